Background: an optimization exercise with open tools, aiming at small area. Do not read the settings as production practice. RTL that was checked went through simulation tests only; none was proved equivalent to the original. Runs are listed by start time; runs that overlapped did not see each other's results, and the first one shown may already differ from the original design. Not every run is shown, and edits may drop behaviour that the tests do not exercise. Only the layout flow was run in run 2; the RTL was not checked for function there. The clock cells of runs 5 and 6 come from the design's own scripts or RTL, not from TritonCTS. No driver is modelled on the clock port, so clock power and skew are understated where the tree is cut down; a real chip needs a root buffer or a tree. Power is estimated from default activity; no workload was simulated.

==> flow/constraint.sdc <==
create_clock -name core_clock -period 25.0 [get_ports {clk}]
set_input_delay 5.0000 -clock core_clock [delete_from_list [all_inputs] [get_ports {clk}]]
set_output_delay 5.0000 -clock core_clock [all_outputs]
set_load 0.01 [all_outputs]
==> flow/config.mk <==
export PLATFORM = sky130hd
export DESIGN_NAME = top
export DESIGN_NICKNAME = top
export VERILOG_FILES = /design/flow/design.v
export SDC_FILE = /design/flow/constraint.sdc
export NUM_CORES = 8
export LEC_CHECK = 0
export CAP_MARGIN = 20
export CORE_MARGIN = 2
export CORE_UTILIZATION = 40
export SLEW_MARGIN = 20
==> flow/design.v <==
module rst(
    input [3:0] key_input,
    output rst_n
);
assign rst_n = (key_input == 4'b0000) ? 1'b0 : 1'b1;
endmodule
module key (
    input clk,
    input rst_n,
    input [3:0] key_in,
    output reg [3:0] key_out
);
    reg [3:0] last_valid_value;
    always @(posedge clk) begin
        if (~rst_n) begin
            key_out <= 4'b0001;  
            last_valid_value <= 4'b0001; 
        end
        else begin
            case (~key_in) 
                4'b0001: begin 
                    key_out <= 4'b0001;
                    last_valid_value <= 4'b0001;
                end
                4'b0010: begin 
                    key_out <= 4'b0010;
                    last_valid_value <= 4'b0010;
                end
                4'b0100: begin 
                    key_out <= 4'b0011;
                    last_valid_value <= 4'b0011;
                end
                4'b1000: begin 
                    key_out <= 4'b0100;
                    last_valid_value <= 4'b0100;
                end
                4'b0000: begin  
                    key_out <= last_valid_value;
                end
                default: begin  
                    key_out <= 4'b1111;  
                end
            endcase
        end
    end
endmodule
module sw(
    input [3:0] sw_i,
    output reg [3:0] sw_o
);
    always @(*) begin
        case (sw_i)
            4'b0001: sw_o = 4'b0001; 
            4'b0010: sw_o = 4'b0010; 
            4'b0100: sw_o = 4'b0011; 
            4'b1000: sw_o = 4'b0100; 
            default: sw_o = 4'b1111;  
        endcase
    end
endmodule
module clk_divider 
#(
   parameter   clk_freq = 480_000  
) 
(
    input         clk,
    input         rst_n,
    input [3:0]   period,  
    output reg    clk_out,
    output        tick      
);
    reg [31:0] counter;
    localparam [31:0] PERIOD_VALUE0 = clk_freq / 240000 / 2;
    localparam [31:0] PERIOD_VALUE1 = clk_freq / 120000 / 2;
    localparam [31:0] PERIOD_VALUE2 = clk_freq / 80000 / 2;
    localparam [31:0] PERIOD_VALUE3 = clk_freq / 60000 / 2;
    reg toggle;
    always @(*) begin
        case (period)
            4'd1: toggle = (counter >= PERIOD_VALUE0);
            4'd2: toggle = (counter >= PERIOD_VALUE1);
            4'd3: toggle = (counter >= PERIOD_VALUE2);
            4'd4: toggle = (counter >= PERIOD_VALUE3);
            default: toggle = 1'b0;
        endcase
    end
    assign tick = toggle & ~clk_out;
    always @(posedge clk) begin
        if (~rst_n) begin
            counter <= 0;
            clk_out <= 0;
        end
        else begin
            counter <= counter + 1;
            case (period)
                4'd1, 4'd2, 4'd3, 4'd4: begin
                    if (toggle) begin
                        counter <= 0;
                        clk_out <= ~clk_out;
                    end
                end
                default: begin
                    counter <= 0;
                    clk_out <= 0;
                end
            endcase
        end
    end
endmodule
module seg_display (
    input clk,
    input rst_n,
    input [7:0] value,   
    output [8:0] seg1,   
    output [8:0] seg2    
);
    reg [7:0] value_reg;
    always @(posedge clk) begin
        if(~rst_n)begin
            value_reg <= 8'hFF;
        end
        else begin
            value_reg <= value;
        end
    end
    wire [3:0] digit1 = value_reg[7:4];  
    wire [3:0] digit2 = value_reg[3:0];  
    nine_seg_decoder decoder1(.binary_value(digit1), .seg(seg1));
    nine_seg_decoder decoder2(.binary_value(digit2), .seg(seg2));
endmodule
module nine_seg_decoder (
    input [3:0] binary_value,
    output reg [8:0] seg
);
    always @(*) begin
        case (binary_value)
            4'h0: seg = 9'b111111000;  
            4'h1: seg = 9'b011000000;  
            4'h2: seg = 9'b110110100;  
            4'h3: seg = 9'b111100100;  
            4'h4: seg = 9'b011001100;  
            4'h5: seg = 9'b101101100;  
            4'h6: seg = 9'b101111100;  
            4'h7: seg = 9'b111000000;  
            4'h8: seg = 9'b111111100;  
            4'h9: seg = 9'b111101100;  
            4'hA: seg = 9'b111011100;  
            4'hB: seg = 9'b001111100;  
            4'hC: seg = 9'b100111000;  
            4'hD: seg = 9'b011110100;  
            4'hE: seg = 9'b100111100;  
            4'hF: seg = 9'b100011100;  
            default: seg = 9'b000000001;  
        endcase
    end
endmodule
module LED_mode1_driver 
#(
    parameter PERIOD = 240000   
) 
(
    input clk,
    input en,
    input rst_n,
    output reg [7:0] led_out
);
    reg [31:0] counter; 
    reg [2:0] current_led;
    always @(posedge clk) begin
        if (~rst_n) begin
            counter <= 32'd0;
            current_led <= 8'd0;
            led_out <= 8'b0000_0000; 
        end
        else if (en) begin
            if (counter < PERIOD / 4) begin
                led_out <= 1 << current_led;
                counter <= counter + 1;
            end
            else if (counter >= PERIOD / 4 && counter < PERIOD / 2) begin
                led_out <= 8'b0000_0000;
                counter <= counter + 1;
            end
            else if (counter >= PERIOD / 2 && counter < PERIOD / 4 * 3) begin
                led_out <= 1 << current_led;
                counter <= counter + 1;
            end
            else if (counter >= PERIOD / 4 * 3 && counter < PERIOD) begin
                led_out <= 8'b0000_0000;
                counter <= counter + 1;
            end
            else begin
                counter <= 32'd0;
                current_led <= current_led + 1;
                if (current_led >= 7) begin
                    current_led <= 8'd0;
                end
            end
        end
    end
endmodule
module LED_mode2_driver
#(
    parameter PERIOD = 240000   
)
(
    input clk,
    input en,
    input rst_n,
    output reg [7:0] led_out
);
    reg [31:0] counter; 
    reg [2:0] current_led; 
    reg [31:0] duty;
    reg [31:0] duty_counter; 
    wire [31:0] counter_inc = counter + 1;
    always @(posedge clk) begin
        if (~rst_n) begin
            duty <= 32'd0;
            counter <= 12'd0;
            current_led <= 8'd0;
        end
        else if (en) begin
            if (counter <= PERIOD / 4) begin
                counter <= counter_inc;
                if(counter_inc % 60 == 0) begin
                    duty <= duty + 1;
                end
            end
            else if (counter > PERIOD / 4 && counter <= PERIOD / 2) begin
                counter <= counter_inc;
                if(counter_inc % 60 == 0) begin
                    duty <= duty - 1;
                end
            end
            else if (counter > PERIOD / 2 && counter <= PERIOD / 4 * 3) begin
                counter <= counter_inc;
                if(counter_inc % 60 == 0) begin
                    duty <= duty + 1;
                end
            end
            else if (counter > PERIOD / 4 * 3 && counter < PERIOD) begin
                counter <= counter_inc;
                if(counter_inc % 60 == 0) begin
                    duty <= duty - 1;
                end
            end
            else if (counter == PERIOD) begin
                counter <= 32'd0;
                current_led <= current_led + 1;
            end
        end
    end
    wire [31:0] duty_counter_next = duty_counter >= PERIOD / 8 / 60  ? 0 : duty_counter + 1;
    always @(posedge clk) begin
        if(~rst_n)begin
            led_out <= 8'b0000_0000;
            duty_counter <= 32'd0;
        end
        else if (en) begin
            duty_counter <= duty_counter_next;
            led_out <= (duty_counter_next <= duty) ? (1 << current_led) : (8'b0000_0000); 
        end
    end
endmodule
module LED_mode3_driver(
    input clk,
    input en,
    input rst_n,
    output reg [7:0] led_out
);
reg [31:0] counter;
reg [31:0] pwm_counter[7:0];
reg [31:0] pwm_duty[7:0];
reg [2:0] current_led;
integer i;
always @(posedge clk) begin
    if (~rst_n) begin
        counter <= 0;
        current_led <= 0;
        for (i = 0; i < 8; i++) begin
            pwm_duty[i] <= 0;
        end
    end 
    else if (en) begin
        if (counter >= 30000) begin
            counter <= 0;
            current_led <= (current_led - 1) % 8;  
            pwm_duty[current_led] <= 900; 
            pwm_duty[(current_led + 1) % 8] <= pwm_duty[(current_led + 1) % 8] > 50 ? pwm_duty[(current_led + 1) % 8] - 250 : 0;
            pwm_duty[(current_led + 2) % 8] <= pwm_duty[(current_led + 2) % 8] > 50 ? pwm_duty[(current_led + 2) % 8] - 250 : 0;
            pwm_duty[(current_led + 3) % 8] <= pwm_duty[(current_led + 3) % 8] > 50 ? pwm_duty[(current_led + 3) % 8] - 100 : 0;
            pwm_duty[(current_led + 4) % 8] <= pwm_duty[(current_led + 4) % 8] > 50 ? pwm_duty[(current_led + 4) % 8] - 100 : 0;
            pwm_duty[(current_led + 5) % 8] <= pwm_duty[(current_led + 5) % 8] > 50 ? pwm_duty[(current_led + 5) % 8] - 50 : 0;
            pwm_duty[(current_led + 6) % 8] <= pwm_duty[(current_led + 6) % 8] > 50 ? pwm_duty[(current_led + 6) % 8] - 50 : 0;
            pwm_duty[(current_led + 7) % 8] <= pwm_duty[(current_led + 7) % 8] > 50 ? pwm_duty[(current_led + 7) % 8] - 50 : 0;
        end
        else begin
            counter <= counter + 1;
        end
    end
end
always @(posedge clk) begin
    if (~rst_n) begin
        for (i = 0; i < 8; i++) begin
            pwm_counter[i] <= 0;
        end
        led_out <= 0;
    end else if (en) begin
        for (i = 0; i < 8; i++) begin
            pwm_counter[i] <= pwm_counter[i] >= 900 ? 0 : pwm_counter[i] + 1;
            led_out[i] <= (pwm_counter[i] < pwm_duty[i]) ? 1 : 0;
        end
    end
end
endmodule
module LED_mode4_driver 
#(
    parameter PERIOD = 240000  
)
(
    input clk,
    input en,
    input rst_n,
    output reg [7:0] led_out
);
    reg [31:0] counter;
    reg [7:0] led_mask; 
    always @(posedge clk) begin
        if(~rst_n) begin
            led_mask <= 8'b0;
        end
        else if (en) begin
            if (counter <= PERIOD / 2 + 1) begin
                led_mask <= 8'b1111_0000;
            end
            else begin
                led_mask <= 8'b0000_1111;
            end
        end
    end
    wire [31:0] counter_inc = counter + 1;
    always @(posedge clk) begin
        if(~rst_n) begin
            led_out <= 8'b0;
            counter <= 32'd0;
        end
        else if (en) begin
            counter <= counter_inc;
            if (counter_inc % (PERIOD / 2 / 6) == 0) begin  
                led_out <= led_out ^ led_mask;
            end
            if (counter_inc == PERIOD) begin
                counter <= 32'd0;
            end
        end
    end 
endmodule
module driver_selector(
    input clk,
    input en,
    input rst_n,
    input [3:0]  mode_select,  
    output reg [7:0]  signal 
);
    wire [31:0] dirvers_signal;
    LED_mode1_driver driver1(
        .clk(clk),
        .en(en),
        .rst_n(rst_n),
        .led_out(dirvers_signal[7:0])
    );
    LED_mode2_driver driver2(
        .clk(clk),
        .en(en),
        .rst_n(rst_n),
        .led_out(dirvers_signal[15:8])
    );
    LED_mode3_driver driver3(
        .clk(clk),
        .en(en),
        .rst_n(rst_n),
        .led_out(dirvers_signal[23:16])
    );
    LED_mode4_driver driver4(
        .clk(clk),
        .en(en),
        .rst_n(rst_n),
        .led_out(dirvers_signal[31:24])
    );
    always @(posedge clk) begin
        if(~rst_n)begin
            signal <= 8'b1111_1111;
        end
        else if (en)
            case (mode_select)
                4'b0001: begin
                    signal <= ~dirvers_signal[7:0];
                end
                4'b0010: begin
                    signal <= ~dirvers_signal[15:8];
                end
                4'b0011: begin
                    signal <= ~dirvers_signal[23:16];
                end
                4'b0100: begin
                    signal <= ~dirvers_signal[31:24];
                end
                default: begin
                    signal <= 8'b1111_1111;
                end
            endcase
    end
endmodule   
module top (
    input clk,           
    input [3:0] sw_input,
    input [3:0] key_input,
    output [7:0] led,
    output [8:0] seg1,   
    output [8:0] seg2    
);
    wire [3:0] key_reg;
    wire [3:0] sw_input_reg;
    wire clk_divided;
    wire clk_tick;
    wire rst_n;
    rst rst_inst(
        .key_input(key_input),
        .rst_n(rst_n)
    );
    key key_inst(
        .clk(clk),
        .rst_n(rst_n),
        .key_in(key_input),
        .key_out(key_reg)
    );
    sw sw_inst(
        .sw_i(sw_input),
        .sw_o(sw_input_reg)
    );
    clk_divider clk_divider_inst(
        .clk(clk),
        .rst_n(rst_n),
        .period(sw_input_reg),
        .clk_out(clk_divided),
        .tick(clk_tick)
    );
    seg_display seg_display_inst(
        .clk(clk),
        .rst_n(rst_n),
        .value({key_reg, sw_input_reg}),
        .seg1(seg1),
        .seg2(seg2)
    );
    driver_selector driver_selector_inst(
        .clk(clk),
        .en(clk_tick),
        .rst_n(rst_n),
        .mode_select(key_reg),
        .signal(led)
    );
endmodule
==> flow/run.sh <==
#!/bin/bash
# synth_recipe.tcl (not shown) runs the flow's synth.tcl, then flattens the netlist and writes it again
# the make line also repeats each setting of config.mk as NAME=value (left out here)
make -C /OpenROAD-flow-scripts/flow DESIGN_CONFIG=/design/flow/config.mk WORK_HOME=/design/flow/orfs CLKGATE_MAP_FILE= SYNTH_SCRIPT=/design/flow/synth_recipe.tcl finish
==> summary.txt, run 1 <==
GRT overflow = 0
Async S/R FF share, synth = 0
Final min period = 21.60 ns
GPL Wtd Cong = 1.127
initial drt markers = 11.58k
vias in the first global route = 72.09k
Post-DP HPWL = 235.7 mm
CP Class = reg -> reg
CP Data Required Time = 25.61 ns
Layout area overhead = 8.678%
layout net count = 9282
Area contributors post-synth = dfxtp_1 15%, edfxtp_1 10%, mux4_2 7.9%, nor2_1 6.1%, ha_1 6.0%
Least-Margin Pin Slew = 1.232 ns
share of layout cells above drive strength 1 = 0.08922
CP max stage delay = 0.76 ns
FMAX = 0.04629 GHz
Worst-path clk slew = 0.06 ns
Mapped Cells = 9140
max cap viols = 0
final WL = 332.0 mm
total die area = 186900 um2
Seq/Total Area, Yosys = 0.2557
largest net degree at the start of global routing = 93
Fin Hold WS = 0.4574 ns
IO buf count = 30
Worst Hold Class = reg -> reg
Setup TNS Final = 0 ns
Tcrit/Tclk final = 0.8641
DRT antenna net count = 0
Syn Area/Cell = 8.027 um2
Total Routing Usage GR = 0.3412
Hold-fix buffers, CTS = 0
met3 usage = 0.1365
total number of vias = 77.88k
Slew Viols, Final = 0
status = no timing/DRC/antenna violations
htree depth = 3
grt met1 use = 0.4097
total CTS buffers = 96
Top Usage Layer GRT = met2
Buf+Inv Stages, Crit Path = 0
r2r setup slk = 3.40 ns
CTS resizes = 0
Yosys top cell area share = 0.1509
starting density of the core = 0.4016
RSZ-0062 raised after global routing = false
DR pass1 iterations = 13
antenna violations before repair = 25
routed vias/inst = 6.831
Synth area leader = dfxtp_1
ys flop type = dfxtp_1
Slowest-stage cell, CP = a211oi_2
CTS tree = yes
die width = 432.3 um
netlist area before placement = 73370 um2
CP arrival = 22.21 ns
Remaining DRCs = 0
Clk Latency, worst-skew pair = 0.79 ns
I/O pin cnt = 35
commonest non-fill, non-tap cell in the layout = nor2_1
setup violators final = 0
Netlist cell types = 135
crit path max fanout = 13
max_slew headroom = 0.1722
CTS max path bufs = 3
clock skew = 0.04312 ns
synth warn = 11
number of enable flip-flop cells after synthesis = 256
synthesis-stage register bit count = 809
root buffer cell = clkbuf_16
Avg WL per Cell = 29.12 um
clock sinks = 809
CP endpoint kind = register
most frequent cells in the layout = 1183 x nor2_1, 731 x a21oi_1, 638 x nand2_1
Core Region = 182700 um2
row count = 157
chip height = 432.3 um
Hold Vio Cnt, Final = 0
first-pass GRT wire length = 479.3 mm
grt met2 use = 0.5015
crit start category = register
post-CTS setup buffer count = 0
family with the most delay on the worst path = compound AO/OA/AOI/OAI gates
## stage by stage
step | setup slack, ns | instances | instance area [um2] | utilization
after floorplan | 7.589 | 9195 | 73580 | -
after global placement | 4.038 | 11203 | 76270 | 0.4175
after detailed placement | 3.640 | 11203 | 76280 | 0.4175
after CTS | 3.608 | 11382 | 79660 | 0.4360
after global routing | 1.741 | 11387 | 79700 | 0.4363
final | 3.398 | 11401 | 79740 | 0.4365
## worst paths after layout
kind	from	end	cells after the start
setup / recovery	driver_selector_inst.driver4.counter[0]	driver_selector_inst.driver4.led_out[2]	66
hold / removal	driver_selector_inst.driver3.led_out[2]	driver_selector_inst.driver3.led_out[2]	2
hold reg to reg	driver_selector_inst.driver3.led_out[2]	driver_selector_inst.driver3.led_out[2]	2
setup reg to reg	driver_selector_inst.driver4.counter[0]	driver_selector_inst.driver4.led_out[2]	66
## logic make-up after synthesis
family / Yosys count / share of synthesized area
multiplexers: 527 / 0.1159
XOR/XNOR: 496 / 0.06039
other: 1 / 0.00005111
flip-flops: 809 / 0.2557
adder cells (fa/ha/maj): 370 / 0.06260
AO/OA/AOI/OAI: 2553 / 0.2300
AND/OR/NAND/NOR: 3407 / 0.2243
buffers and inverters: 977 / 0.05107
## area by class of cell
class,count,area (um2)
sequential,809,18770
antenna,16,40.04
tap,2385,2984
inverter,418,1569
fill,18073,103000
timing repair buffer,185,1484
clock buffer,123,2654
clock inverter,56,724.4
multi-input combinational,7409,51520
## sequential cells by signal, indices dropped and copies added, names as in the netlist, 4 cells and up
name / cells
driver_selector_inst.driver3.pwm_counter: 256
driver_selector_inst.driver3.pwm_duty: 256
clk_divider_inst.counter: 32
driver_selector_inst.driver1.counter: 32
driver_selector_inst.driver2.counter: 32
driver_selector_inst.driver2.duty: 32
driver_selector_inst.driver2.duty_counter: 32
driver_selector_inst.driver3.counter: 32
driver_selector_inst.driver4.counter: 32
driver_selector_inst.driver1.led_out: 8
driver_selector_inst.driver2.led_out: 8
driver_selector_inst.driver3.led_out: 8
driver_selector_inst.driver4.led_out: 8
driver_selector_inst.signal: 8
seg1: 7
seg2: 7
key_inst.key_out: 4
## cell usage after synthesis (all sizes together) (39+ instances only)
cell type  number
nor2         1202
a21oi         737
nand2         656
dfxtp         553
clkbuf        458
o21ai         428
inv           414
ha            354
xnor2         286
edfxtp        256
mux4          256
nand3         256
nor3          255
mux2i         254
o22ai         226
xor2          210
and3          198
a211oi        176
nand4         143
a31oi         139
nor4          128
nand2b        119
and2          103
o221ai        103
a2111oi       101
buf           101
nor2b          92
a22oi          81
or3            78
a221oi         76
o211ai         59
a21o           45
or2            45
and4           42
o21a           39
## metal layers
layer / up-vias / routed length, um
met5: - / 415
met4: 22 / 27380
met3: 1630 / 44810
met2: 5687 / 136600
met1: 36741 / 122800
li1: 33797 / -
## tightest hold or removal path, cell delays in order (launching register included)
cell and delay (ns):
dfxtp_1 0.31, nand2_1 0.05, a21oi_1 0.05
Power of run 1 is left out: the tool's default activity adds up to more than one toggle a clock period on the data nets, which glitch-free logic cannot reach.
==> inputs of run 2 (changes only) <==
==> flow/design.v (replaced) <==
module top (
    input        clk,
    input  [3:0] sw_input,
    input  [3:0] key_input,
    output [7:0] led,
    output [8:0] seg1,
    output [8:0] seg2
);
    wire rst = (key_input == 4'b0000);
    wire       sw_ok  = (sw_input == 4'b0001) | (sw_input == 4'b0010) |
                        (sw_input == 4'b0100) | (sw_input == 4'b1000);
    wire [1:0] sw_idx = {sw_input[3] | sw_input[2], sw_input[3] | sw_input[1]};
    wire [3:0] nk     = ~key_input;
    wire       k_one  = (nk == 4'b0001) | (nk == 4'b0010) | (nk == 4'b0100) | (nk == 4'b1000);
    wire       k_none = (nk == 4'b0000);
    wire [1:0] k_idx  = {nk[3] | nk[2], nk[3] | nk[1]};
    reg  [1:0] lv;
    reg        kinv;
    always @(posedge clk) begin
        if (rst) begin
            lv   <= 2'd0;
            kinv <= 1'b0;
        end else begin
            if (k_one) lv <= k_idx;
            kinv <= ~(k_one | k_none);
        end
    end
    reg       kd_inv, sd_inv;
    reg [1:0] kd_idx, sd_idx;
    always @(posedge clk) begin
        if (rst) begin
            kd_inv <= 1'b1;
            sd_inv <= 1'b1;
        end else begin
            kd_inv <= kinv;
            sd_inv <= ~sw_ok;
        end
        kd_idx <= lv;
        sd_idx <= sw_idx;
    end
    function [8:0] segdec(input inv, input [1:0] idx);
        begin
            if (inv) segdec = 9'b100011100;
            else case (idx)
                2'd0: segdec = 9'b011000000;
                2'd1: segdec = 9'b110110100;
                2'd2: segdec = 9'b111100100;
                default: segdec = 9'b011001100;
            endcase
        end
    endfunction
    assign seg1 = segdec(kd_inv, kd_idx);
    assign seg2 = segdec(sd_inv, sd_idx);
    reg  [2:0] dcnt;
    reg        dco;
    wire       tog  = sw_ok & (dcnt > {1'b0, sw_idx});
    wire       tick = tog & ~dco;
    always @(posedge clk) begin
        if (rst | ~sw_ok) begin
            dcnt <= 3'd0;
            dco  <= 1'b0;
        end else if (tog) begin
            dcnt <= 3'd0;
            dco  <= ~dco;
        end else begin
            dcnt <= dcnt + 3'd1;
        end
    end
    reg       mv;
    reg [1:0] mi;
    always @(posedge clk) begin
        if (rst) begin
            mv <= 1'b0;
            mi <= 2'b10;
        end else if (tick) begin
            if (~mv & mi[1]) begin
                mv <= 1'b0;
                mi <= 2'b00;
            end else begin
                mv <= ~kinv;
                mi <= kinv ? 2'b00 : lv;
            end
        end
    end
    reg [5:0] r;
    reg [9:0] d;
    reg       up, sec;
    reg [2:0] cur;
    wire      wrap12 = ~up & (d == 10'd0);
    always @(posedge clk) begin
        if (rst) begin
            r   <= 6'd59;
            d   <= 10'd1;
            up  <= 1'b0;
            sec <= 1'b1;
            cur <= 3'd7;
        end else if (tick) begin
            if (wrap12) begin
                up  <= 1'b1;
                sec <= 1'b0;
                cur <= cur + 3'd1;
            end else if (r == 6'd59) begin
                r <= 6'd0;
                if (up) begin
                    d <= d + 10'd1;
                    if (d == 10'd999) up <= 1'b0;
                end else begin
                    d <= d - 10'd1;
                    if (d == 10'd1 && !sec) begin
                        up  <= 1'b1;
                        sec <= 1'b1;
                    end
                end
            end else begin
                r <= r + 6'd1;
            end
        end
    end
    reg [8:0] dc;
    always @(posedge clk) begin
        if (rst) dc <= 9'd500;
        else if (tick) dc <= (dc == 9'd500) ? 9'd0 : dc + 9'd1;
    end
    reg [14:0] c3;
    reg [2:0]  h3;
    reg [3:0]  nev;
    reg [9:0]  pwm;
    always @(posedge clk) begin
        if (rst) begin
            c3  <= 15'd29999;
            h3  <= 3'd2;
            nev <= 4'd15;
            pwm <= 10'd899;
        end else if (tick) begin
            pwm <= (pwm == 10'd900) ? 10'd0 : pwm + 10'd1;
            if (c3 == 15'd30000) begin
                c3 <= 15'd0;
                h3 <= h3 - 3'd1;
                if (nev != 4'd8) nev <= nev + 4'd1;
            end else begin
                c3 <= c3 + 15'd1;
            end
        end
    end
    reg [14:0] t4;
    reg [3:0]  s4;
    always @(posedge clk) begin
        if (rst) begin
            t4 <= 15'd19999;
            s4 <= 4'd11;
        end else if (tick) begin
            if (t4 == 15'd19999) begin
                t4 <= 15'd0;
                s4 <= (s4 == 4'd11) ? 4'd0 : s4 + 4'd1;
            end else begin
                t4 <= t4 + 15'd1;
            end
        end
    end
    wire sel1 = mv & (mi == 2'd0);
    wire sel2 = mv & (mi == 2'd1);
    wire sel3 = mv & (mi == 2'd2);
    wire sel4 = mv & (mi == 2'd3);
    wire on1  = up;
    wire on2  = ({1'b0, dc} <= d);
    wire blk  = s4[0];
    wire hi4  = (s4 >= 4'd6);
    wire [7:0] thr;
    assign thr[0] = (nev > 4'd0) & (pwm < 10'd900);
    assign thr[1] = (nev > 4'd1) & (pwm < 10'd650);
    assign thr[2] = (nev > 4'd2) & (pwm < 10'd400);
    assign thr[3] = (nev > 4'd3) & (pwm < 10'd300);
    assign thr[4] = (nev > 4'd4) & (pwm < 10'd200);
    assign thr[5] = (nev > 4'd5) & (pwm < 10'd150);
    assign thr[6] = (nev > 4'd6) & (pwm < 10'd100);
    assign thr[7] = (nev > 4'd7) & (pwm < 10'd50);
    wire [7:0] p;
    assign p[0]   = (sel1 & on1) | (sel2 & on2) | (sel3 & thr[0]) | (sel4 & blk);
    assign p[3:1] = ({3{sel3}} & thr[3:1]) | {3{sel4 & blk}};
    assign p[7:4] = {4{sel3}} & thr[7:4];
    wire [2:0] a = sel3 ? h3 : sel4 ? {~hi4, 2'b00} : cur;
    wire [15:0] pp = {p, p} << a;
    assign led = ~pp[15:8];
endmodule
==> summary.txt, run 2 <==
IO buf count = 30 (unchanged)
r2r setup slk = 22.18 ns (+18.78 ns)
Worst Reg2Reg Path Length in Cells = 8 (-88%)
Layout area overhead = 10.54%
clock sinks = 97 (-88%)
FMAX = 0.1182 GHz (+160%)
CTS max path bufs = 2 (-1)
Least-Margin Pin Slew = 0.9650 ns (-0.2671 ns)
GRT overflow = 0 (unchanged)
CTS tree = yes
peak supply drop = 0.05013 mV
Total Routing Usage GR = 0.1834 (-0.1578)
Slew Viols, Final = 0 (unchanged)
Synth area leader = dfxtp_1
Clk Latency, worst-skew pair = 0.35 ns (-0.44 ns)
CP max stage delay = 0.52 ns (-0.24 ns)
crit start category = register
Psw = 0.2772 mW
final WL = 14.59 mm (-96%)
Syn Area/Cell = 7.929 um2 (-1.2%)
htree depth = 3 (unchanged)
Worst Hold Class = reg -> reg
Fin Hold WS = 0.4105 ns (-0.04696 ns)
instance count on the critical path = 9 (-86%)
most frequent cells in the layout = 97 x dfxtp_1, 70 x nand2_1, 57 x nor2_1
Storage cell area = 1942 um2 (-90%)
max cap viols = 0 (unchanged)
setup violators final = 0 (unchanged)
row count = 45 (-71%)
commonest non-fill, non-tap cell in the layout = dfxtp_1
initial drt markers = 404 (-97%)
Post-DP HPWL = 10.29 mm (-96%)
largest net degree at the start of global routing = 57 (-39%)
terminus of the critical flop-to-flop path = h3[1]
routed vias/inst = 5.810 (-15%)
clock skew = 0.007380 ns (-0.03574 ns)
Setup crit start = d[7]
Multi-input gate area = 3829 um2 (-93%)
layout net count = 820 (-91%)
# diodes = 0 (-16)
Setup TNS Final = 0 ns (unchanged)
netlist area before placement = 6137 um2 (-92%)
CP cell instances = inv_1, ha_1, a211oi_1, o21ai_0, o32ai_1, nand2_1, a211o_1, mux2_2, clkdlybuf4s50_1
RR Startpoint = dcnt[1]
Seq/Total Area, Yosys = 0.3164 (+0.06075)
Remaining DRCs = 0 (unchanged)
share of layout cells above drive strength 1 = 0.06298 (-0.02624)
synth warn = 1 (-10)
CP Data Required Time = 20.00 ns (-5.61 ns)
status = no timing/DRC/antenna violations
Mapped Cells = 774 (-92%)
commonest cells in the netlist = 97 x dfxtp_1, 70 x nand2_1, 57 x nor2_1
Sequential Power Share = 0.378
CP endpoint kind = primary output
grt met2 use = 0.3042 (-0.1973)
fillers = 1487 (-92%)
Area contributors post-synth = dfxtp_1 32%, ha_1 7.7%, xnor2_1 5.7%, nand2_1 4.3%, nand3_1 4.1%
Hold-fix buffers, CTS = 0 (unchanged)
synthesis-stage register bit count = 97 (-88%)
Leak = 2.588 nW
I/O pin cnt = 35 (unchanged)
first-pass GRT wire length = 24.78 mm (-95%)
root buffer cell = clkbuf_16
post-CTS setup buffer count = 0 (unchanged)
Top Usage Layer GRT = met2
family with the most delay on the worst path = compound AO/OA/AOI/OAI gates
Slowest-stage cell, CP = o32ai_1
CTS resizes = 0 (unchanged)
antenna violations before repair = 0 (-100%)
count leader, synth = dfxtp_1
Final min period = 8.459 ns (-13.14 ns)
Avg WL per Cell = 15.10 um (-48%)
DR pass1 iterations = 5 (-8)
vias in the first global route = 5272 (-93%)
dpl ws = 16.75 ns (+13.11 ns)
Largest regs = c3: 15 flops, t4: 15 flops
RSZ-0062 raised after global routing = false
Core Region = 15090 um2 (-92%)
worst setup path end = led[0]
Hold Vio Cnt, Final = 0 (unchanged)
Yosys top cell area share = 0.3164 (+0.1655)
total number of vias = 5612 (-93%)
PwrDens = 98.13 nW/um2
die width = 127.9 um (-70%)
starting density of the core = 0.4067 (+0.005100)
Buf+Inv Stages, Crit Path = 2 (+2)
number of enable flip-flop cells after synthesis = 0 (-100%)
chip height = 127.9 um (-70%)
GPL Wtd Cong = 0.9062 (-20%)
power share of the combinational group = 0.420
max_slew headroom = 0.3550 (+0.1828)
total CTS buffers = 9 (-91%)
ys flop type = dfxtp_1
clock power share = 0.202
DRT antenna net count = 0 (unchanged)
Netlist cell types = 76 (-44%)
total die area = 16350 um2 (-91%)
grt met1 use = 0.2387 (-0.1710)
Tcrit/Tclk final = 0.3384 (-0.5257)
Worst-path clk slew = 0.07 ns (about the same)
CP arrival = 3.46 ns (-18.75 ns)
P_int = 0.3885 mW
met3 usage = 0.03381 (-0.1027)
sw frac = 0.4164
CP Class = reg -> out
final worst slack = 16.54 ns (+13.14 ns)
Async S/R FF share, synth = 0 (unchanged)
crit path max fanout = 4 (-9)
## run 2: changes by cell type in the layout (fill, tap and decap cells not counted), sizes merged, moves of 256 or more
| cell | previous run | this run |
|---|---|---|
| mux4 | 256 | 0 |
| dfxtp | 553 | 97 |
| a21oi | 737 | 27 |
| edfxtp | 256 | 0 |
| nand2 | 656 | 70 |
| nor2 | 1202 | 57 |
| ha | 354 | 38 |
| inv | 418 | 46 |
| o21ai | 428 | 44 |
## run 2: worst min-delay path by stage
stage / start / endpoint / slack (ns) / depth (start not counted)
after floorplan: lv[0] / kd_idx[0] / 0.37 / 0
after global placement: lv[0] / kd_idx[0] / 0.40 / 0
after detailed placement: lv[0] / kd_idx[0] / 0.41 / 0
after CTS: lv[0] / kd_idx[0] / 0.41 / 0
after global routing: lv[1] / kd_idx[1] / 0.44 / 0
final: lv[0] / kd_idx[0] / 0.41 / 0
## run 2: logic make-up after synthesis
kind of cell / Yosys count / share of synthesized area
AND/OR/NAND/NOR: 336 / 0.2903
AO/OA/AOI/OAI: 156 / 0.1743
flip-flops: 97 / 0.3164
buffers and inverters: 93 / 0.06259
XOR/XNOR: 43 / 0.06137
adder cells (fa/ha/maj): 39 / 0.07910
multiplexers: 9 / 0.01529
other: 1 / 0.0006110
## run 2: worst register-to-register path: cells and delay by family (launching register included)
kind,cells,cell delay (ns)
AOI/OAI and AO/OA,3,0.72
DFF,1,0.32
and+or+nand+nor,3,1.00
buffers and inverters,1,0.34
adders and majority gates,1,0.30
## run 2: final cells by class
type / instances / area share
Clock buffer: 11 / 0.03578
Multi-Input combinational cell: 587 / 0.5644
Tap cell: 188 / 0.03467
Clock inverter: 5 / 0.005349
Timing Repair Buffer: 35 / 0.04980
Inverter: 43 / 0.02379
Sequential cell: 97 / 0.2862
## run 2: routing by layer
| metal | vias to the layer above | share of wire |
|---|---|---|
| met5 | - | 0 |
| met4 | 0 | 0.022 |
| met3 | 23 | 0.038 |
| met2 | 133 | 0.47 |
| met1 | 2645 | 0.47 |
| li1 | 2811 | - |
## run 2: metrics by stage
step	std cells	instance area, um2	power (mW)	utilization
floorplan	777	6148	0.4486	-
global placement	950	6505	0.5239	0.4311
detailed placement	950	6505	0.5312	0.4311
CTS	966	6784	0.6677	0.4496
global route	966	6784	0.7208	0.4496
finish	966	6784	0.6657	0.4496
## run 2: power groups by stage
stage          clock (mW)  sequential [mW]  combinational, mW
6_report            0.135            0.251              0.280
5_1_grt             0.144            0.259              0.317
4_1_cts             0.138            0.250              0.280
3_5_place_dp            0            0.253              0.278
3_3_place_gp            0            0.251              0.272
2_1_floorplan           0            0.229              0.220
==> inputs of run 3 (changes only) <==
--- a/flow/design.v
+++ b/flow/design.v
@@ -87,6 +87,10 @@
     reg       up, sec;
     reg [2:0] cur;
     wire      wrap12 = ~up & (d == 10'd0);
+    wire      adv12  = tick & ~wrap12;
+    wire      r_end  = adv12 & r[5] & r[4] & r[3] & r[1] & r[0];           
+    wire      d_top  = d[9] & d[8] & d[7] & d[6] & d[5] & d[2] & d[1] & d[0];  
+    wire      d_one  = (d == 10'd1);
     always @(posedge clk) begin
         if (rst) begin
             r   <= 6'd59;
@@ -94,77 +98,70 @@
             up  <= 1'b0;
             sec <= 1'b1;
             cur <= 3'd7;
-        end else if (tick) begin
-            if (wrap12) begin
+        end else begin
+            r   <= r_end ? 6'd0 : r + {5'd0, adv12};
+            if (r_end) d <= up ? d + 10'd1 : d - 10'd1;
+            if (tick & wrap12) begin
                 up  <= 1'b1;
                 sec <= 1'b0;
-                cur <= cur + 3'd1;
-            end else if (r == 6'd59) begin
-                r <= 6'd0;
-                if (up) begin
-                    d <= d + 10'd1;
-                    if (d == 10'd999) up <= 1'b0;
-                end else begin
-                    d <= d - 10'd1;
-                    if (d == 10'd1 && !sec) begin
-                        up  <= 1'b1;
-                        sec <= 1'b1;
-                    end
-                end
-            end else begin
-                r <= r + 6'd1;
+            end else if (r_end & up & d_top) begin
+                up  <= 1'b0;
+            end else if (r_end & ~up & d_one & ~sec) begin
+                up  <= 1'b1;
+                sec <= 1'b1;
             end
+            cur <= cur + {2'd0, tick & wrap12};
         end
     end
-    reg [8:0] dc;
+    reg  [8:0] dc;
+    wire       dc_end = tick & dc[8] & dc[7] & dc[6] & dc[5] & dc[4] & dc[2];   
     always @(posedge clk) begin
         if (rst) dc <= 9'd500;
-        else if (tick) dc <= (dc == 9'd500) ? 9'd0 : dc + 9'd1;
+        else dc <= dc_end ? 9'd0 : dc + {8'd0, tick};
     end
-    reg [14:0] c3;
-    reg [2:0]  h3;
-    reg [3:0]  nev;
-    reg [9:0]  pwm;
+    reg  [14:0] c3;
+    reg  [2:0]  h3;
+    reg  [3:0]  nev;
+    reg  [9:0]  pwm;
+    wire        c3_end  = tick & c3[14] & c3[13] & c3[12] & c3[10] & c3[8] & c3[5] & c3[4];  
+    wire        pwm_end = tick & pwm[9] & pwm[8] & pwm[7] & pwm[2];   
     always @(posedge clk) begin
         if (rst) begin
             c3  <= 15'd29999;
             h3  <= 3'd2;
             nev <= 4'd15;
             pwm <= 10'd899;
-        end else if (tick) begin
-            pwm <= (pwm == 10'd900) ? 10'd0 : pwm + 10'd1;
-            if (c3 == 15'd30000) begin
-                c3 <= 15'd0;
-                h3 <= h3 - 3'd1;
-                if (nev != 4'd8) nev <= nev + 4'd1;
-            end else begin
-                c3 <= c3 + 15'd1;
+        end else begin
+            pwm <= pwm_end ? 10'd0 : pwm + {9'd0, tick};
+            c3  <= c3_end ? 15'd0 : c3 + {14'd0, tick};
+            h3  <= h3 - {2'd0, c3_end};
+            nev <= nev + {3'd0, c3_end & ~(nev[3] & ~nev[2])};
+        end
+    end
+    reg  [14:0] t4;
+    reg         blk;
+    reg  [2:0]  q4;
+    wire        t4_end = tick & t4[14] & t4[11] & t4[10] & t4[9] & t4[4] & t4[3] & t4[2] & t4[1] & t4[0];  
+    always @(posedge clk) begin
+        if (rst) begin
+            t4  <= 15'd19999;
+            blk <= 1'b1;
+            q4  <= 3'b100;
+        end else begin
+            t4  <= t4_end ? 15'd0 : t4 + {14'd0, tick};
+            if (t4_end) begin
+                blk <= ~blk;
+                if (blk) q4 <= {q4[1:0], ~q4[2]};
             end
         end
     end
-    reg [14:0] t4;
-    reg [3:0]  s4;
-    always @(posedge clk) begin
-        if (rst) begin
-            t4 <= 15'd19999;
-            s4 <= 4'd11;
-        end else if (tick) begin
-            if (t4 == 15'd19999) begin
-                t4 <= 15'd0;
-                s4 <= (s4 == 4'd11) ? 4'd0 : s4 + 4'd1;
-            end else begin
-                t4 <= t4 + 15'd1;
-            end
-        end
-    end
+    wire hi4 = q4[2];
     wire sel1 = mv & (mi == 2'd0);
     wire sel2 = mv & (mi == 2'd1);
     wire sel3 = mv & (mi == 2'd2);
     wire sel4 = mv & (mi == 2'd3);
     wire on1  = up;
-    wire on2  = ({1'b0, dc} <= d);
-    wire blk  = s4[0];
-    wire hi4  = (s4 >= 4'd6);
+    wire on2  = d[9] | (dc <= d[8:0]);
     wire [7:0] thr;
     assign thr[0] = (nev > 4'd0) & (pwm < 10'd900);
     assign thr[1] = (nev > 4'd1) & (pwm < 10'd650);
==> summary.txt, run 3 <==
status = no timing/DRC/antenna violations
overall power = 0.5887 mW (-12%)
GPL Wtd Cong = 0.8808 (-2.8%)
I/O pin cnt = 35 (unchanged)
Fin Hold WS = 0.4160 ns (+0.005581 ns)
starting density of the core = 0.4094 (+0.002694)
final WL = 11.21 mm (-23%)
peak supply drop = 0.03199 mV (-36%)
clock sinks = 97 (unchanged)
CP cell instances = clkdlybuf4s50_1, or2_2, ha_1, nand2_1, o21ai_0, nand2_1, or4b_4, clkinv_2, ha_1, ha_1, nand3_1, nor3_1, and3_1, nand3_1, xor2_1, o21ai_0
Netlist cell types = 62 (-18%)
IO buf count = 30 (unchanged)
Async S/R FF share, synth = 0 (unchanged)
post-synthesis compound-gate area fraction = 0.1253 (-0.04896)
Final min period = 8.494 ns (+0.03520 ns)
Util after Layout = 0.4635 (+0.01389)
die width = 120.2 um (-6.0%)
Worst Hold Class = reg -> reg
htree depth = 3 (unchanged)
Total Routing Usage GR = 0.1637 (-0.01965)
Slowest-stage cell, CP = or4b_4
max_slew headroom = 0.3720 (+0.01697)
total CTS buffers = 9 (unchanged)
share of layout cells above drive strength 1 = 0.05357 (-0.009411)
crit path max fanout = 23 (+19)
Synth Area in Adders = 0.08990 (+0.01080)
family with the most delay on the worst path = simple AND/OR/NAND/NOR gates
synthesis-stage register bit count = 97 (unchanged)
Hold-fix buffers, CTS = 0 (unchanged)
Min-Delay Path Depth = 0 (unchanged)
grt met1 use = 0.2093 (-0.02935)
Setup TNS Final = 0 ns (unchanged)
# diodes = 0 (unchanged)
Least-Margin Pin Slew = 0.9348 ns (-0.03021 ns)
initial drt markers = 289 (-28%)
Syn Area/Cell = 8.245 um2 (+4.0%)
RR Startpoint = dcnt[0]
r2r setup slk = 21.48 ns (-0.70 ns)
DR pass1 iterations = 4 (-1)
antenna violations before repair = 0 (unchanged)
CP Class = in -> reg
largest net degree at the start of global routing = 54 (-5.3%)
vias in the first global route = 4221 (-20%)
Core Region = 13190 um2 (-13%)
terminus of the critical flop-to-flop path = c3[12]
CTS max path bufs = 2 (unchanged)
main combinational cell family by area after synthesis = simple AND/OR/NAND/NOR gates
Seq/Total Area, Yosys = 0.3596 (+0.04318)
root buffer cell = clkbuf_16
Synth Area in Simple Gates = 0.2486 (-0.04171)
commonest non-fill, non-tap cell in the layout = dfxtp_1
Worst-path clk slew = 0.07 ns (about the same)
Synth area leader = dfxtp_1
clock skew = 0.01230 ns (+0.004925 ns)
Post-Synth XOR/XNOR Area = 0.09569 (+0.03432)
Layout area overhead = 13.21%
CP endpoint kind = register
CTS tree = yes
synth warn = 1 (unchanged)
ys flop type = dfxtp_1
met3 usage = 0.02500 (-0.008806)
grt met2 use = 0.2678 (-0.03643)
Worst Reg2Reg Path Length in Cells = 15 (+7)
setup violators final = 0 (unchanged)
hold path startpoint = lv[0]
CP max stage delay = 0.55 ns (+0.03 ns)
Mapped Cells = 655 (-15%)
PwrDens = 96.30 nW/um2 (-1.9%)
CP arrival = 8.71 ns (+5.25 ns)
total die area = 14450 um2 (-12%)
netlist area before placement = 5400 um2 (-12%)
routed vias/inst = 5.314 (-8.5%)
crit start category = input port
post-CTS setup buffer count = 0 (unchanged)
RSZ-0062 raised after global routing = false
Buf+Inv Stages, Crit Path = 2 (unchanged)
CTS resizes = 0 (unchanged)
chip height = 120.2 um (-6.0%)
layout net count = 714 (-13%)
Setup crit start = sw_input[3]
Largest regs = c3: 15 flops, t4: 15 flops
Avg WL per Cell = 13.21 um (-12%)
Post-DP HPWL = 7.918 mm (-23%)
row count = 42 (-6.7%)
hold path endpoint = kd_idx[0]
Remaining DRCs = 0 (unchanged)
Slew Viols, Final = 0 (unchanged)
GRT overflow = 0 (unchanged)
count leader, synth = dfxtp_1
FMAX = 0.1177 GHz (-0.41%)
number of enable flip-flop cells after synthesis = 0 (unchanged)
Hold Vio Cnt, Final = 0 (unchanged)
DRT antenna net count = 0 (unchanged)
max cap viols = 0 (unchanged)
CP dominant cell by count = ha_1
first-pass GRT wire length = 19.23 mm (-22%)
most frequent cells in the layout = 97 x dfxtp_1, 55 x nand2_1, 54 x nor2_1
Area contributors post-synth = dfxtp_1 36%, ha_1 8.8%, xnor2_1 5.5%, nand3_1 4.4%, o21ai_0 4.4%
total number of vias = 4506 (-20%)
Top Usage Layer GRT = met2
commonest cells in the netlist = 97 x dfxtp_1, 55 x nand2_1, 54 x nor2_1
Yosys top cell area share = 0.3596 (+0.04318)
Clk Latency, worst-skew pair = 0.36 ns (about the same)
Tcrit/Tclk final = 0.3398 (+0.001408)
Leak = 2.481 nW (-4.2%)
mux cell area share after synthesis = 0.02456 (+0.009269)
CP Data Required Time = 25.21 ns (+5.21 ns)
==> run 3: kinds of logic after synthesis <==
logic type | Yosys count
flip-flops | 97
adder cells (fa/ha/maj) | 39
AO/OA/AOI/OAI | 111
AND/OR/NAND/NOR | 263
buffers and inverters | 72
other | 1
multiplexers | 13
XOR/XNOR | 59
==> run 3: cell type report <==
cell class,count,area [um2]
fillers,1291,7077
repair buffers,32,315.3
clock inverters,5,80.08
inverters,38,143.9
well taps,176,220.2
flip-flops and latches,97,1942
multi-input cells,489,3179
clock buffers,11,232.7
==> run 3: through the flow <==
step / area, um2 / cells / setup WS (ns)
2_1_floorplan: 5411 / 658 / 16.89
3_3_place_gp: 5797 / 832 / 16.33
3_5_place_dp: 5797 / 832 / 16.19
4_1_cts: 6110 / 848 / 16.52
5_1_grt: 6113 / 848 / 16.29
6_report: 6113 / 848 / 16.51
==> run 3: how the worst max path moves through the flow <==
stage               endpoint  cells past startpoint
global placement      c3[12]                     16
detailed placement    c3[12]                     16
CTS                   c3[12]                     16
floorplan             c3[12]                     17
finish                c3[12]                     16
global route          c3[12]                     16
==> run 3: routing by layer <==
| metal | routed length (um) | share of wire |
|---|---|---|
| met5 | 0 | 0 |
| met4 | 254 | 0.023 |
| met3 | 325 | 0.029 |
| met2 | 5140 | 0.46 |
| met1 | 5484 | 0.49 |
==> run 3: report_power, final <==
group | total [mW] | switching [mW] | internal (mW)
clock | 0.147 | 0.0599 | 0.0876
combinational | 0.198 | 0.103 | 0.0954
sequential | 0.243 | 0.0475 | 0.196
total | 0.589 | 0.210 | 0.379
==> inputs of run 4 (changes only) <==
--- a/flow/design.v
+++ b/flow/design.v
@@ -25,32 +25,30 @@
             kinv <= ~(k_one | k_none);
         end
     end
-    reg       kd_inv, sd_inv;
-    reg [1:0] kd_idx, sd_idx;
+    wire [3:0] swv = sw_input;
+    wire       s8 = ~((swv == 4'b0001) | (swv == 4'b1000));                
+    wire       s6 = (swv == 4'b0001) | (swv == 4'b0100) | (swv == 4'b1000);  
+    wire       s3 = ~((swv == 4'b0001) | (swv == 4'b0010) | (swv == 4'b0100));  
+    wire       k8 = kinv | (lv == 2'd1) | (lv == 2'd2);
+    wire       k6 = ~kinv & (lv != 2'd1);
+    wire       k3 = kinv | (lv == 2'd3);
+    reg  [2:0] ks, ss;    
     always @(posedge clk) begin
         if (rst) begin
-            kd_inv <= 1'b1;
-            sd_inv <= 1'b1;
+            ks <= 3'b101;
+            ss <= 3'b101;
         end else begin
-            kd_inv <= kinv;
-            sd_inv <= ~sw_ok;
+            ks <= {k8, k6, k3};
+            ss <= {s8, s6, s3};
         end
-        kd_idx <= lv;
-        sd_idx <= sw_idx;
     end
-    function [8:0] segdec(input inv, input [1:0] idx);
+    function [8:0] segdec(input [2:0] e);
         begin
-            if (inv) segdec = 9'b100011100;
-            else case (idx)
-                2'd0: segdec = 9'b011000000;
-                2'd1: segdec = 9'b110110100;
-                2'd2: segdec = 9'b111100100;
-                default: segdec = 9'b011001100;
-            endcase
+            segdec = {e[2], ~(e[2] & e[0]), e[1], e[2] & ~e[0], ~e[1], e[0], e[2] | e[0], 2'b00};
         end
     endfunction
-    assign seg1 = segdec(kd_inv, kd_idx);
-    assign seg2 = segdec(sd_inv, sd_idx);
+    assign seg1 = segdec(ks);
+    assign seg2 = segdec(ss);
     reg  [2:0] dcnt;
     reg        dco;
     wire       tog  = sw_ok & (dcnt > {1'b0, sw_idx});
@@ -68,14 +66,16 @@
     end
     reg       mv;
     reg [1:0] mi;
+    wire      m_r0 = ~mv & mi[1];
+    wire      m_r1 = ~mv & mi[0];
     always @(posedge clk) begin
         if (rst) begin
             mv <= 1'b0;
             mi <= 2'b10;
         end else if (tick) begin
-            if (~mv & mi[1]) begin
+            if (m_r0) begin
                 mv <= 1'b0;
-                mi <= 2'b00;
+                mi <= 2'b01;
             end else begin
                 mv <= ~kinv;
                 mi <= kinv ? 2'b00 : lv;
@@ -121,23 +121,33 @@
     end
     reg  [14:0] c3;
     reg  [2:0]  h3;
-    reg  [3:0]  nev;
-    reg  [9:0]  pwm;
+    reg         sat;
+    reg  [4:0]  pwa;    
+    reg  [5:0]  pwb;
     wire        c3_end  = tick & c3[14] & c3[13] & c3[12] & c3[10] & c3[8] & c3[5] & c3[4];  
-    wire        pwm_end = tick & pwm[9] & pwm[8] & pwm[7] & pwm[2];   
+    wire        pwb_end = tick & pwb[5] & pwb[4] & pwb[0];           
+    wire        pwm_end = tick & pwa[4] & pwa[1];                    
     always @(posedge clk) begin
         if (rst) begin
             c3  <= 15'd29999;
             h3  <= 3'd2;
-            nev <= 4'd15;
-            pwm <= 10'd899;
+            sat <= 1'b0;
+            pwa <= 5'd17;
+            pwb <= 6'd49;
         end else begin
-            pwm <= pwm_end ? 10'd0 : pwm + {9'd0, tick};
+            pwb <= (pwb_end | pwm_end) ? 6'd0 : pwb + {5'd0, tick};
+            pwa <= pwm_end ? 5'd0 : pwa + {4'd0, pwb_end};
             c3  <= c3_end ? 15'd0 : c3 + {14'd0, tick};
             h3  <= h3 - {2'd0, c3_end};
-            nev <= nev + {3'd0, c3_end & ~(nev[3] & ~nev[2])};
+            if (c3_end & (h3 == 3'd2) & ~m_r1) sat <= 1'b1;
         end
     end
+    wire [7:0] vis;
+    genvar gv;
+    generate for (gv = 0; gv < 8; gv = gv + 1) begin : g_vis
+        if (gv == 0) assign vis[gv] = sat | (h3 != 3'd1);
+        else         assign vis[gv] = sat | ((h3 >= 3'd2) & (h3 <= gv));
+    end endgenerate
     reg  [14:0] t4;
     reg         blk;
     reg  [2:0]  q4;
@@ -163,19 +173,19 @@
     wire on1  = up;
     wire on2  = d[9] | (dc <= d[8:0]);
     wire [7:0] thr;
-    assign thr[0] = (nev > 4'd0) & (pwm < 10'd900);
-    assign thr[1] = (nev > 4'd1) & (pwm < 10'd650);
-    assign thr[2] = (nev > 4'd2) & (pwm < 10'd400);
-    assign thr[3] = (nev > 4'd3) & (pwm < 10'd300);
-    assign thr[4] = (nev > 4'd4) & (pwm < 10'd200);
-    assign thr[5] = (nev > 4'd5) & (pwm < 10'd150);
-    assign thr[6] = (nev > 4'd6) & (pwm < 10'd100);
-    assign thr[7] = (nev > 4'd7) & (pwm < 10'd50);
+    assign thr[0] = (pwa < 5'd18);
+    assign thr[1] = (pwa < 5'd13);
+    assign thr[2] = (pwa < 5'd8);
+    assign thr[3] = (pwa < 5'd6);
+    assign thr[4] = (pwa < 5'd4);
+    assign thr[5] = (pwa < 5'd3);
+    assign thr[6] = (pwa < 5'd2);
+    assign thr[7] = (pwa < 5'd1);
     wire [7:0] p;
     assign p[0]   = (sel1 & on1) | (sel2 & on2) | (sel3 & thr[0]) | (sel4 & blk);
     assign p[3:1] = ({3{sel3}} & thr[3:1]) | {3{sel4 & blk}};
     assign p[7:4] = {4{sel3}} & thr[7:4];
     wire [2:0] a = sel3 ? h3 : sel4 ? {~hi4, 2'b00} : cur;
     wire [15:0] pp = {p, p} << a;
-    assign led = ~pp[15:8];
+    assign led = ~(pp[15:8] & (sel3 ? vis : 8'hff));
 endmodule
==> flow/flow/run.sh (new file) <==
#!/bin/bash
# Own layout flow: ORFS with the standard synthesis steps, except that ABC
# maps for area (flow/area.abc), ports get the smallest buffer, and CTS uses no
# dummy loads. Each tool's output goes to a log file in this folder.
set -euo pipefail
W=$PWD
F=$W/flow
KNOBS=$(sed -n 's/^make .*CLKGATE_MAP_FILE= \(.*\) "\${@:-finish}"$/\1/p' standard.sh)

# synthesis script: synth_recipe.tcl, with the abc call using our own script
{
  echo "proc abc {args} {"
  echo "  set i [lsearch -exact \$args -script]"
  echo "  if {\$i >= 0} { set args [lreplace \$args \$i [expr {\$i + 1}] -script $F/area.abc] }"
  echo "  yosys abc {*}\$args"
  echo "}"
  cat synth_recipe.tcl
} > my_synth.tcl

MK=(make -C "$FLOW_HOME" DESIGN_CONFIG="$W/config.mk" WORK_HOME="$W/orfs" CLKGATE_MAP_FILE=)
eval "KN=($KNOBS)"
# drop the standard flow's SYNTH_SCRIPT, use ours
ARGS=()
for a in "${KN[@]}"; do
  case "$a" in SYNTH_SCRIPT=*) ;; *) ARGS+=("$a") ;; esac
done
ARGS+=("SYNTH_SCRIPT=$W/my_synth.tcl" "ADDER_MAP_FILE=")
ARGS+=("BUFFER_PORTS_ARGS=-buffer_cell sky130_fd_sc_hd__buf_1")
ARGS+=("CTS_ARGS=-sink_clustering_enable -repair_clock_nets -dont_use_dummy_load -buf_list sky130_fd_sc_hd__clkbuf_8")

"${MK[@]}" "${ARGS[@]}" synth > "$W/log_synth.txt" 2>&1
"${MK[@]}" "${ARGS[@]}" finish > "$W/log_layout.txt" 2>&1
R=$W/orfs/results/$FLOW_PLATFORM/top/base
: # left out here: write the final layout as DEF
==> flow/flow/area.abc (new file) <==
strash; ifraig; dc2; balance -l; resub -K 6 -l; rewrite -l; resub -K 6 -N 2 -l; refactor -l; resub -K 8 -l; balance -l; resub -K 8 -N 2 -l; rewrite -l; resub -K 10 -l; rewrite -z -l; resub -K 10 -N 2 -l; balance -l; resub -K 12 -l; refactor -z -l; resub -K 12 -N 2 -l; rewrite -z -l; balance -l; &get -n; &deepsyn -T 20; &put; &get -n; &dch -f; &nf -R 1000; &put; topo
==> flow/standard.sh (new file) <==
#!/bin/bash
# synth_recipe.tcl (not shown) runs the flow's synth.tcl, then flattens the netlist and writes it again
# the make line also repeats each setting of config.mk as NAME=value (left out here)
make -C /OpenROAD-flow-scripts/flow DESIGN_CONFIG=/design/flow/config.mk WORK_HOME=/design/flow/orfs CLKGATE_MAP_FILE= SYNTH_SCRIPT=/design/flow/synth_recipe.tcl "${@:-finish}"
removed: flow/run.sh
==> summary.txt, run 4 <==
CP cell instances = clkinv_1, maj3_1, a21o_1, o221ai_1, a31oi_1, a221oi_1, nor2_1, o21ai_0, nand2_1, a211oi_1, o31a_1, a21boi_0, nand3_1, nor2_1, a21oi_1, buf_1
CTS max path bufs = 2 (unchanged)
Leak = 1.725 nW (-30%)
CP max stage delay = 0.50 ns (-0.05 ns)
commonest cells in the netlist = 95 x dfxtp_1, 53 x a21oi_1, 50 x nor2_1
first-pass GRT wire length = 15.10 mm (-21%)
antenna violations before repair = 0 (unchanged)
Clk Latency, worst-skew pair = 0.35 ns (about the same)
final instance area = 4587 um2 (-25%)
routed vias/inst = 5.290 (-0.45%)
total number of vias = 3650 (-19%)
starting density of the core = 0.4071 (-0.002292)
clock power share = 0.226 (-0.024)
Avg WL per Cell = 12.52 um (-5.2%)
peak supply drop = 0.02593 mV (-19%)
Psw = 0.1085 mW (-48%)
number of enable flip-flop cells after synthesis = 0 (unchanged)
ys flop type = dfxtp_1
sw frac = 0.3165 (-0.04048)
Worst Reg2Reg Path Length in Cells = 15 (unchanged)
most frequent cells in the layout = 95 x dfxtp_1, 53 x a21oi_1, 50 x nor2_1
family with the most delay on the worst path = compound AO/OA/AOI/OAI gates
Least-Margin Pin Slew = 0.8550 ns (-0.07979 ns)
Layout area overhead = 10.12%
status = no timing/DRC/antenna violations
Async S/R FF share, synth = 0 (unchanged)
Syn Area/Cell = 8.119 um2 (-1.5%)
CP arrival = 3.74 ns (-4.97 ns)
final WL = 8.642 mm (-23%)
Setup TNS Final = 0 ns (unchanged)
power share of the combinational group = 0.200 (-0.137)
Netlist cell types = 47 (-24%)
vias in the first global route = 3334 (-21%)
Yosys top cell area share = 0.4566 (+0.09700)
CTS resizes = 0 (unchanged)
chip height = 106.0 um (-12%)
instance count on the critical path = 16 (unchanged)
Post-Synth XOR/XNOR Area = 0.02734 (-0.06835)
Remaining DRCs = 0 (unchanged)
Synth Area in Simple Gates = 0.2397 (-0.008898)
Sequential Power Share = 0.574 (+0.161)
Hold-fix buffers, CTS = 0 (unchanged)
I/O pin cnt = 35 (unchanged)
commonest non-fill, non-tap cell in the layout = dfxtp_1
Hold Vio Cnt, Final = 0 (unchanged)
Tcrit/Tclk final = 0.3497 (+0.009884)
Slowest-stage cell, CP = dfxtp_1
Area contributors post-synth = dfxtp_1 46%, a21oi_1 6.4%, o21ai_0 5.5%, nor2_1 4.5%, nand2_1 4.1%
setup violators final = 0 (unchanged)
clock skew = 0.02411 ns (+0.01181 ns)
Synth area leader = dfxtp_1
FMAX = 0.1144 GHz (-2.8%)
P_int = 0.2343 mW (-38%)
Core Region = 10230 um2 (-22%)
max_slew headroom = 0.4256 (+0.05360)
GPL Wtd Cong = 0.8426 (-4.3%)
row count = 37 (-12%)
CP Class = reg -> out
share of layout cells above drive strength 1 = 0.02527 (-0.02830)
clock sinks = 95 (-2.1%)
die width = 106.0 um (-12%)
post-CTS setup buffer count = 0 (unchanged)
layout net count = 565 (-21%)
synthesis-stage register bit count = 95 (-2.1%)
Synth Area in Adders = 0.002403 (-0.08749)
hold path startpoint = t4[13]
synth warn = 1 (unchanged)
Largest regs = c3: 15 flops, t4: 15 flops, d: 10 flops
DR pass1 iterations = 4 (unchanged)
PwrDens = 74.72 nW/um2 (-22%)
Worst Hold Class = reg -> reg
Fin Hold WS = 0.4599 ns (+0.04386 ns)
Seq/Total Area, Yosys = 0.4566 (+0.09700)
post-synthesis compound-gate area fraction = 0.2322 (+0.1069)
Buf+Inv Stages, Crit Path = 2 (unchanged)
DRT antenna net count = 0 (unchanged)
Final min period = 8.741 ns (+0.2471 ns)
Min-Delay Path Depth = 1 (+1)
htree depth = 3 (unchanged)
Util after Layout = 0.4483 (-0.01515)
overall power = 0.3427 mW (-42%)
initial drt markers = 161 (-44%)
mux cell area share after synthesis = 0.007510 (-0.01705)
# diodes = 0 (unchanged)
max cap viols = 0 (unchanged)
root buffer cell = clkbuf_8
Total Routing Usage GR = 0.1618 (-0.001954)
CP dominant cell by count = nor2_1
CTS tree = yes
total CTS buffers = 9 (unchanged)
crit start category = register
count leader, synth = dfxtp_1
total die area = 11250 um2 (-22%)
crit path max fanout = 8 (-65%)
RR Startpoint = dcnt[0]
CP endpoint kind = primary output
Post-DP Area = 4463 um2 (-23%)
IO buf count = 30 (unchanged)
Slew Viols, Final = 0 (unchanged)
Setup crit start = d[1]
CP Data Required Time = 20.00 ns (-5.21 ns)
RSZ-0062 raised after global routing = false
Worst-path clk slew = 0.09 ns (+0.02 ns)
netlist area before placement = 4165 um2 (-23%)
largest net degree at the start of global routing = 50 (-7.4%)
r2r setup slk = 21.43 ns (-0.05 ns)
fillers = 1020 (-21%)
Post-DP HPWL = 6.213 mm (-22%)
Mapped Cells = 513 (-22%)
GRT overflow = 0 (unchanged)
main combinational cell family by area after synthesis = simple AND/OR/NAND/NOR gates
[run 4: cells by family (layout without fill, tap and decap cells)]
| kind of cell | after synthesis | in the layout |
|---|---|---|
| muxes | 3 | 3 |
| and+or+nand+nor | 206 | 206 |
| buffers and inverters | 33 | 71 |
| adders and majority gates | 1 | 1 |
| AOI/OAI and AO/OA | 161 | 161 |
| xor gates and xnor gates | 13 | 13 |
| DFF | 95 | 95 |
| other | 1 | 4 |
[run 4: final timing paths]
kind | endpoint
setup reg to reg | d[9]
hold / removal | t4[13]
setup / recovery | led[5]
hold reg to reg | t4[13]
[run 4: per-layer routing]
layer	up-vias	track usage	share of wire
met5	-	0	0
met4	0	0.05733	0.011
met1	1671	0.2185	0.51
li1	1927	-	-
met2	42	0.2627	0.46
met3	10	0.02575	0.020
[run 4: area by class of cell]
class	count	area, um2	area share
Inverter	29	108.9	0.02373
Sequential cell	95	1902	0.4146
Timing Repair Buffer	33	135.1	0.02946
Multi-Input combinational cell	388	2147	0.4681
Tap cell	136	170.2	0.03710
Clock buffer	9	123.9	0.02700
[run 4: power groups by stage]
| stage | logic [mW] | registers, mW | clock network, mW |
|---|---|---|---|
| final | 0.0687 | 0.197 | 0.0774 |
| after global routing | 0.0800 | 0.200 | 0.0850 |
| after CTS | 0.0688 | 0.196 | 0.0803 |
| after detailed placement | 0.0688 | 0.200 | 0 |
| after global placement | 0.0673 | 0.199 | 0 |
| after floorplan | 0.0533 | 0.194 | 0 |
[run 4: metrics by stage]
step,setup slack [ns],instances
6_report,16.26,690
5_1_grt,15.88,690
4_1_cts,16.23,690
3_5_place_dp,16.31,681
3_3_place_gp,16.45,681
2_1_floorplan,16.05,516
==> inputs of run 5 (changes only) <==
--- a/flow/flow/run.sh
+++ b/flow/flow/run.sh
@@ -1,7 +1,10 @@
 #!/bin/bash
-# Own layout flow: ORFS with the standard synthesis steps, except that ABC
-# maps for area (flow/area.abc), ports get the smallest buffer, and CTS uses no
-# dummy loads. Each tool's output goes to a log file in this folder.
+# Own layout flow: ORFS with the standard synthesis steps, except that
+# Yosys does not extract adders and ABC maps for area (flow/area.abc); ports
+# get the smallest buffer; the clock tree is built by flow/mycts.tcl (a few
+# clock buffers, each driving one group of nearby flip-flops); one tie cell
+# drives all constant outputs.  Each tool's output goes to a log file in this
+# folder.
 set -euo pipefail
 W=$PWD
 F=$W/flow
@@ -26,7 +29,8 @@
 done
 ARGS+=("SYNTH_SCRIPT=$W/my_synth.tcl" "ADDER_MAP_FILE=")
 ARGS+=("BUFFER_PORTS_ARGS=-buffer_cell sky130_fd_sc_hd__buf_1")
-ARGS+=("CTS_ARGS=-sink_clustering_enable -repair_clock_nets -dont_use_dummy_load -buf_list sky130_fd_sc_hd__clkbuf_8")
+ARGS+=("SKIP_REPAIR_TIE_FANOUT=1")
+export PRE_CTS_TCL=$F/mycts.tcl MYCTS_K=5 MYCTS_LEAF=sky130_fd_sc_hd__clkbuf_8 MYCTS_ROOT=sky130_fd_sc_hd__clkbuf_4 MYCTS_SLEW=115
 
 "${MK[@]}" "${ARGS[@]}" synth > "$W/log_synth.txt" 2>&1
 "${MK[@]}" "${ARGS[@]}" finish > "$W/log_layout.txt" 2>&1
==> flow/flow/mycts.tcl (new file) <==
# Own clock tree: the flops are split into groups by position (k-means); each
# group gets one clock buffer at its centre, driven straight from the clock
# port (or from one root buffer when there are more than 4 groups).
# Settings: MYCTS_K (groups), MYCTS_LEAF (leaf buffer), MYCTS_ROOT (root buffer).
proc mycts_build {} {
set mycts_k    $::env(MYCTS_K)
set mycts_leaf $::env(MYCTS_LEAF)
set mycts_root $::env(MYCTS_ROOT)
set block [ord::get_db_block]
set db [ord::get_db]
set clk_net [$block findNet clk]
set sinks {}
foreach it [$clk_net getITerms] {
  set inst [$it getInst]
  if {[string match "sky130_fd_sc_hd__df*" [[$inst getMaster] getName]]} {
    set b [$inst getBBox]
    lappend sinks [list $it [expr {([$b xMin] + [$b xMax]) / 2.0}] [expr {([$b yMin] + [$b yMax]) / 2.0}]]
  }
}
set n [llength $sinks]
puts "mycts: $n sinks, $mycts_k groups"
# k-means, deterministic start: sinks sorted by x then split evenly
set sorted [lsort -real -index 1 $sinks]
set cent {}
for {set k 0} {$k < $mycts_k} {incr k} {
  set grp [lrange $sorted [expr {$k * $n / $mycts_k}] [expr {($k + 1) * $n / $mycts_k - 1}]]
  set gx 0; set gy 0
  foreach s $grp { set gx [expr {$gx + [lindex $s 1]}]; set gy [expr {$gy + [lindex $s 2]}] }
  lappend cent [list [expr {$gx / [llength $grp]}] [expr {$gy / [llength $grp]}]]
}
set cap [expr {int(ceil(double($n) / $mycts_k))}]
for {set iter 0} {$iter < 30} {incr iter} {
  # balanced assignment: each sink to nearest centre with room (greedy by distance)
  set pairs {}
  set i 0
  foreach s $sinks {
    set k 0
    foreach c $cent {
      set d [expr {abs([lindex $s 1] - [lindex $c 0]) + abs([lindex $s 2] - [lindex $c 1])}]
      lappend pairs [list $d $i $k]
      incr k
    }
    incr i
  }
  set pairs [lsort -real -index 0 $pairs]
  array unset asg; array unset cnt
  for {set k 0} {$k < $mycts_k} {incr k} { set cnt($k) 0 }
  set left $n
  foreach p $pairs {
    set i [lindex $p 1]; set k [lindex $p 2]
    if {[info exists asg($i)] || $cnt($k) >= $cap} { continue }
    set asg($i) $k; incr cnt($k); incr left -1
    if {$left == 0} { break }
  }
  set newc {}
  for {set k 0} {$k < $mycts_k} {incr k} { set sx($k) 0.0; set sy($k) 0.0 }
  for {set i 0} {$i < $n} {incr i} {
    set k $asg($i); set s [lindex $sinks $i]
    set sx($k) [expr {$sx($k) + [lindex $s 1]}]; set sy($k) [expr {$sy($k) + [lindex $s 2]}]
  }
  for {set k 0} {$k < $mycts_k} {incr k} { lappend newc [list [expr {$sx($k) / max(1,$cnt($k))}] [expr {$sy($k) / max(1,$cnt($k))}]] }
  set cent $newc
}
set leafm [$db findMaster $mycts_leaf]
set src $clk_net
if {$mycts_k > 4} {
  set rootm [$db findMaster $mycts_root]
  set rx 0; set ry 0
  foreach c $cent { set rx [expr {$rx + [lindex $c 0]}]; set ry [expr {$ry + [lindex $c 1]}] }
  set r [odb::dbInst_create $block $rootm "clkbuf_root"]
  $r setLocation [expr {int($rx / $mycts_k)}] [expr {int($ry / $mycts_k)}]
  $r setPlacementStatus PLACED
  set rnet [odb::dbNet_create $block "clknet_root"]
  $rnet setSigType CLOCK
  [$r findITerm A] connect $clk_net
  [$r findITerm X] connect $rnet
  set src $rnet
}
for {set k 0} {$k < $mycts_k} {incr k} {
  set b [odb::dbInst_create $block $leafm "clkbuf_leaf_$k"]
  set c [lindex $cent $k]
  $b setLocation [expr {int([lindex $c 0])}] [expr {int([lindex $c 1])}]
  $b setPlacementStatus PLACED
  set net [odb::dbNet_create $block "clknet_leaf_$k"]
  $net setSigType CLOCK
  [$b findITerm A] connect $src
  [$b findITerm X] connect $net
  set leafnet($k) $net
}
for {set i 0} {$i < $n} {incr i} {
  set it [lindex [lindex $sinks $i] 0]
  $it disconnect
  $it connect $leafnet($asg($i))
}
for {set k 0} {$k < $mycts_k} {incr k} { puts "mycts: group $k: $cnt($k) sinks" }
}
mycts_build
# size each leaf buffer up until the estimated slew at its flops is under
# MYCTS_SLEW ps (placement parasitics)
proc mycts_slew {k} {
  set w 0
  foreach pin [get_pins -of_objects [get_nets clknet_leaf_$k] -filter "direction == input"] {
    foreach edge {rise fall} {
      set s [get_property $pin slew_max_$edge]
      set w [expr {max($w, [sta::time_ui_sta $s] * 1e12)}]
    }
  }
  return $w
}
proc mycts_size {} {
  set sizes {sky130_fd_sc_hd__clkbuf_2 sky130_fd_sc_hd__clkbuf_4 sky130_fd_sc_hd__clkbuf_8 sky130_fd_sc_hd__clkbuf_16}
  set_propagated_clock [all_clocks]
  estimate_parasitics -placement
  set k 0
  while {[llength [get_nets -quiet clknet_leaf_$k]]} {
    set inst [get_cells clkbuf_leaf_$k]
    while {1} {
      set w [mycts_slew $k]
      set cur [get_property [get_lib_cells -of_objects $inst] name]
      set i [lsearch $sizes $cur]
      puts "mycts: leaf $k $cur slew [format %.1f $w]"
      if {$w <= $::env(MYCTS_SLEW) || $i < 0 || $i >= [llength $sizes] - 1} { break }
      replace_cell $inst [lindex $sizes [expr {$i + 1}]]
      estimate_parasitics -placement
    }
    incr k
  }
}
mycts_size
# the clock tree is built; skip TritonCTS
rename clock_tree_synthesis triton_clock_tree_synthesis
proc clock_tree_synthesis {args} { puts "mycts: TritonCTS skipped" }
--- a/flow/config.mk
+++ b/flow/config.mk
@@ -7,5 +7,5 @@
 export LEC_CHECK = 0
 export CAP_MARGIN = 20
 export CORE_MARGIN = 2
-export CORE_UTILIZATION = 40
+export CORE_UTILIZATION = 75
 export SLEW_MARGIN = 20
==> summary.txt, run 5 <==
status = no timing/DRC/antenna violations
CP endpoint kind = primary output
commonest non-fill, non-tap cell in the layout = dfxtp_1
final worst slack = 16.34 ns (+0.07880 ns)
Least-Margin Pin Slew = 0.8419 ns (-0.01315 ns)
CP dominant cell by count = nor2_1
layout net count = 559 (-1.1%)
main combinational cell family by area after synthesis = simple AND/OR/NAND/NOR gates
total number of vias = 3816 (+4.5%)
I/O pin cnt = 35 (unchanged)
synth warn = 1 (unchanged)
FMAX = 0.1154 GHz (+0.91%)
Worst Reg2Reg Path Length in Cells = 15 (unchanged)
commonest cells in the netlist = 95 x dfxtp_1, 53 x a21oi_1, 50 x nor2_1
synthesis-stage register bit count = 95 (unchanged)
Synth Area in Adders = 0.002403 (unchanged)
worst setup path end = led[5]
Slowest-stage cell, CP = dfxtp_1
number of enable flip-flop cells after synthesis = 0 (unchanged)
ys flop type = dfxtp_1
most frequent cells in the layout = 95 x dfxtp_1, 53 x a21oi_1, 50 x nor2_1
starting density of the core = 0.7658 (+0.3587)
post-synthesis compound-gate area fraction = 0.2322 (unchanged)
share of layout cells above drive strength 1 = 0.02007 (-0.005198)
CP cell instances = clkinv_1, maj3_1, a21o_1, o221ai_1, a31oi_1, a221oi_1, nor2_1, o21ai_0, nand2_1, a211oi_1, o31a_1, a21boi_0, nand3_1, nor2_1, a21oi_1, buf_1
Post-DP HPWL = 6.345 mm (+2.1%)
Tcrit/Tclk final = 0.3465 (-0.003152)
CP Data Required Time = 20.00 ns (about the same)
RR Startpoint = dcnt[0]
vias in the first global route = 3524 (+5.7%)
Total Routing Usage GR = 0.2923 (+0.1305)
Area contributors post-synth = dfxtp_1 46%, a21oi_1 6.4%, o21ai_0 5.5%, nor2_1 4.5%, nand2_1 4.1%
RSZ-0062 raised after global routing = false
# diodes = 0 (unchanged)
Syn Area/Cell = 8.119 um2 (unchanged)
clock skew = 0.01037 ns (-0.01374 ns)
GPL Wtd Cong = 0.8366 (-0.71%)
Slew Viols, Final = 0 (unchanged)
CP max stage delay = 0.51 ns (about the same)
Mapped Cells = 513 (unchanged)
CP arrival = 3.66 ns (-0.08 ns)
Setup TNS Final = 0 ns (unchanged)
chip height = 78.52 um (-26%)
netlist area before placement = 4165 um2 (unchanged)
hold path startpoint = dcnt[0]
row count = 27 (-27%)
Synth area leader = dfxtp_1
first-pass GRT wire length = 15.19 mm (+0.59%)
Setup crit start = d[1]
Avg WL per Cell = 14.14 um (+13%)
r2r setup slk = 21.31 ns (-0.12 ns)
max_slew headroom = 0.4344 (+0.008836)
Synth Area in Simple Gates = 0.2397 (unchanged)
Final min period = 8.663 ns (-0.07880 ns)
Yosys top cell area share = 0.4566 (unchanged)
antenna violations before repair = 0 (unchanged)
initial drt markers = 158 (-1.9%)
crit start category = register
Seq/Total Area, Yosys = 0.4566 (unchanged)
die width = 78.52 um (-26%)
setup violators final = 0 (unchanged)
Core Region = 5439 um2 (-47%)
total die area = 6165 um2 (-45%)
dpl ws = 16.32 ns (+0.01480 ns)
Leak = 1.691 nW (-2.0%)
Netlist cell types = 47 (unchanged)
Worst Hold Class = reg -> reg
DRT antenna net count = 0 (unchanged)
final WL = 8.769 mm (+1.5%)
IO buf count = 30 (unchanged)
Post-Synth XOR/XNOR Area = 0.02734 (unchanged)
PwrDens = 73.31 nW/um2 (-1.9%)
max cap viols = 0 (unchanged)
Largest regs = c3: 15 flops, t4: 15 flops, d: 10 flops
Worst-path clk slew = 0.11 ns (+0.02 ns)
CP Class = reg -> out
Hold Vio Cnt, Final = 0 (unchanged)
CTS resizes = 0 (unchanged)
crit path max fanout = 8 (unchanged)
Async S/R FF share, synth = 0 (unchanged)
post-CTS setup buffer count = 0 (unchanged)
Clk Latency, worst-skew pair = 0.40 ns (+0.05 ns)
Remaining DRCs = 0 (unchanged)
Hold-fix buffers, CTS = 0 (unchanged)
mux cell area share after synthesis = 0.007510 (unchanged)
Layout area overhead = 6.789%
peak supply drop = 0.06292 mV (+140%)
routed vias/inst = 6.155 (+16%)
terminus of the critical flop-to-flop path = d[9]
count leader, synth = dfxtp_1
largest net degree at the start of global routing = 49 (-2.0%)
DR pass1 iterations = 5 (+1)
GRT overflow = 0 (unchanged)
==> run 5: worst min path at each step <==
stage	endpoint	slack, ns	depth (start not counted)
finish	dcnt[0]	0.47	1
global route	t4[13]	0.50	1
CTS	dcnt[0]	0.47	1
detailed placement	dcnt[0]	0.45	1
global placement	t4[13]	0.44	1
floorplan	q4[0]	0.43	2
==> run 5: through the flow <==
stage / hold slack [ns] / total power [mW] / util / area [um2] / std cells
CTS: 0.4716 / 0.3269 / 0.8178 / 4448 / 620
global route: 0.5011 / 0.3450 / 0.8178 / 4448 / 620
finish: 0.4691 / 0.3261 / 0.8178 / 4448 / 620
global placement: 0.4391 / 0.2632 / 0.8038 / 4372 / 614
detailed placement: 0.4474 / 0.2676 / 0.8038 / 4372 / 614
floorplan: 0.4259 / 0.2478 / - / 4165 / 513
==> run 5: power breakdown <==
part           total (mW)  internal, mW  switching [mW]
clock              0.0602        0.0200          0.0402
sequential          0.197         0.174          0.0229
combinational      0.0690        0.0279          0.0411
==> run 5: critical path, delay by kind of cell, from the launching register on <==
kind	cells	cell delay (ns)
AND/OR/NAND/NOR	4	0.42
adder cells (fa/ha/maj)	1	0.38
flip-flops	1	0.51
buffers and inverters	2	0.33
AO/OA/AOI/OAI	9	1.62
==> run 5: final cells by class <==
type | instances | area (um2)
Multi-Input combinational cell | 385 | 2136
Sequential cell | 95 | 1902
Fill cell | 379 | 991.0
Timing Repair Buffer | 33 | 135.1
Inverter | 29 | 108.9
Tap cell | 72 | 90.09
Buffer | 6 | 76.32
==> run 5: metal layers <==
layer,vias up,global-route usage,part of all wire
met5,-,0,0
li1,1922,-,-
met1,1779,0.3665,0.43
met4,0,0.05088,0.014
met3,14,0.01839,0.040
met2,101,0.5556,0.51
==> run 5: cells by family (layout without fill, tap and decap cells) <==
logic type | Yosys count | count (layout)
flops | 95 | 95
fa+ha+maj | 1 | 1
compound gates | 161 | 161
mux | 3 | 3
simple gates | 206 | 206
xor+xnor | 13 | 13
buf+inv | 33 | 68
other cells | 1 | 1
==> inputs of run 6 (changes only) <==
--- a/flow/flow/run.sh
+++ b/flow/flow/run.sh
@@ -1,8 +1,9 @@
 #!/bin/bash
 # Own layout flow: ORFS with the standard synthesis steps, except that
 # Yosys does not extract adders and ABC maps for area (flow/area.abc); ports
-# get the smallest buffer; the clock tree is built by flow/mycts.tcl (a few
-# clock buffers, each driving one group of nearby flip-flops); one tie cell
+# get the smallest buffer; the clock tree is built by flow/mycts.tcl (a root
+# clock inverter and a few leaf inverters, each driving one group of nearby
+# flip-flops); one tie cell
 # drives all constant outputs.  Each tool's output goes to a log file in this
 # folder.
 set -euo pipefail
@@ -30,7 +31,7 @@
 ARGS+=("SYNTH_SCRIPT=$W/my_synth.tcl" "ADDER_MAP_FILE=")
 ARGS+=("BUFFER_PORTS_ARGS=-buffer_cell sky130_fd_sc_hd__buf_1")
 ARGS+=("SKIP_REPAIR_TIE_FANOUT=1")
-export PRE_CTS_TCL=$F/mycts.tcl MYCTS_K=5 MYCTS_LEAF=sky130_fd_sc_hd__clkbuf_8 MYCTS_ROOT=sky130_fd_sc_hd__clkbuf_4 MYCTS_SLEW=115
+export PRE_CTS_TCL=$F/mycts.tcl MYCTS_K=6 MYCTS_LEAF=sky130_fd_sc_hd__clkinv_4 MYCTS_ROOT=sky130_fd_sc_hd__clkinv_4 MYCTS_SLEW=115
 
 "${MK[@]}" "${ARGS[@]}" synth > "$W/log_synth.txt" 2>&1
 "${MK[@]}" "${ARGS[@]}" finish > "$W/log_layout.txt" 2>&1
==> flow/flow/area.abc (replaced) <==
strash; ifraig; dc2; balance -l; resub -K 6 -l; rewrite -l; resub -K 6 -N 2 -l; refactor -l; resub -K 8 -l; balance -l; resub -K 8 -N 2 -l; rewrite -l; resub -K 10 -l; rewrite -z -l; resub -K 10 -N 2 -l; balance -l; resub -K 12 -l; refactor -z -l; resub -K 12 -N 2 -l; rewrite -z -l; balance -l; &get -n; &deepsyn -J 100 -T 600; &put; &get -n; &dch -f; &nf -R 1000; &put; topo
--- a/flow/flow/mycts.tcl
+++ b/flow/flow/mycts.tcl
@@ -1,7 +1,15 @@
-# Own clock tree: the flops are split into groups by position (k-means); each
-# group gets one clock buffer at its centre, driven straight from the clock
-# port (or from one root buffer when there are more than 4 groups).
-# Settings: MYCTS_K (groups), MYCTS_LEAF (leaf buffer), MYCTS_ROOT (root buffer).
+# Own clock tree, sourced by ORFS's cts step (PRE_CTS_TCL) in place of
+# TritonCTS.  The flip-flops are split into MYCTS_K groups of equal size by
+# position (k-means); each group gets one leaf driver (MYCTS_LEAF) at its
+# centre.  When there are more than four groups, or the leaves are
+# inverters, the leaves are driven by one root cell (MYCTS_ROOT) at the clock
+# port, so the port drives a single pin (root and leaf inverters together
+# keep the clock's polarity); otherwise the port drives the leaves.  Each leaf is then sized up
+# until the estimated slew at its flip-flops' clock pins is at most
+# MYCTS_SLEW ps.
+foreach {v d} {MYCTS_K 6 MYCTS_LEAF sky130_fd_sc_hd__clkinv_4 MYCTS_ROOT sky130_fd_sc_hd__clkinv_4 MYCTS_SLEW 115} {
+  if {![info exists ::env($v)]} { set ::env($v) $d }
+}
 proc mycts_build {} {
 set mycts_k    $::env(MYCTS_K)
 set mycts_leaf $::env(MYCTS_LEAF)
@@ -63,7 +71,8 @@
 }
 set leafm [$db findMaster $mycts_leaf]
 set src $clk_net
-if {$mycts_k > 4} {
+set inv [string match "*inv*" $mycts_leaf]
+if {$mycts_k > 4 || $inv} {
   set rootm [$db findMaster $mycts_root]
   set rx 0; set ry 0
   foreach c $cent { set rx [expr {$rx + [lindex $c 0]}]; set ry [expr {$ry + [lindex $c 1]}] }
@@ -73,7 +82,7 @@
   set rnet [odb::dbNet_create $block "clknet_root"]
   $rnet setSigType CLOCK
   [$r findITerm A] connect $clk_net
-  [$r findITerm X] connect $rnet
+  [$r findITerm [expr {[string match "*inv*" $mycts_root] ? "Y" : "X"}]] connect $rnet
   set src $rnet
 }
 for {set k 0} {$k < $mycts_k} {incr k} {
@@ -84,7 +93,7 @@
   set net [odb::dbNet_create $block "clknet_leaf_$k"]
   $net setSigType CLOCK
   [$b findITerm A] connect $src
-  [$b findITerm X] connect $net
+  [$b findITerm [expr {$inv ? "Y" : "X"}]] connect $net
   set leafnet($k) $net
 }
 for {set i 0} {$i < $n} {incr i} {
@@ -108,7 +117,11 @@
   return $w
 }
 proc mycts_size {} {
-  set sizes {sky130_fd_sc_hd__clkbuf_2 sky130_fd_sc_hd__clkbuf_4 sky130_fd_sc_hd__clkbuf_8 sky130_fd_sc_hd__clkbuf_16}
+  if {[string match "*inv*" $::env(MYCTS_LEAF)]} {
+    set sizes {sky130_fd_sc_hd__clkinv_2 sky130_fd_sc_hd__clkinv_4 sky130_fd_sc_hd__clkinv_8 sky130_fd_sc_hd__clkinv_16}
+  } else {
+    set sizes {sky130_fd_sc_hd__clkbuf_2 sky130_fd_sc_hd__clkbuf_4 sky130_fd_sc_hd__clkbuf_8 sky130_fd_sc_hd__clkbuf_16}
+  }
   set_propagated_clock [all_clocks]
   estimate_parasitics -placement
   set k 0
@@ -130,3 +143,7 @@
 # the clock tree is built; skip TritonCTS
 rename clock_tree_synthesis triton_clock_tree_synthesis
 proc clock_tree_synthesis {args} { puts "mycts: TritonCTS skipped" }
+# ORFS would next clone clock inverters next to each flip-flop; the tree is
+# already built, so skip that too.
+rename repair_clock_inverters orfs_repair_clock_inverters
+proc repair_clock_inverters {args} { puts "mycts: repair_clock_inverters skipped" }
==> summary.txt, run 6 <==
Least-Margin Pin Slew = 0.8630 ns (+0.02110 ns)
row count = 27 (unchanged)
antenna violations before repair = 0 (unchanged)
met3 WL = 281 um (-21%)
max cap viols = 0 (unchanged)
max_slew headroom = 0.4203 (-0.01417)
Leak = 1.682 nW (-0.53%)
die width = 78.52 um (unchanged)
Hold-fix buffers, CTS = 0 (unchanged)
initial drt markers = 174 (+10%)
Min-Delay Path Depth = 1 (unchanged)
dpl ws = 16.32 ns (unchanged)
synthesis-stage register bit count = 95 (unchanged)
FMAX = 0.1172 GHz (+1.5%)
largest net degree at the start of global routing = 49 (unchanged)
Layout area overhead = 6.609%
terminus of the critical flop-to-flop path = d[8]
non-filler cells, final = 621 (+0.16%)
most frequent cells in the layout = 95 x dfxtp_1, 53 x a21oi_1, 50 x nor2_1
CP Data Required Time = 25.20 ns (+5.20 ns)
synth warn = 1 (unchanged)
chip height = 78.52 um (unchanged)
hold path startpoint = dcnt[0]
clock skew = 0.02832 ns (+0.01796 ns)
Post-DP Area = 4372 um2 (unchanged)
Worst Reg2Reg Path Length in Cells = 16 (+1)
RSZ-0062 raised after global routing = false
total number of vias = 3839 (+0.60%)
DRT antenna net count = 0 (unchanged)
Seq/Total Area, Yosys = 0.4566 (unchanged)
GPL Wtd Cong = 0.8366 (unchanged)
post-CTS setup buffer count = 0 (unchanged)
count leader, synth = dfxtp_1
Async S/R FF share, synth = 0 (unchanged)
Buf+Inv Stages, Crit Path = 2 (unchanged)
CP cell instances = buf_1, or2_0, a21oi_1, o21ai_0, a21boi_0, nor3_2, buf_4, o211ai_1, nor2_1, nand4_1, or3_1, nor3_1, nor2_1, a21oi_1, o21ai_0, nor2_1, o21ai_0, a21oi_1
Synth area leader = dfxtp_1
PwrDens = 72.51 nW/um2 (-1.1%)
Avg WL per Cell = 14.02 um (-0.87%)
met2 WL = 4.457 mm (-1.1%)
routed vias/inst = 6.182 (+0.44%)
CP arrival = 8.73 ns (+5.07 ns)
Area contributors post-synth = dfxtp_1 46%, a21oi_1 6.4%, o21ai_0 5.5%, nor2_1 4.5%, nand2_1 4.1%
Total Routing Usage GR = 0.2919 (-0.0003178)
vias in the first global route = 3518 (-0.17%)
crit path max fanout = 20 (+12)
CTS resizes = 0 (unchanged)
crit start category = input port
placed insts = 614 (unchanged)
Largest regs = c3: 15 flops, t4: 15 flops, d: 10 flops
layout net count = 560 (+0.18%)
CP Class = in -> reg
IO buf count = 30 (unchanged)
Fin Hold WS = 0.4676 ns (-0.001442 ns)
Netlist cell types = 47 (unchanged)
Post-DP HPWL = 6.345 mm (unchanged)
DR top layer = met4
Hold Vio Cnt, Final = 0 (unchanged)
commonest cells in the netlist = 95 x dfxtp_1, 53 x a21oi_1, 50 x nor2_1
Metal-1 WL = 3.862 mm (+2.0%)
Tcrit/Tclk final = 0.3414 (-0.005132)
share of layout cells above drive strength 1 = 0.02186 (+0.001785)
I/O pin cnt = 35 (unchanged)
Worst Hold Class = reg -> reg
DR pass1 iterations = 5 (unchanged)
CP endpoint kind = register
status = no timing/DRC/antenna violations
ys flop type = dfxtp_1
final instance area = 4441 um2 (-0.17%)
Mapped Cells = 513 (unchanged)
Clk Latency, worst-skew pair = 0.30 ns (-0.10 ns)
Yosys top cell area share = 0.4566 (unchanged)
fillers = 382 (+0.79%)
GRT overflow = 0 (unchanged)
starting density of the core = 0.7658 (unchanged)
Syn Area/Cell = 8.119 um2 (unchanged)
family with the most delay on the worst path = simple AND/OR/NAND/NOR gates
overall power = 0.3220 mW (-1.2%)
total die area = 6165 um2 (unchanged)
Slowest-stage cell, CP = or3_1
Worst-path clk slew = 0.11 ns (about the same)
setup violators final = 0 (unchanged)
final WL = 8.707 mm (-0.71%)
peak supply drop = 0.07513 mV (+19%)
first-pass GRT wire length = 15.14 mm (-0.36%)
number of enable flip-flop cells after synthesis = 0 (unchanged)
Slew Viols, Final = 0 (unchanged)
r2r setup slk = 21.28 ns (-0.03 ns)
hold path endpoint = dcnt[0]
Final min period = 8.534 ns (-0.1283 ns)
Util after Layout = 0.8164 (-0.001380)
CP max stage delay = 0.41 ns (-0.10 ns)
RR Startpoint = dcnt[0]
Setup TNS Final = 0 ns (unchanged)
netlist area before placement = 4165 um2 (unchanged)
Core Region = 5439 um2 (unchanged)
final worst slack = 16.47 ns (+0.1283 ns)
commonest non-fill, non-tap cell in the layout = dfxtp_1
Remaining DRCs = 0 (unchanged)
# diodes = 0 (unchanged)
## run 6: cell counts after synthesis
Identical to the previous run, type by type.
## run 6: layer usage
layer  vias up  GRT usage
met2        97     0.5547
li1       1926          -
met3        13    0.01609
met1      1803     0.3685
met5         -          0
met4         0    0.04912
## run 6: worst max-delay path by stage
stage          endpoint  slack (ns)        start  cells past startpoint
3_3_place_gp       d[9]       16.51  sw_input[3]                     17
4_1_cts          led[5]       16.49         d[1]                     16
3_5_place_dp       d[9]       16.32  sw_input[3]                     17
2_1_floorplan      d[9]       16.05  sw_input[3]                     15
5_1_grt            d[8]       15.90  sw_input[3]                     18
6_report           d[8]       16.47  sw_input[3]                     18
## run 6: layout make-up
class                           count  area, um2  area share
Tap cell                           72      90.09     0.02029
Inverter                           36      177.7     0.04001
Timing Repair Buffer               33      135.1     0.03043
Multi-Input combinational cell    385       2136      0.4810
Sequential cell                    95       1902      0.4283
## run 6: where the power goes
part           switching (mW)  internal, mW  total (mW)  leakage (nW)
sequential             0.0230         0.174       0.197         0.779
clock                  0.0495       0.00654      0.0560        0.0316
combinational          0.0410        0.0279      0.0689         0.871
## run 6: kinds of logic (layout without fill, tap and decap cells)
group	count (synthesis)	after routing	share of synthesized area
and+or+nand+nor	206	206	0.2397
AOI/OAI and AO/OA	161	161	0.2322
DFF	95	95	0.4566
buffers and inverters	33	69	0.03334
xor gates and xnor gates	13	13	0.02734
muxes	3	3	0.007510
adders and majority gates	1	1	0.002403
other	1	1	0.0009003

==> what the ideal ports hide <==
How much do the figures lean on ideal ports? The routed layouts below were timed once more, with nothing changed but the port constraints.
Step 1: set_driving_cell puts a clkbuf_16 on clk and a buf_2 on each other input, an assumption about the parent block.
Step 2 times the ports against the registers' clock, not the clock port: input delays grow and output delays shrink by t, the midpoint of the rising clock arrivals with the driver on.
Three values: ideal ports, drivers, drivers and shift; two values: the first two.
run | t (ns) | slack for setup (ns) | worst slew at a driven data input, ns | cell pins on the clock port's net
run 1 | 0.852 | 3.398 / 3.398 / 3.398 | 0.04 | 1
run 2 | 0.390 | 16.541 / 16.499 / 16.794 | 0.03 | 1
run 3 | 0.391 | 16.506 / 16.522 / 16.131 | 0.03 | 1
run 4 | 0.368 | 16.259 / 16.226 / 16.291 | 0.03 | 1
run 5 | 0.417 | 16.337 / 16.311 / 16.175 | 0.03 | 1
run 6 | 0.322 | 16.466 / 16.459 / 16.160 | 0.03 | 1
After both steps every run listed still meets setup and hold. For run 3, which loses most, drivers alone change the setup slack by +0.016 ns; drivers and shift together by -0.375 ns.
